Background: an optimization exercise with open tools, aiming at small area and a short achievable clock period. Do not read the settings as production practice. RTL that was checked went through simulation tests only; none was proved equivalent to the original. Order is by start time. A run may have started before the one above it ended, and the first run may already hold edits. The series may have gaps, and a smaller design here may also do less where the tests do not look. No functional check of the RTL was part of run 4.

$ cat design/flow/design.v
`timescale 1ns / 1ps
module power_of_8(
    input 			clk,
    input 			reset_n,
	input 			i_valid,
    input	[31:0] 	i_value,
	output 			o_valid,
    output 	[63:0] 	o_power_of_8
    );
	reg 	[2:0] 	r_valid;  
	reg 	[63:0] 	r_power_of_2;  
	reg 	[63:0] 	r_power_of_4;  
	reg 	[63:0] 	r_power_of_8;  
	wire 	[63:0] 	power_of_2;  
	wire 	[63:0] 	power_of_4;  
	wire 	[63:0] 	power_of_8;  
	always @(posedge clk or negedge reset_n) begin
	    if(!reset_n) begin
			r_valid <= 3'd0;
	    end else begin
			r_valid <= {r_valid[1:0], i_valid};
	    end
	end
	always @(posedge clk or negedge reset_n) begin
	    if(!reset_n) begin
			r_power_of_2 <= 64'd0;
			r_power_of_4 <= 64'd0;
			r_power_of_8 <= 64'd0;
	    end else begin
			r_power_of_2 <= power_of_2;
			r_power_of_4 <= power_of_4;
			r_power_of_8 <= power_of_8;
	    end
	end
	assign power_of_2 = i_value * i_value;
	assign power_of_4 = r_power_of_2 * r_power_of_2;
	assign power_of_8 = r_power_of_4 * r_power_of_4;
	assign o_valid = r_valid[2];
	assign o_power_of_8 = r_power_of_8;
endmodule
$ cat design/flow/run.sh
#!/bin/bash
# synth_recipe.tcl (not shown) runs the flow's synth.tcl, then flattens the netlist and writes it again
# the make line also repeats each setting of config.mk as NAME=value (left out here)
make -C /OpenROAD-flow-scripts/flow DESIGN_CONFIG=/design/flow/config.mk WORK_HOME=/design/flow/orfs CLKGATE_MAP_FILE= SYNTH_SCRIPT=/design/flow/synth_recipe.tcl finish
$ cat design/flow/config.mk
export PLATFORM = sky130hd
export DESIGN_NAME = power_of_8
export DESIGN_NICKNAME = power_of_8
export VERILOG_FILES = /design/flow/design.v
export SDC_FILE = /design/flow/constraint.sdc
export NUM_CORES = 4
export LEC_CHECK = 0
export CAP_MARGIN = 20
export CORE_MARGIN = 2
export CORE_UTILIZATION = 40
export SLEW_MARGIN = 20
$ cat design/flow/constraint.sdc
create_clock -name core_clock -period 11.0 [get_ports {clk}]
set_input_delay 2.2000 -clock core_clock [delete_from_list [all_inputs] [get_ports {clk}]]
set_output_delay 2.2000 -clock core_clock [all_outputs]
set_load 0.01 [all_outputs]
==> results by group, run 1 <==
GRT
  • Global Route met2 Usage: 37.8%
  • Vias in the first global route: 101,672
  • GRT Residual Overflow: 0
  • Initial antenna violation count: 12
  • Top Usage Layer GRT: met2
  • M3 GR Usage: 2.84%
  • Largest net degree at the start of global routing: 106
  • First-pass GRT wire length: 595 mm
  • GRT Overall Usage: 22.3%
  • GR Layer Usage met1: 30.0%

Placement
  • HPWL reported at the end of detailed placement: 322 mm
  • IO Port Bufs: 98
  • Area after DPL: 0.146 mm2
  • GP Congestion: 0.904

CTS
  • Clock Latency Late Sink: 0.60 ns
  • Post-cts sizing count: 0
  • CTS tree: built
  • Clock Sinks: 190
  • H-tree Lvls: 4
  • Post-CTS setup repair buffer count: 0
  • Clock root buffer master: clkbuf_16
  • # hold bufs at CTS: 0
  • Worst-path clk slew: 0.06 ns
  • TritonCTS buffer count: 25
  • Clock tree buffer depth: 3

Route
  • Post-route ant nets: 0
  • DRC: 0
  • Drt wl/cell: 19.7 um
  • Total Wirelength: 371 mm
  • Via count: 89,214
  • Initial DRC count: 4,927
  • DR pass1 iterations: 6
  • Via density: 4.73

Setup path
  • Reg2Reg Setup Slack: 0.94 ns
  • Crit Path Class: primary input to flop
  • Crit path capture type: flop
  • Peak fanout along the critical path: 15
  • Worst reg2reg startpoint: r_power_of_2[12]$_DFF_PN0_
  • Required @ worst endpoint: 11.50 ns
  • Setup crit start: i_value[12]
  • CP Launch Type: primary input
  • Worst Path Arrival: 10.58 ns
  • Reg2reg path depth: 30

Layout
  • Area of the multi-input gates: 0.113 mm2
  • # fillers: 33,893
  • Register area: 0.00480 mm2
  • Synthesis-to-layout area growth: 5.76%
  • Share of cells above drive strength 1: 2.59%
  • Final #Nets: 19,396
  • Fin area: 0.146 mm2

Hold path
  • Hold Startpoint: r_valid[1]$_DFF_PN0_
  • Min-Delay Path Class: flop to flop
  • Hold path cells: 0

Timing
  • Count of final setup violators: 0
  • RSZ-0062 raised after global routing: no
  • Slew margin rel.: 27.7%
  • Final Critical Period: 10.08 ns
  • Hold Fails Final Rpt: 0
  • Slew Limit Fails: 0
  • Fin Clk Skew: 0.0328 ns
  • Tcrit/Tclk final: 91.7%
  • Worst slew pin tran: 1.08 ns
  • Fmax achieved: 0.0992 GHz
  • Total negative slack: 0 ns

Logic synthesis
  • Synth Cell Area: 0.138 mm2
  • Synth top area share: 58.2%
  • Ranking of synthesized cells by area: fa_1 (58%), inv_1 (13%), ha_1 (9.6%)
  • Ys async rst share: 100%
  • Cell taking the most area after synthesis: fa_1
  • EDFF count, synth: 0
  • #FFs+latches synth: 190
  • Avg Cell Area, Syn: 9.67 um2
  • Ys flop type: dfrtp_1
  • Cell count after synthesis: 14,322
  • YS warnings: 1
  • Cell with the most instances after synthesis: inv_1
  • Top cells by count, synth: inv_1 (4,971), fa_1 (4,028), nand2_1 (1,285), ha_1 (1,059), and2_1 (1,056)
  • Sequential element share of the synthesized area: 3.43%
  • Post-synth cell types: 76

Run
  • Max_cap viols: 0

Floorplan
  • Core area: 0.345 mm2
  • I/O pins: 100
  • Horiz. Die Dim: 592 um
  • Die area: 0.351 mm2
  • Row cnt: 216
  • Starting density of the core: 40.1%
  • Die height: 592 um

Status
  • Status: no timing/DRC/antenna violations
## worst max-delay path: stages
cell	delay (ns)
clkdlybuf4s50_1	1.01
buf_4	0.27
buf_4	0.24
and2_1	0.24
fa_1	0.45
fa_1	0.48
fa_1	0.54
inv_1	0.05
fa_1	0.53
fa_1	0.47
fa_1	0.54
inv_1	0.06
fa_1	0.49
fa_1	0.43
ha_1	0.39
a21oi_1	0.21
o21ai_0	0.14
a221oi_1	0.43
o211ai_1	0.16
a22oi_1	0.38
a21o_1	0.28
o21bai_1	0.16
a31o_2	0.27
a32oi_1	0.14
## area by class of cell
type	count	area share, %
diodes	4	0.00683
clock buffers	29	0.444
clock inverters	4	0.0325
inverters	4990	12.8
multi-input cells	8714	77.4
flip-flops and latches	190	3.28
well taps	4578	3.91
repair buffers	353	2.12
## path summary, 6_finish.rpt
check,end
min reg2reg,r_valid[2]$_DFF_PN0_
min in group asynchronous,r_power_of_8[4]$_DFF_PN0_
max,r_power_of_2[62]$_DFF_PN0_
min,r_valid[2]$_DFF_PN0_
max reg2reg,r_power_of_4[56]$_DFF_PN0_
max in group asynchronous,r_power_of_2[19]$_DFF_PN0_
## cell families (layout without fill, tap and decap cells)
group | Yosys count | in the layout | synth area share (%)
xor gates and xnor gates | 265 | 265 | 1.68
adders and majority gates | 5087 | 5087 | 67.8
other | 2 | 46 | 0.00542
and+or+nand+nor | 2770 | 2770 | 9.74
AOI/OAI and AO/OA | 544 | 544 | 2.52
muxes | 6 | 6 | 0.0443
DFF | 190 | 190 | 3.43
buffers and inverters | 5458 | 5376 | 14.8
## per-layer routing
layer / share of wire, % / wire (um) / vias up
met1: 43 / 159000 / 46991
li1: - / - / 39491
met5: 0 / 0 / -
met3: 5.4 / 20200 / 460
met2: 49 / 180000 / 2272
met4: 3.3 / 12200 / 0
## cells in the final DEF (no fill, tap or decap), types with 78 or more instances in the layout
| cell | n |
|---|---|
| nand2_1 | 1285 |
| xnor2_1 | 180 |
| a21o_1 | 78 |
| clkdlybuf4s50_1 | 97 |
| fa_1 | 4028 |
| and2_1 | 1056 |
| nor2_1 | 242 |
| ha_1 | 1059 |
| inv_1 | 4971 |
| a21oi_1 | 191 |
| buf_4 | 239 |
| xor2_1 | 85 |
| dfrtp_1 | 154 |
| o21ai_0 | 96 |
## state kept, by name, indices dropped and copies added (netlist names)
name / count
r_power_of_2: 62
r_power_of_4: 62
r_power_of_8: 63
r_valid: 3
## metrics by stage
stage                     hold slack (ns)  std cells  util, %  setup WS (ns)
final                               0.349      18862     42.4          0.918
after global placement              0.336      18825     42.2          0.447
after detailed placement            0.337      18825     42.2          0.418
after floorplan                     0.331      14362        -           1.63
after CTS                           0.354      18858     42.4          0.895
after global routing                0.362      18861     42.4          0.483
Power of run 1 is left out: the tool's default activity adds up to more than one toggle a clock period on the data nets, which glitch-free logic cannot reach.
--- run 2: outline of the changes from run 1 ---
design/flow/design.v: 40 -> 6640 lines; modules unchanged: 0
  power_of_8: edited, 39 -> 6636 lines, shown in part
  p8_fa: new, 4 lines
  code outside the modules changed too, not shown
==> module power_of_8, changes in run 2, first 61 of 6673 lines <==
@@ -1,39 +1,6636 @@
 module power_of_8(
-    input 			clk,
-    input 			reset_n,
-	input 			i_valid,
-    input	[31:0] 	i_value,
-	output 			o_valid,
-    output 	[63:0] 	o_power_of_8
+    input         clk,
+    input         reset_n,
+    input         i_valid,
+    input  [31:0] i_value,
+    output        o_valid,
+    output [63:0] o_power_of_8
     );
-	reg 	[2:0] 	r_valid;  
-	reg 	[63:0] 	r_power_of_2;  
-	reg 	[63:0] 	r_power_of_4;  
-	reg 	[63:0] 	r_power_of_8;  
-	wire 	[63:0] 	power_of_2;  
-	wire 	[63:0] 	power_of_4;  
-	wire 	[63:0] 	power_of_8;  
-	always @(posedge clk or negedge reset_n) begin
-	    if(!reset_n) begin
-			r_valid <= 3'd0;
-	    end else begin
-			r_valid <= {r_valid[1:0], i_valid};
-	    end
-	end
-	always @(posedge clk or negedge reset_n) begin
-	    if(!reset_n) begin
-			r_power_of_2 <= 64'd0;
-			r_power_of_4 <= 64'd0;
-			r_power_of_8 <= 64'd0;
-	    end else begin
-			r_power_of_2 <= power_of_2;
-			r_power_of_4 <= power_of_4;
-			r_power_of_8 <= power_of_8;
-	    end
-	end
-	assign power_of_2 = i_value * i_value;
-	assign power_of_4 = r_power_of_2 * r_power_of_2;
-	assign power_of_8 = r_power_of_4 * r_power_of_4;
-	assign o_valid = r_valid[2];
-	assign o_power_of_8 = r_power_of_8;
+  reg [2:0] r_valid;
+  always @(posedge clk or negedge reset_n) begin
+    if (!reset_n) r_valid <= 3'd0;
+    else          r_valid <= {r_valid[1:0], i_valid};
+  end
+  assign o_valid = r_valid[2];
+  reg [61:0] r1;
+  reg [59:0] r2;
+  reg [59:0] r3;
+  wire p0 = i_value[0] & i_value[1];
+  wire p1 = i_value[0] & i_value[2];
+  wire p2 = i_value[0] & i_value[3];
+  wire p3 = i_value[0] & i_value[4];
+  wire p4 = i_value[0] & i_value[5];
+  wire p5 = i_value[0] & i_value[6];
+  wire p6 = i_value[0] & i_value[7];
==> module p8_fa as of run 2 <==
module p8_fa(input a, input b, input c, output s, output co);
  assign s  = a ^ b ^ c;
  assign co = (a & b) | (a & c) | (b & c);
endmodule
--- a/design/flow/config.mk
+++ b/design/flow/config.mk
@@ -9,3 +9,5 @@
 export CORE_MARGIN = 2
 export CORE_UTILIZATION = 40
 export SLEW_MARGIN = 20
+export SYNTH_HIERARCHICAL = 1
+export SYNTH_MINIMUM_KEEP_SIZE = 0
==> run 2 against run 1 <==
Area after synthesis fell by 54%. Highest routed layer is now met5. Critical endpoint is now r1[57]$_DFF_P_. Final cell count fell by 57%. Via count fell by 47%. Still clean. Clock-buffer cell count fell by 8. Flip-flop and latch count fell by 6. Clock skew fell by 0.0034 ns. Wire length fell by 46%. Global-route usage rose by 2.7 points. Critical path depth fell by 6. Core utilization fell by 0.27 points. Worst hold slack improved by 0.0083 ns. Die area fell by 53%.
==> results by group, run 2 <==
Setup path
  • CP Launch Type: primary input
  • Cell mode on critical path: fa_1
  • Slowest stage delay, CP: 0.98 ns
  • Reg2Reg Setup Slack: 3.13 ns
  • Worst Path Arrival: 8.93 ns
  • Crit Path Class: primary input to flop
  • Peak fanout along the critical path: 22
  • Worst reg2reg startpoint: r2[1]$_DFF_P_
  • Required @ worst endpoint: 11.38 ns
  • Crit path capture type: flop
  • Cells along the critical path: clkdlybuf4s50_1 -> and2_1 -> fa_1 -> fa_1 -> fa_1 -> fa_1 -> fa_1 -> ha_1 -> nand2_1 -> nor4_1 -> a21oi_1 -> o21ai_0 -> a31oi_1 -> o21ai_1 -> a21oi_2 -> o41ai_2 -> a311oi_1 -> xor2_1
  • Slowest stage cell, crit path: clkdlybuf4s50_1
  • R2R Path End: r3[59]$_DFF_P_
  • Reg2reg path depth: 17

Logic synthesis
  • Avg Cell Area, Syn: 10.2 um2
  • Sequential element share of the synthesized area: 5.75%
  • Synth Cell Area: 0.0643 mm2
  • Ys flop type: dfxtp_1
  • Synth top area share: 58.9%
  • Top cells by count, synth: fa_1 (1,892), nor2_1 (1,797), and2_1 (503), clkbuf_1 (436), ha_1 (309)
  • #FFs+latches synth: 184
  • Ys async rst share: 1.63%
  • EDFF count, synth: 0
  • Cell with the most instances after synthesis: fa_1
  • Cell count after synthesis: 6,327
  • Ranking of synthesized cells by area: fa_1 (59%), nor2_1 (10%), ha_1 (6.0%)
  • Cell taking the most area after synthesis: fa_1
  • YS warnings: 7
  • Post-synth cell types: 83

Layout
  • Final #Nets: 8,283
  • Finished Layout Cells: 8,147
  • Fin area: 0.0674 mm2
  • Max FFs per register: 61
  • Commonest non-fill, non-tap cells in the layout: fa_1 (1,892), nor2_1 (1,797), and2_1 (503)
  • Post-layout util: 42.1%
  • Share of cells above drive strength 1: 3.50%
  • Largest registers: r1: 61 flops, r2: 60 flops, r3: 60 flops
  • Biggest register: r1
  • Synthesis-to-layout area growth: 4.90%
  • Commonest non-fill, non-tap cell in the layout: fa_1

CTS
  • H-tree Lvls: 4
  • CTS tree: built
  • Post-cts sizing count: 0
  • Post-CTS setup repair buffer count: 0
  • # hold bufs at CTS: 0
  • Clock Latency Late Sink: 0.52 ns
  • Clock tree buffer depth: 2
  • TritonCTS buffer count: 17
  • Clock Sinks: 184
  • Worst-path clk slew: 0.09 ns
  • Clock root buffer master: clkbuf_16

Route
  • Via count: 46,880
  • Total Wirelength: 199 mm
  • DRC: 0
  • Via density: 5.75
  • Initial DRC count: 3,860
  • Post-route ant nets: 0
  • Drt wl/cell: 24.4 um
  • DR pass1 iterations: 8

GRT
  • GRT Residual Overflow: 0
  • Largest net degree at the start of global routing: 59
  • Initial antenna violation count: 2
  • First-pass GRT wire length: 312 mm
  • GRT Overall Usage: 25.0%
  • Vias in the first global route: 53,411

Timing
  • Slew Limit Fails: 0
  • Worst slew pin tran: 1.11 ns
  • Fmax achieved: 0.117 GHz
  • RSZ-0062 raised after global routing: no
  • Fin Clk Skew: 0.0294 ns
  • Total negative slack: 0 ns
  • Hold Fails Final Rpt: 0
  • Final Critical Period: 8.55 ns
  • Slew margin rel.: 25.5%
  • Count of final setup violators: 0
  • Tcrit/Tclk final: 77.7%

Placement
  • IO Port Bufs: 95
  • GP Congestion: 0.895
  • Area after DPL: 0.0669 mm2
  • DP Cell Count: 8,114
  • HPWL reported at the end of detailed placement: 140 mm

Hold path
  • Worst Hold Path EP: r_valid[1]$_DFF_PN0_
  • Min-Delay Path Class: flop to flop
  • Hold path cells: 0
  • Hold Startpoint: r_valid[0]$_DFF_PN0_

Floorplan
  • Die area: 0.164 mm2
  • Horiz. Die Dim: 405 um
  • Core area: 0.160 mm2
  • I/O pins: 100
  • Row cnt: 147
  • Starting density of the core: 40.2%
  • Die height: 405 um

Run
  • Max_cap viols: 0

Status
  • Status: no timing/DRC/antenna violations
[run 2: changes by cell type after synthesis, sizes merged, moves of 553 or more]
| cell | change |
|---|---|
| and2 | -553 |
| fa | -2136 |
| ha | -750 |
| inv | -4869 |
| nand2 | -1160 |
| nor2 | +1555 |
[run 2: final cells by class]
| cell class | instances | area, um2 |
|---|---|---|
| fill | 15310 | 92600 |
| multi-input combinational | 5518 | 58200 |
| sequential | 184 | 3780 |
| tap | 2086 | 2610 |
| timing repair buffer | 216 | 1850 |
| clock buffer | 21 | 462 |
| inverter | 110 | 413 |
| clock inverter | 11 | 101 |
| antenna | 1 | 2.50 |
[run 2: worst max path at each step]
stage	startpoint	endpoint	slack [ns]	cells after the start
floorplan	i_value[31]	r1[60]$_DFF_P_	3.50	21
global placement	i_value[22]	r1[57]$_DFF_P_	2.09	18
detailed placement	i_value[8]	r1[54]$_DFF_P_	2.07	19
CTS	i_value[14]	r1[57]$_DFF_P_	2.59	19
global route	i_value[22]	r1[59]$_DFF_P_	2.02	18
finish	i_value[22]	r1[57]$_DFF_P_	2.45	18
[run 2: metrics by stage]
step / setup WS [ns] / hold slack [ns]
3_5_place_dp: 2.07 / 0.340
6_report: 2.45 / 0.357
4_1_cts: 2.59 / 0.363
2_1_floorplan: 3.50 / 0.329
5_1_grt: 2.02 / 0.376
3_3_place_gp: 2.09 / 0.338
[run 2: modules after synthesis, one instance, submodules excluded]
module      flip-flops and latches  cells inside
p8_fa                            0             1
power_of_8                     184          4435
[run 2: logic make-up (layout without fill, tap and decap cells)]
kind of cell	count (synthesis)	count (layout)	synth area share, %
DFF	184	184	5.75
adders and majority gates	2201	2201	64.9
and+or+nand+nor	2595	2595	17.7
AOI/OAI and AO/OA	552	552	5.60
muxes	1	1	0.0156
xor gates and xnor gates	165	165	2.25
buffers and inverters	628	358	3.71
other	1	5	0.00583
[run 2: metal layers]
metal | share of wire [%] | track usage (%) | wire, um | up-vias
li1 | - | - | - | 19050
met1 | 39 | 31.1 | 77100 | 24996
met2 | 50 | 43.6 | 99400 | 2296
met3 | 7.6 | 4.26 | 15200 | 536
met4 | 3.7 | 8.83 | 7450 | 2
met5 | 0.0085 | 0 | 17 | -
[run 2: critical path, delay by kind of cell]
kind | cells | cell delay [ns]
compound gates | 7 | 1.86
buf+inv | 1 | 0.98
simple gates | 3 | 0.89
xor+xnor | 1 | 0.19
fa+ha+maj | 6 | 2.81
Power of run 2 is left out for the same reason.
--- run 3: outline of the changes from run 2 ---
design/flow/design.v: 6640 -> 6759 lines; modules unchanged: 1
  power_of_8: edited, 6636 -> 6755 lines, shown in part
==> module power_of_8, changes in run 3, first 22 of 9287 lines <==
@@ -12,9 +12,12 @@
     else          r_valid <= {r_valid[1:0], i_valid};
   end
   assign o_valid = r_valid[2];
-  reg [61:0] r1;
-  reg [59:0] r2;
-  reg [59:0] r3;
+  reg [61:0] r1a;
+  reg [59:0] r1b;
+  reg [61:0] r2a;
+  reg [58:0] r2b;
+  reg [59:0] r3a;
+  reg [54:0] r3b;
   wire p0 = i_value[0] & i_value[1];
   wire p1 = i_value[0] & i_value[2];
   wire p2 = i_value[0] & i_value[3];
@@ -1381,5256 +1384,5372 @@
   p8_fa u929 (p489, p491, c873, s929, c929);
   wire s930, c930;
   p8_fa u930 (i_value[30], p492, p493, s930, c930);
-  wire [63:0] ra931 = {1'b0, i_value[31], c930, c929, c928, c927, c926, c925, c924, c923, c922, c921, c920, c919, c918, c917, c916, c915, c914, c913, c912, c911, c910, c909, c908, c907, c906, c905, c904, c903, c902, c901, c900, c899, c898, c897, c896, c895, c894, c893, c892, c891, c890, c889, c888, c887, c886, c885, c884, c883, c882, c881, c880, c879, c878, c877, c876, c875, c874, s874, p1, i_value[1], 1'b0, i_value[0]};
-  wire [63:0] rb931 = {1'b0, p495, p494, s930, s929, s928, s927, s926, s925, s924, s923, s922, s921, s920, s919, s918, s917, s916, s915, s914, s913, s912, s911, s910, s909, s908, s907, s906, s905, s904, s903, s902, s901, s900, s899, s898, s897, s896, s895, s894, s893, s892, s891, s890, s889, s888, s887, s886, s885, s884, s883, s882, s881, s880, s879, s878, s877, s876, s875, p31, 1'b0, p0, 1'b0, 1'b0};
==> run 3 against run 2 <==
Still clean on timing, DRC and antenna. Clock skew up 0.015 ns. Via count up 3.6%. Critical path depth unchanged. Synthesized cell count up 2.6%. Core utilization up 1.2 points. Maximum frequency up 11%. Setup slack better by 0.88 ns. Final cell count up 5.0%. Die area up 5.7%. Highest routed layer is now met4.
==> results by group, run 3 <==
Timing
  • Tcrit/Tclk final: 69.7%
  • Final setup margin: 3.33 ns
  • Worst slew pin tran: 1.18 ns
  • Fmax achieved: 0.130 GHz
  • RSZ-0062 raised after global routing: no
  • Count of final setup violators: 0
  • Final Critical Period: 7.67 ns
  • Slew Limit Fails: 0
  • Hold slack: 0.353 ns
  • Hold Fails Final Rpt: 0
  • Slew margin rel.: 21.1%
  • Fin Clk Skew: 0.0441 ns
  • Total negative slack: 0 ns

Hold path
  • Hold path cells: 0
  • Hold Startpoint: r_valid[1]$_DFF_PN0_
  • Min-Delay Path Class: flop to flop
  • Worst Hold Path EP: r_valid[2]$_DFF_PN0_

CTS
  • CTS tree: built
  • TritonCTS buffer count: 44
  • Post-CTS setup repair buffer count: 0
  • Worst-path clk slew: 0.06 ns
  • Clock root buffer master: clkbuf_16
  • H-tree Lvls: 2
  • # hold bufs at CTS: 0
  • Post-cts sizing count: 0
  • Clock Latency Late Sink: 0.66 ns
  • Clock tree buffer depth: 3
  • Clock Sinks: 356

Logic synthesis
  • Ys async rst share: 0.843%
  • EDFF count, synth: 0
  • Cell with the most instances after synthesis: fa_1
  • Sequential element share of the synthesized area: 10.5%
  • Avg Cell Area, Syn: 10.5 um2
  • YS warnings: 7
  • Cell taking the most area after synthesis: fa_1
  • Top cells by count, synth: fa_1 (1,892), nor2_1 (1,774), and2_1 (529), clkbuf_1 (413), dfxtp_1 (353)
  • Ys flop type: dfxtp_1
  • Ranking of synthesized cells by area: fa_1 (56%), dfxtp_1 (10%), nor2_1 (9.8%)
  • Cell count after synthesis: 6,491
  • Synth Cell Area: 0.0680 mm2
  • #FFs+latches synth: 356
  • Post-synth cell types: 82
  • Synth top area share: 55.7%

GRT
  • Vias in the first global route: 55,171
  • GRT Residual Overflow: 0
  • GRT Overall Usage: 24.1%
  • Initial antenna violation count: 1
  • Largest net degree at the start of global routing: 57
  • First-pass GRT wire length: 323 mm

Setup path
  • Reg2Reg Setup Slack: 3.33 ns
  • Cells along the critical path: ha_1 -> ha_1 -> a211oi_1 -> o21ai_0 -> a41oi_1 -> o21ai_1 -> a21oi_2 -> o22ai_1 -> a31oi_1 -> xor2_2 -> nor2_1 -> fa_1 -> fa_1 -> fa_1 -> fa_1 -> fa_1 -> fa_1 -> fa_1
  • Crit Path Class: flop to flop
  • Cell mode on critical path: fa_1
  • Required @ worst endpoint: 11.54 ns
  • Crit path buf inv count: 0
  • R2R Path End: r3b[54]$_DFF_P_
  • Worst reg2reg startpoint: r2a[2]$_DFF_P_
  • Slowest stage delay, CP: 0.90 ns
  • CP Launch Type: flop
  • Reg2reg path depth: 18
  • Crit. path cell count: 18
  • Worst Path Arrival: 8.21 ns
  • Peak fanout along the critical path: 14
  • Crit path capture type: flop
  • Slowest stage cell, crit path: xor2_2
  • CP delay by family, top: adder cells

Layout
  • Largest registers: r1a: 61 flops, r2a: 60 flops, r3a: 60 flops
  • Synthesis-to-layout area growth: 7.88%
  • Biggest register: r1a
  • Finished Layout Cells: 8,551
  • Share of cells above drive strength 1: 5.32%
  • Final #Nets: 8,531
  • Max FFs per register: 61
  • Commonest non-fill, non-tap cells in the layout: fa_1 (1,892), nor2_1 (1,774), and2_1 (529)
  • Commonest non-fill, non-tap cell in the layout: fa_1

Route
  • Initial DRC count: 4,178
  • Via count: 48,579
  • Total Wirelength: 205 mm
  • Drt wl/cell: 24.0 um
  • Via density: 5.68
  • DR pass1 iterations: 7
  • DRC: 0
  • Post-route ant nets: 0

Floorplan
  • Horiz. Die Dim: 416 um
  • Die area: 0.173 mm2
  • Die height: 416 um
  • Starting density of the core: 40.2%
  • Row cnt: 151
  • I/O pins: 100
  • Core area: 0.169 mm2

Status
  • Status: no timing/DRC/antenna violations

Placement
  • Setup WS pre-CTS: 3.35 ns
  • IO Port Bufs: 95
  • HPWL reported at the end of detailed placement: 141 mm
  • DP Cell Count: 8,470
  • GP Congestion: 0.876

Run
  • Max_cap viols: 0
run 3: changes by cell type after synthesis, sizes merged, moves of 8 or more:
cell / delta
inv: -12
nor4: +8
a221oi: +8
clkbuf: -23
and2: +28
nor2: -23
buf: -27
a21o: +9
dfxtp: +172
nand4: +13
xor2: -8
run 3: worst max-delay path by stage:
stage                         startpoint               to
after floorplan           r2a[5]$_DFF_P_  r3b[49]$_DFF_P_
after global placement    r1a[3]$_DFF_P_  r2b[45]$_DFF_P_
after CTS                 r2a[2]$_DFF_P_  r3b[54]$_DFF_P_
final                     r2a[2]$_DFF_P_  r3b[54]$_DFF_P_
after detailed placement  r2a[2]$_DFF_P_  r3b[54]$_DFF_P_
after global routing      r1a[3]$_DFF_P_  r2b[45]$_DFF_P_
run 3: cell type report:
cell class	instances	area [um2]
fill	15891	95700
multi-input combinational	5572	59600
sequential	356	7140
tap	2218	2780
timing repair buffer	227	1920
clock buffer	54	1190
clock inverter	25	372
inverter	98	368
antenna	1	2.50
run 3: modules after synthesis, one instance, submodules excluded:
| module | cell area (um2) | cells inside | flip-flops and latches |
|---|---|---|---|
| p8_fa | 20.0 | 1 | 0 |
| power_of_8 | 30100 | 4599 | 356 |
run 3: logic make-up (layout without fill, tap and decap cells):
family,count (synthesis),in the layout,share of synthesized area (%)
other cells,1,5,0.00552
simple gates,2627,2627,17.1
compound gates,575,575,5.55
flops,356,356,10.5
xor+xnor,164,164,2.17
fa+ha+maj,2197,2197,61.3
mux,5,5,0.0736
buf+inv,566,404,3.25
run 3: per-layer routing:
| layer | vias up | GRT usage (%) | share of wire, % |
|---|---|---|---|
| li1 | 19856 | - | - |
| met1 | 25889 | 30.5 | 39 |
| met2 | 2367 | 41.3 | 49 |
| met3 | 467 | 4.40 | 8.1 |
| met4 | 0 | 8.92 | 3.9 |
| met5 | - | 0 | 0 |
run 3: metrics by stage:
step / instance area [um2] / utilization, %
3_5_place_dp: 71800 / 42.4
2_1_floorplan: 68000 / -
5_1_grt: 73300 / 43.4
3_3_place_gp: 71700 / 42.4
4_1_cts: 73300 / 43.4
6_report: 73300 / 43.4
run 3: worst register-to-register path, cell delays in order, from the launching register on:
cell and delay (ns):
dfxtp_1 0.30, ha_1 0.22, ha_1 0.24, a211oi_1 0.22, o21ai_0 0.17, a41oi_1 0.70
o21ai_1 0.26, a21oi_2 0.41, o22ai_1 0.24, a31oi_1 0.32, xor2_2 0.91, nor2_1 0.16
fa_1 0.55, fa_1 0.48, fa_1 0.58, fa_1 0.47, fa_1 0.43, fa_1 0.51
fa_1 0.40
Power of run 3 is left out for the same reason.
==> run 4: too many edits to list; what changed since run 3 <==
design/flow/design.v: 6759 -> 9158 lines; modules unchanged: 1
  power_of_8: edited, 6755 -> 9151 lines, shown in part
  p8_nor: new, 3 lines
==> module power_of_8 as of run 4, first 75 of 9151 lines <==
module power_of_8(
    input         clk,
    input         reset_n,
    input         i_valid,
    input  [31:0] i_value,
    output        o_valid,
    output [63:0] o_power_of_8
    );
  reg [2:0] r_valid;
  always @(posedge clk or negedge reset_n) begin
    if (!reset_n) r_valid <= 3'd0;
    else          r_valid <= {r_valid[1:0], i_valid};
  end
  assign o_valid = r_valid[2];
  reg [61:0] r1a;
  reg [59:0] r1b;
  reg [61:0] r2a;
  reg [58:0] r2b;
  reg [59:0] r3a;
  reg [54:0] r3b;
  wire q0 = ~i_value[0];
  wire q1 = ~i_value[1];
  wire q2 = ~i_value[2];
  wire q3 = ~i_value[3];
  wire q4 = ~i_value[4];
  wire q5 = ~i_value[5];
  wire q6 = ~i_value[6];
  wire q7 = ~i_value[7];
  wire q8 = ~i_value[8];
  wire q9 = ~i_value[9];
  wire q10 = ~i_value[10];
  wire q11 = ~i_value[11];
  wire q12 = ~i_value[12];
  wire q13 = ~i_value[13];
  wire q14 = ~i_value[14];
  wire q15 = ~i_value[15];
  wire q16 = ~i_value[16];
  wire q17 = ~i_value[17];
  wire q18 = ~i_value[18];
  wire q19 = ~i_value[19];
  wire q20 = ~i_value[20];
  wire q21 = ~i_value[21];
  wire q22 = ~i_value[22];
  wire q23 = ~i_value[23];
  wire q24 = ~i_value[24];
  wire q25 = ~i_value[25];
  wire q26 = ~i_value[26];
  wire q27 = ~i_value[27];
  wire q28 = ~i_value[28];
  wire q29 = ~i_value[29];
  wire q30 = ~i_value[30];
  wire q31 = ~i_value[31];
  wire p32;
  p8_nor v32 (q0, q1, p32);
  wire p33;
  p8_nor v33 (q0, q2, p33);
  wire p34;
  p8_nor v34 (q0, q3, p34);
  wire p35;
  p8_nor v35 (q0, q4, p35);
  wire p36;
  p8_nor v36 (q0, q5, p36);
  wire p37;
  p8_nor v37 (q0, q6, p37);
  wire p38;
  p8_nor v38 (q0, q7, p38);
  wire p39;
  p8_nor v39 (q0, q8, p39);
  wire p40;
  p8_nor v40 (q0, q9, p40);
  wire p41;
  p8_nor v41 (q0, q10, p41);
  wire p42;
  p8_nor v42 (q0, q11, p42);
  wire p43;
==> module p8_nor as of run 4 <==
module p8_nor(input an, input bn, output y);
  assign y = ~(an | bn);
endmodule
--- a/design/flow/config.mk
+++ b/design/flow/config.mk
@@ -8,6 +8,7 @@
 export CAP_MARGIN = 20
 export CORE_MARGIN = 2
 export CORE_UTILIZATION = 40
+export SETUP_SLACK_MARGIN = 5
 export SLEW_MARGIN = 20
 export SYNTH_HIERARCHICAL = 1
 export SYNTH_MINIMUM_KEEP_SIZE = 0
==> run 4 against run 3 <==
Still clean on timing, DRC and antenna. Core utilization up 6.0 points. Wire length up 4.8%. First-iteration DRC count increased by 9.1%. Clock skew increased by 0.012 ns. Cell area up 8.3%. Final cell count rose by 2.8%. Critical path type unchanged. Critical endpoint is now r2b[56]$_DFF_P_. Largest cell class unchanged. Highest routed layer unchanged.
==> results by group, run 4 <==
Status
  • Status: no timing/DRC/antenna violations

CTS
  • Clock Latency Late Sink: 0.65 ns
  • TritonCTS buffer count: 44
  • Clock Sinks: 356
  • Worst-path clk slew: 0.06 ns
  • Clock tree buffer depth: 3
  • H-tree Lvls: 2
  • Clock root buffer master: clkbuf_16
  • CTS tree: built

Route
  • Initial DRC count: 4,559
  • Drt wl/cell: 24.5 um
  • Post-route ant nets: 0
  • DR pass1 iterations: 8
  • Total Wirelength: 215 mm
  • DRC: 0
  • Via density: 5.73
  • Via count: 50,352

Logic synthesis
  • EDFF count, synth: 0
  • Synth Cell Area: 0.0650 mm2
  • Cell taking the most area after synthesis: fa_1
  • Cell count after synthesis: 6,064
  • Ys async rst share: 0.843%
  • YS warnings: 7
  • Avg Cell Area, Syn: 10.7 um2
  • Post-synth cell types: 75
  • Cell with the most instances after synthesis: nor2_1
  • Ranking of synthesized cells by area: fa_1 (58%), nor2_1 (13%), dfxtp_1 (11%)
  • Synth top area share: 58.3%
  • Top cells by count, synth: nor2_1 (2,282), fa_1 (1,892), dfxtp_1 (353), ha_1 (310), a21oi_1 (177)
  • #FFs+latches synth: 356
  • Sequential element share of the synthesized area: 11.0%
  • Ys flop type: dfxtp_1

Floorplan
  • Starting density of the core: 40.4%
  • Horiz. Die Dim: 407 um
  • I/O pins: 100
  • Die height: 407 um
  • Row cnt: 147
  • Core area: 0.161 mm2
  • Die area: 0.166 mm2

Layout
  • Commonest non-fill, non-tap cells in the layout: nor2_1 (2,166), fa_1 (1,508), fa_2 (384)
  • Largest registers: r1a: 61 flops, r2a: 60 flops, r3a: 60 flops
  • Commonest non-fill, non-tap cell in the layout: nor2_1
  • Area of the multi-input gates: 0.0620 mm2
  • Register area: 0.00718 mm2
  • Inserted Diodes: 0
  • Max FFs per register: 61
  • Final #Nets: 8,829
  • Synthesis-to-layout area growth: 22.1%
  • # fillers: 14,100
  • Share of cells above drive strength 1: 22.0%
  • Biggest register: r1a

Setup path
  • Worst reg2reg startpoint: r1a[8]$_DFF_P_
  • Reg2reg path depth: 20
  • Crit path capture type: flop
  • Required @ worst endpoint: 11.50 ns
  • Peak fanout along the critical path: 4
  • Reg2Reg Setup Slack: 4.45 ns
  • R2R Path End: r2b[56]$_DFF_P_
  • CP Launch Type: flop
  • Crit Path Class: flop to flop
  • Worst Path Arrival: 7.05 ns

Timing
  • Fmax achieved: 0.153 GHz
  • Slew margin rel.: 38.3%
  • Hold Fails Final Rpt: 0
  • Worst slew pin tran: 0.926 ns
  • Count of final setup violators: 0
  • RSZ-0062 raised after global routing: yes
  • Total negative slack: 0 ns
  • Slew Limit Fails: 0
  • Tcrit/Tclk final: 59.6%
  • Fin Clk Skew: 0.0556 ns
  • Final Critical Period: 6.55 ns

GRT
  • GRT Overall Usage: 25.9%
  • Largest net degree at the start of global routing: 49
  • First-pass GRT wire length: 332 mm
  • GRT Residual Overflow: 0
  • Initial antenna violation count: 0
  • Vias in the first global route: 56,489

Hold path
  • Hold Startpoint: r1a[0]$_DFF_P_
  • Hold path cells: 0
  • Min-Delay Path Class: flop to flop
  • Worst Hold Path EP: r2a[0]$_DFF_P_

Run
  • Max_cap viols: 0

Placement
  • IO Port Bufs: 95
  • HPWL reported at the end of detailed placement: 144 mm
  • GP Congestion: 0.891
[run 4: changes by cell type after synthesis, moves of 15 or more]
cell      previous run  this run
nor2_1            1774      2282
inv_1               92       129
a21o_1              98       116
buf_2               27         3
clkbuf_1           413        52
buf_1               15         0
and2_1             529         8
[run 4: how the worst max path moves through the flow]
| stage | depth (start not counted) | start | endpoint | slack (ns) |
|---|---|---|---|---|
| floorplan | 20 | r2a[26]$_DFF_P_ | r3b[52]$_DFF_P_ | 4.85 |
| global placement | 19 | r2a[7]$_DFF_P_ | r3b[52]$_DFF_P_ | 3.75 |
| detailed placement | 19 | r1a[1]$_DFF_P_ | r2b[56]$_DFF_P_ | 3.74 |
| CTS | 21 | r1a[8]$_DFF_P_ | r2b[56]$_DFF_P_ | 4.50 |
| global route | 20 | r1a[8]$_DFF_P_ | r2b[56]$_DFF_P_ | 4.32 |
| finish | 20 | r1a[8]$_DFF_P_ | r2b[56]$_DFF_P_ | 4.45 |
[run 4: cell type report]
cell class | instances | share of cell area (%)
clock buffers | 47 | 1.43
clock inverters | 35 | 0.534
inverters | 129 | 0.737
multi-input cells | 5526 | 78.0
flip-flops and latches | 356 | 9.04
well taps | 2160 | 3.40
repair buffers | 529 | 6.74
repair inverters | 6 | 0.0693
[run 4: cells by family (layout without fill, tap and decap cells)]
family                     Yosys count  after routing  synth area share (%)
AOI/OAI and AO/OA                  568            568                  5.78
xor gates and xnor gates           168            177                  2.26
adders and majority gates         2202           2202                  64.2
buffers and inverters              194            746                  1.19
DFF                                356            356                  11.0
muxes                                1              1                0.0173
other                                1              4               0.00577
and+or+nand+nor                   2574           2574                  15.5
[run 4: per-layer routing]
layer	track usage, %	up-vias	part of all wire (%)
met2	43.0	2853	48
met3	5.44	630	9.7
li1	-	20370	-
met1	32.4	26499	37
met4	11.9	0	5.0
met5	0	-	0
[run 4: modules after synthesis (local to each module, per instance)]
| module | times used | cells inside | flops+latches | cell area [um2] |
|---|---|---|---|---|
| power_of_8 | 1 | 1962 | 356 | 18800 |
| p8_nor | 2210 | 1 | 0 | 3.75 |
| p8_fa | 1892 | 1 | 0 | 20.0 |
[run 4: stage by stage]
stage          util, %  setup WS [ns]  cells  instance area (um2)  hold slack [ns]
3_5_place_dp      43.6           3.74   8375                70200            0.338
6_report          49.3           4.45   8788                79400            0.334
5_1_grt           49.3           4.32   8788                79400            0.346
3_3_place_gp      43.6           3.75   8375                70200            0.337
2_1_floorplan        -           4.85   6067                65900            0.331
4_1_cts           48.0           4.50   8710                77200            0.326
[run 4: timing repair]
action / 4_1_cts / 5_1_grt
pin swaps: 233 / 274
hold buffers: 0 / 0
setup buffers: 232 / 69
resized for setup: 693 / 441
cloned: 21 / 8
setup endpoints to repair: 181 / 143
[run 4: critical path, stage by stage (launching register included)]
cell and delay, ns:
dfxtp_2 0.33, ha_4 0.25, a2111oi_4 0.32, o21ai_2 0.15, a31oi_4 0.26, nor2b_4 0.23, o31a_4 0.20, o21ai_4 0.08
and4_1 0.18, a211o_1 0.28, o41ai_4 0.34, xor2_2 0.28, buf_6 0.17, nor2_4 0.03, fa_2 0.54, fa_2 0.46
fa_1 0.52, fa_2 0.44, fa_2 0.35, fa_1 0.55, fa_2 0.45
Power of run 4 is left out for the same reason.
==> inputs of run 5 (changes only) <==
==> design/flow/design.v: back to that of run 3 <==
==> run 5 against run 4 <==
Clock-buffer cell count increased by 11. Wire length increased by 4.6%. Area after synthesis increased by 4.6%. Flip-flop and latch count unchanged. Core utilization decreased by 0.94 points. Die area increased by 4.5%. Sequential share of layout area decreased by 0.27 points.
==> results by group, run 5 <==
Status
  • Status: no timing/DRC/antenna violations

Logic synthesis
  • EDFF count, synth: 0
  • Cell count after synthesis: 6,491
  • Cell with the most instances after synthesis: fa_1
  • #FFs+latches synth: 356
  • Synth Cell Area: 0.0680 mm2
  • Top cells by count, synth: fa_1 (1,892), nor2_1 (1,774), and2_1 (529), clkbuf_1 (413), dfxtp_1 (353)
  • Post-synth cell types: 82
  • Synth top area share: 55.7%
  • Sequential element share of the synthesized area: 10.5%
  • YS warnings: 7
  • Ys flop type: dfxtp_1
  • Avg Cell Area, Syn: 10.5 um2
  • Ys async rst share: 0.843%
  • Ranking of synthesized cells by area: fa_1 (56%), dfxtp_1 (10%), nor2_1 (9.8%)
  • Cell taking the most area after synthesis: fa_1

CTS
  • TritonCTS buffer count: 45
  • Clock Sinks: 356
  • # hold bufs at CTS: 0
  • H-tree Lvls: 2
  • Clock Latency Late Sink: 0.70 ns
  • Worst-path clk slew: 0.06 ns
  • Clock root buffer master: clkbuf_16
  • CTS tree: built
  • Clock tree buffer depth: 3

GRT
  • GRT Residual Overflow: 0
  • GRT Overall Usage: 26.0%
  • Initial antenna violation count: 2
  • First-pass GRT wire length: 345 mm
  • Vias in the first global route: 57,979
  • Largest net degree at the start of global routing: 56

Timing
  • Hold slack: 0.348 ns
  • Slew margin rel.: 26.6%
  • Worst slew pin tran: 1.10 ns
  • Fmax achieved: 0.158 GHz
  • Tcrit/Tclk final: 57.6%
  • RSZ-0062 raised after global routing: yes
  • Total negative slack: 0 ns
  • Count of final setup violators: 0
  • Final Critical Period: 6.33 ns
  • Fin Clk Skew: 0.0835 ns
  • Slew Limit Fails: 0
  • Hold Fails Final Rpt: 0

Setup path
  • CP Launch Type: flop
  • Peak fanout along the critical path: 12
  • Required @ worst endpoint: 11.49 ns
  • CP delay by family, top: adder cells
  • Crit path buf inv count: 2
  • Crit path capture type: flop
  • Slowest stage cell, crit path: fa_2
  • Worst Path Arrival: 6.82 ns
  • Slowest stage delay, CP: 0.62 ns
  • Cells along the critical path: ha_4 -> nand2_1 -> o21ai_0 -> a31oi_1 -> o21ai_1 -> a21oi_4 -> buf_4 -> nor3_2 -> nor2_2 -> o21ai_2 -> xnor2_4 -> buf_12 -> nor2_1 -> fa_2 -> fa_2 -> fa_2 -> fa_2 -> fa_2 -> fa_2 -> fa_2
  • Crit Path Class: flop to flop
  • Cell mode on critical path: fa_2

Layout
  • Final #Nets: 8,875
  • Post-layout util: 48.4%
  • Commonest non-fill, non-tap cells in the layout: nor2_1 (1,672), fa_1 (1,494), and2_1 (522)
  • Commonest non-fill, non-tap cell in the layout: nor2_1
  • Largest registers: r1a: 61 flops, r2a: 60 flops, r3a: 60 flops
  • Synthesis-to-layout area growth: 20.4%
  • Biggest register: r1a
  • Share of cells above drive strength 1: 22.5%
  • Max FFs per register: 61

Floorplan
  • I/O pins: 100
  • Starting density of the core: 40.2%
  • Row cnt: 151
  • Core area: 0.169 mm2
  • Horiz. Die Dim: 416 um
  • Die area: 0.173 mm2
  • Die height: 416 um

Placement
  • IO Port Bufs: 95
  • HPWL reported at the end of detailed placement: 143 mm
  • GP Congestion: 0.878

Route
  • Drt wl/cell: 25.3 um
  • Initial DRC count: 4,551
  • DRC: 0
  • Post-route ant nets: 0
  • DR pass1 iterations: 8
  • Total Wirelength: 225 mm
  • Via density: 5.75
  • Via count: 51,147

Hold path
  • Min-Delay Path Class: flop to flop

Run
  • Max_cap viols: 0
-- run 5: cell types whose count changed after synthesis, moves of 12 or more --
cell / change
and2_1: +521
nor2_1: -508
clkbuf_1: +361
inv_1: -37
buf_2: +24
a21o_1: -18
buf_1: +15
nor4_1: +13
nand2_1: +12
-- run 5: final cells by class --
cell class,instances,area [um2]
Clock buffer,58,1230
Timing Repair Buffer,568,6300
Antenna cell,1,2.50
Tap cell,2218,2780
Sequential cell,356,7180
Clock inverter,23,332
Fill cell,14950,87300
Multi-Input combinational cell,5574,63700
Inverter,98,368
-- run 5: timing repair --
action | in CTS | in global routing
setup buffers | 203 | 100
pin swaps | 262 | 304
hold endpoints to repair | 0 | 0
cloned | 27 | 8
resized for setup | 841 | 454
endpoints found under the setup margin | 159 | 130
-- run 5: per-layer routing --
layer	vias up	track usage, %	wire length [um]
met2	2858	44.1	108000
li1	20597	-	-
met5	-	0	0
met1	27006	32.0	84400
met3	686	4.98	20300
met4	0	12.0	12200
-- run 5: through the flow --
stage / instances / area [um2] / setup WS (ns)
after floorplan: 6494 / 68100 / 5.00
after global placement: 8475 / 71900 / 3.35
after detailed placement: 8475 / 71900 / 3.65
after CTS: 8786 / 79500 / 4.65
after global routing: 8896 / 81800 / 4.52
final: 8896 / 81800 / 4.67
-- run 5: cell families (layout without fill, tap and decap cells) --
family	after synthesis	count (layout)	share of synthesized area, %
other	1	5	0.00552
adders and majority gates	2197	2197	61.3
and+or+nand+nor	2627	2627	17.1
buffers and inverters	566	747	3.25
AOI/OAI and AO/OA	575	575	5.55
xor gates and xnor gates	164	166	2.17
muxes	5	5	0.0736
DFF	356	356	10.5
-- run 5: worst paths after layout --
kind | from | endpoint | slack, ns | cells past startpoint
hold / removal | r_valid[0]$_DFF_PN0_ | r_valid[1]$_DFF_PN0_ | 0.35 | 0
hold reg to reg | r_valid[0]$_DFF_PN0_ | r_valid[1]$_DFF_PN0_ | 0.35 | 0
setup / recovery | r1a[28]$_DFF_P_ | r2b[56]$_DFF_P_ | 4.67 | 20
min in group asynchronous | reset_n | r_valid[1]$_DFF_PN0_ | 1.71 | 1
max in group asynchronous | reset_n | r_valid[2]$_DFF_PN0_ | 9.15 | 1
setup reg to reg | r1a[28]$_DFF_P_ | r2b[56]$_DFF_P_ | 4.67 | 20
-- run 5: Yosys stat by module, one instance, submodules excluded --
| module | times used | flops+latches | area (um2) | cells inside |
|---|---|---|---|---|
| p8_fa | 1892 | 0 | 20.0 | 1 |
| power_of_8 | 1 | 356 | 30100 | 4599 |
-- run 5: worst reg2reg max path, cell delays in order, from the launching register on --
cell and delay, ns:
dfxtp_1 0.33, ha_4 0.36, nand2_1 0.18, o21ai_0 0.24, a31oi_1 0.12, o21ai_1 0.36, a21oi_4 0.08, buf_4 0.16
nor3_2 0.19, nor2_2 0.11, o21ai_2 0.24, xnor2_4 0.11, buf_12 0.16, nor2_1 0.16, fa_2 0.49, fa_2 0.62
fa_2 0.46, fa_2 0.49, fa_2 0.35, fa_2 0.54, fa_2 0.43
Power of run 5 is left out for the same reason.
--- run 6: outline of the changes from run 5 ---
design/flow/design.v: 6759 -> 11121 lines; modules unchanged: 1
  power_of_8: edited, 6755 -> 11114 lines, shown in part
  p8_nor: new, 3 lines
==> module power_of_8 as of run 6, first 74 of 11114 lines <==
module power_of_8(
    input         clk,
    input         reset_n,
    input         i_valid,
    input  [31:0] i_value,
    output        o_valid,
    output [63:0] o_power_of_8
    );
  reg [2:0] r_valid;
  always @(posedge clk or negedge reset_n) begin
    if (!reset_n) r_valid <= 3'd0;
    else          r_valid <= {r_valid[1:0], i_valid};
  end
  assign o_valid = r_valid[2];
  reg [120:0] r1;
  reg [117:0] r2;
  reg [113:0] r3;
  wire q0 = ~i_value[0];
  wire q1 = ~i_value[1];
  wire q2 = ~i_value[2];
  wire q3 = ~i_value[3];
  wire q4 = ~i_value[4];
  wire q5 = ~i_value[5];
  wire q6 = ~i_value[6];
  wire q7 = ~i_value[7];
  wire q8 = ~i_value[8];
  wire q9 = ~i_value[9];
  wire q10 = ~i_value[10];
  wire q11 = ~i_value[11];
  wire q12 = ~i_value[12];
  wire q13 = ~i_value[13];
  wire q14 = ~i_value[14];
  wire q15 = ~i_value[15];
  wire q16 = ~i_value[16];
  wire q17 = ~i_value[17];
  wire q18 = ~i_value[18];
  wire q19 = ~i_value[19];
  wire q20 = ~i_value[20];
  wire q21 = ~i_value[21];
  wire q22 = ~i_value[22];
  wire q23 = ~i_value[23];
  wire q24 = ~i_value[24];
  wire q25 = ~i_value[25];
  wire q26 = ~i_value[26];
  wire q27 = ~i_value[27];
  wire q28 = ~i_value[28];
  wire q29 = ~i_value[29];
  wire q30 = ~i_value[30];
  wire q31 = ~i_value[31];
  wire p32;
  p8_nor v32 (q0, q1, p32);
  wire p33;
  p8_nor v33 (q0, q2, p33);
  wire p34;
  p8_nor v34 (q0, q3, p34);
  wire p35;
  p8_nor v35 (q0, q4, p35);
  wire p36;
  p8_nor v36 (q0, q5, p36);
  wire p37;
  p8_nor v37 (q0, q6, p37);
  wire p38;
  p8_nor v38 (q0, q7, p38);
  wire p39;
  p8_nor v39 (q0, q8, p39);
  wire p40;
  p8_nor v40 (q0, q9, p40);
  wire p41;
  p8_nor v41 (q0, q10, p41);
  wire p42;
  p8_nor v42 (q0, q11, p42);
  wire p43;
  p8_nor v43 (q0, q12, p43);
  wire p44;
==> module p8_nor as of run 6 <==
module p8_nor(input an, input bn, output y);
  assign y = ~(an | bn);
endmodule
--- a/design/flow/config.mk
+++ b/design/flow/config.mk
@@ -7,7 +7,7 @@
 export LEC_CHECK = 0
 export CAP_MARGIN = 20
 export CORE_MARGIN = 2
-export CORE_UTILIZATION = 40
+export CORE_UTILIZATION = 60
 export SETUP_SLACK_MARGIN = 5
 export SLEW_MARGIN = 20
 export SYNTH_HIERARCHICAL = 1
==> run 6 against run 5 <==
Still clean on timing, DRC and antenna. Cell area decreased by 5.2%. Via count fell by 1.1%. Clock skew fell by 0.033 ns. Wire length down 5.1%. Global-route usage up 14 points. Worst hold slack better by 0.0017 ns. First-iteration DRC count is 3.5% higher. Sequential share of layout area up 0.46 points. Final cell count fell by 10%. Non-clock buffer count fell by 72. Maximum frequency down 5.0%. Largest cell class unchanged. Highest routed layer unchanged.
==> results by group, run 6 <==
Route
  • DR pass1 iterations: 9
  • DRC: 0
  • Post-route ant nets: 0
  • Initial DRC count: 4,711
  • Via density: 6.32
  • Total Wirelength: 214 mm
  • Via count: 50,564
  • Drt wl/cell: 26.7 um

Setup path
  • Worst reg2reg startpoint: r2[4]$_DFF_P_
  • Slowest stage delay, CP: 0.58 ns
  • Crit path capture type: flop
  • Reg2reg path depth: 23
  • R2R Path End: r3[107]$_DFF_P_
  • Worst Path Arrival: 7.27 ns
  • Peak fanout along the critical path: 4
  • Crit path buf inv count: 2
  • Crit Path Class: flop to flop
  • Crit. path cell count: 23
  • Cells along the critical path: ha_4 -> a21o_1 -> o2111ai_4 -> a2111oi_4 -> o21a_2 -> o21ai_4 -> a311oi_4 -> buf_6 -> buf_6 -> nor2_4 -> o21bai_4 -> a21oi_4 -> o21ai_2 -> xnor2_2 -> nor2_2 -> fa_2 -> fa_2 -> fa_1 -> fa_2 -> fa_2 -> fa_2 -> fa_1 -> ha_2
  • Reg2Reg Setup Slack: 4.33 ns
  • Cell mode on critical path: fa_2
  • Required @ worst endpoint: 11.60 ns
  • Slowest stage cell, crit path: fa_2
  • CP delay by family, top: adder cells
  • CP Launch Type: flop

Hold path
  • Hold Startpoint: r_valid[0]$_DFF_PN0_
  • Hold path cells: 0
  • Min-Delay Path Class: flop to flop
  • Worst Hold Path EP: r_valid[1]$_DFF_PN0_

Floorplan
  • Core area: 0.107 mm2
  • Die height: 333 um
  • Starting density of the core: 60.6%
  • Row cnt: 120
  • I/O pins: 100
  • Die area: 0.111 mm2
  • Horiz. Die Dim: 333 um

Logic synthesis
  • YS warnings: 7
  • Cell taking the most area after synthesis: fa_1
  • Cell with the most instances after synthesis: nor2_1
  • Synth Cell Area: 0.0651 mm2
  • Synth top area share: 58.2%
  • Avg Cell Area, Syn: 10.6 um2
  • Ys flop type: dfxtp_1
  • #FFs+latches synth: 353
  • Post-synth cell types: 73
  • Ranking of synthesized cells by area: fa_1 (58%), nor2_1 (13%), dfxtp_1 (11%)
  • Cell count after synthesis: 6,109
  • Ys async rst share: 0.850%
  • Top cells by count, synth: nor2_1 (2,307), fa_1 (1,892), dfxtp_1 (350), ha_1 (310), a21oi_1 (212)
  • EDFF count, synth: 0
  • Sequential element share of the synthesized area: 10.9%

Placement
  • GP Congestion: 0.911
  • IO Port Bufs: 95
  • HPWL reported at the end of detailed placement: 144 mm

Timing
  • Slew margin rel.: 26.1%
  • Fmax achieved: 0.150 GHz
  • Tcrit/Tclk final: 60.6%
  • Hold Fails Final Rpt: 0
  • Total negative slack: 0 ns
  • Final Critical Period: 6.67 ns
  • RSZ-0062 raised after global routing: yes
  • Slew Limit Fails: 0
  • Count of final setup violators: 0
  • Worst slew pin tran: 1.10 ns
  • Fin Clk Skew: 0.0505 ns

GRT
  • GRT Overall Usage: 39.5%
  • First-pass GRT wire length: 331 mm
  • Initial antenna violation count: 0
  • Vias in the first global route: 56,260
  • Largest net degree at the start of global routing: 54
  • GRT Residual Overflow: 0

Layout
  • Commonest non-fill, non-tap cells in the layout: nor2_1 (2,152), fa_1 (1,537), fa_2 (355)
  • Synthesis-to-layout area growth: 19.2%
  • Max FFs per register: 119
  • Biggest register: r1
  • Final #Nets: 8,801
  • Share of cells above drive strength 1: 20.7%
  • Largest registers: r1: 119 flops, r2: 117 flops, r3: 114 flops
  • Inserted Diodes: 0
  • Commonest non-fill, non-tap cell in the layout: nor2_1

CTS
  • # hold bufs at CTS: 0
  • Clock Latency Late Sink: 0.66 ns
  • Worst-path clk slew: 0.06 ns
  • TritonCTS buffer count: 45
  • Clock tree buffer depth: 3
  • Clock Sinks: 353
  • CTS tree: built
  • Clock root buffer master: clkbuf_16
  • H-tree Lvls: 2

Run
  • Max_cap viols: 0

Status
  • Status: no timing/DRC/antenna violations
==> run 6: cell count changes in the layout (fill, tap and decap cells not counted), sizes merged, moves of 28 or more <==
cell	delta
and2	-526
a21o	-31
inv	+28
a21oi	+32
nor2	+533
buf	-84
==> run 6: layout make-up <==
| cell class | count | area [um2] |
|---|---|---|
| multi-input combinational | 5519 | 61100 |
| inverter | 144 | 692 |
| sequential | 353 | 7160 |
| clock buffer | 56 | 1240 |
| tap | 1403 | 1760 |
| timing repair inverter | 5 | 50.0 |
| timing repair buffer | 496 | 5210 |
| clock inverter | 26 | 319 |
| fill | 7692 | 29800 |
==> run 6: through the flow <==
step | util [%] | area (um2) | hold slack (ns) | setup WS [ns] | instances
after detailed placement | 64.4 | 69100 | 0.340 | 3.63 | 7606
after global routing | 72.2 | 77500 | 0.363 | 4.16 | 8002
after CTS | 70.0 | 75100 | 0.353 | 4.40 | 7906
after global placement | 64.4 | 69100 | 0.332 | 3.69 | 7606
final | 72.2 | 77500 | 0.349 | 4.33 | 8002
after floorplan | - | 66200 | 0.331 | 4.69 | 6112
==> run 6: how the worst max path moves through the flow <==
stage,start,to
after floorplan,r1[3]$_DFF_P_,r2[107]$_DFF_P_
after global placement,r2[3]$_DFF_P_,r3[105]$_DFF_P_
after detailed placement,r1[3]$_DFF_P_,r2[107]$_DFF_P_
after CTS,r1[3]$_DFF_P_,r2[113]$_DFF_P_
after global routing,r1[3]$_DFF_P_,r2[101]$_DFF_P_
final,r2[4]$_DFF_P_,r3[107]$_DFF_P_
==> run 6: cells by family (layout without fill, tap and decap cells) <==
family / count (synthesis) / count (layout) / synth area share (%)
compound gates: 558 / 558 / 5.41
xor+xnor: 172 / 185 / 2.32
fa+ha+maj: 2202 / 2202 / 64.2
buf+inv: 253 / 727 / 1.85
flops: 353 / 353 / 10.9
other cells: 1 / 4 / 0.00576
simple gates: 2570 / 2570 / 15.4
==> run 6: routing by layer <==
metal | vias up | wire length, um | GRT usage [%]
met4 | 0 | 14100 | 21.5
li1 | 20250 | - | -
met5 | - | 0 | 0
met2 | 3314 | 102000 | 64.4
met3 | 842 | 22500 | 9.29
met1 | 26158 | 74900 | 49.2
==> run 6: what timing repair did <==
item,4_1_cts,5_1_grt
endpoints found under the hold margin,0,0
endpoints found under the setup margin,180,151
setup buffers,196,86
gates resized for setup,508,438
gates cloned,22,10
pin swaps,249,221
==> run 6: modules after synthesis (local to each module, per instance) <==
module | flops+latches | cell area (um2) | cells
p8_fa | 0 | 20.0 | 1
p8_nor | 0 | 3.75 | 1
power_of_8 | 353 | 18900 | 2007
Power of run 6 is left out for the same reason.
==> inputs of run 7 (changes only) <==
--- a/design/flow/config.mk
+++ b/design/flow/config.mk
@@ -5,9 +5,11 @@
 export SDC_FILE = /design/flow/constraint.sdc
 export NUM_CORES = 4
 export LEC_CHECK = 0
+export ABC_AREA = 1
 export CAP_MARGIN = 20
 export CORE_MARGIN = 2
-export CORE_UTILIZATION = 60
+export CORE_UTILIZATION = 65
+export PLACE_DENSITY = 0.8
 export SETUP_SLACK_MARGIN = 5
 export SLEW_MARGIN = 20
 export SYNTH_HIERARCHICAL = 1
==> run 7 against run 6 <==
Critical path depth decreased by 5. Worst hold slack about the same. Clock-buffer cell count decreased by 6. Clock skew decreased by 0.013 ns. Maximum frequency increased by 11%. Flip-flop and latch count unchanged. Area after synthesis increased by 9.2%. Register-to-register slack improved by 0.65 ns. Sequential share of layout area decreased by 0.097 points. Wire length increased by 12%. Critical path type unchanged.
==> results by group, run 7 <==
CTS
  • # hold bufs at CTS: 0
  • Worst-path clk slew: 0.06 ns
  • Clock root buffer master: clkbuf_16
  • Clock Latency Late Sink: 0.66 ns
  • Clock tree buffer depth: 3
  • TritonCTS buffer count: 45
  • Clock Sinks: 353
  • CTS tree: built
  • H-tree Lvls: 2

Timing
  • Tcrit/Tclk final: 54.7%
  • Fin Clk Skew: 0.0375 ns
  • RSZ-0062 raised after global routing: yes
  • Count of final setup violators: 0
  • Fmax achieved: 0.166 GHz
  • Slew margin rel.: 35.4%
  • Worst slew pin tran: 0.970 ns
  • Hold Fails Final Rpt: 0
  • Total negative slack: 0 ns
  • Slew Limit Fails: 0
  • Final Critical Period: 6.02 ns

Placement
  • GP Congestion: 1.01
  • IO Port Bufs: 95
  • HPWL reported at the end of detailed placement: 175 mm

Setup path
  • Slowest stage cell, crit path: fa_1
  • CP Launch Type: flop
  • Peak fanout along the critical path: 40
  • Required @ worst endpoint: 11.53 ns
  • Crit Path Class: flop to flop
  • Cells along the critical path: nand2_1 -> nor2_2 -> nand2_1 -> nand3_2 -> nand2_1 -> nand2_2 -> xor2_2 -> inv_1 -> buf_6 -> nor2_1 -> fa_1 -> fa_1 -> fa_1 -> fa_1 -> fa_1 -> fa_1 -> fa_1 -> ha_1
  • Crit path buf inv count: 2
  • Slowest stage delay, CP: 0.57 ns
  • Reg2Reg Setup Slack: 4.98 ns
  • Worst Path Arrival: 6.55 ns
  • Cell mode on critical path: fa_1
  • Crit path capture type: flop
  • CP delay by family, top: adder cells

Status
  • Status: no timing/DRC/antenna violations

Floorplan
  • I/O pins: 100
  • Starting density of the core: 65.4%
  • Die height: 335 um
  • Die area: 0.112 mm2
  • Core area: 0.109 mm2
  • Row cnt: 121
  • Horiz. Die Dim: 335 um

Logic synthesis
  • Synth top area share: 53.3%
  • Ranking of synthesized cells by area: fa_1 (53%), nor2_1 (13%), dfxtp_1 (9.9%)
  • EDFF count, synth: 0
  • Synth Cell Area: 0.0711 mm2
  • #FFs+latches synth: 353
  • Ys flop type: dfxtp_1
  • Cell taking the most area after synthesis: fa_1
  • Cell count after synthesis: 8,066
  • Sequential element share of the synthesized area: 9.97%
  • Top cells by count, synth: nor2_1 (2,500), fa_1 (1,892), nand2_1 (1,533), inv_1 (872), dfxtp_1 (350)
  • Cell with the most instances after synthesis: nor2_1
  • Post-synth cell types: 33
  • Avg Cell Area, Syn: 8.81 um2
  • Ys async rst share: 0.850%
  • YS warnings: 7

Layout
  • Biggest register: r1
  • Max FFs per register: 119
  • Largest registers: r1: 119 flops, r2: 117 flops, r3: 114 flops
  • Share of cells above drive strength 1: 7.14%
  • Final #Nets: 10,566
  • Commonest non-fill, non-tap cell in the layout: nor2_1
  • Synthesis-to-layout area growth: 10.6%
  • Commonest non-fill, non-tap cells in the layout: nor2_1 (2,458), fa_1 (1,887), nand2_1 (1,475)
  • Inserted Diodes: 0

GRT
  • GRT Overall Usage: 43.7%
  • First-pass GRT wire length: 368 mm
  • Initial antenna violation count: 1
  • GRT Residual Overflow: 0
  • Largest net degree at the start of global routing: 55
  • Vias in the first global route: 66,113

Route
  • DRC: 0
  • Via density: 6.17
  • DR pass1 iterations: 8
  • Post-route ant nets: 0
  • Total Wirelength: 239 mm
  • Initial DRC count: 6,228
  • Via count: 60,354
  • Drt wl/cell: 24.4 um

Run
  • Max_cap viols: 0

Hold path
  • Min-Delay Path Class: flop to flop
run 7: routing by layer:
layer	routed length (um)	track usage, %	share of wire [%]
met3	29400	11.5	12
met4	18600	27.5	7.8
met1	78700	51.7	33
met5	13	0	0.0054
met2	112000	71.4	47
run 7: through the flow:
step | setup WS (ns) | cell area, um2 | instances | hold WS (ns) | utilization [%]
final | 4.98 | 78600 | 9778 | 0.349 | 72.3
after global routing | 4.91 | 78600 | 9778 | 0.355 | 72.3
after CTS | 4.94 | 77200 | 9733 | 0.353 | 71.0
after detailed placement | 4.33 | 74400 | 9628 | 0.342 | 68.4
after global placement | 4.35 | 74400 | 9627 | 0.337 | 68.4
after floorplan | 5.05 | 71200 | 8069 | 0.331 | -
run 7: kinds of logic (layout without fill, tap and decap cells):
family | after synthesis | after routing | synth area share [%]
buffers and inverters | 944 | 1237 | 5.32
AO/OA/AOI/OAI | 132 | 132 | 0.991
AND/OR/NAND/NOR | 4332 | 4332 | 23.7
flip-flops | 353 | 353 | 9.97
other | 1 | 4 | 0.00528
XOR/XNOR | 102 | 104 | 1.26
adder cells (fa/ha/maj) | 2202 | 2202 | 58.8
run 7: final timing paths:
kind,start,endpoint,cells past startpoint
worst max-delay path,r2[13]$_DFF_P_,r3[103]$_DFF_P_,18
worst min-delay path,r_valid[0]$_DFF_PN0_,r_valid[1]$_DFF_PN0_,0
worst max register to register,r2[13]$_DFF_P_,r3[103]$_DFF_P_,18
worst min register to register,r_valid[0]$_DFF_PN0_,r_valid[1]$_DFF_PN0_,0
max in group asynchronous,reset_n,r_valid[0]$_DFF_PN0_,1
min in group asynchronous,reset_n,r_valid[2]$_DFF_PN0_,1
run 7: modules after synthesis (local to each module, per instance):
module,times used,flops+latches,cells
p8_fa,1892,0,1
p8_nor,2210,0,1
power_of_8,1,353,3964
run 7: final cells by class:
cell class	instances	area, um2
Fill cell	8066	30100
Sequential cell	353	7180
Tap cell	1414	1770
Clock inverter	32	495
Clock buffer	50	1180
Timing Repair Buffer	275	2890
Inverter	880	3350
Multi-Input combinational cell	6774	61700
run 7: timing repair:
item                                    in CTS  in global routing
gates cloned                                 2                  4
endpoints found under the setup margin      91                 92
setup buffers                               21                 41
gates resized for setup                    198                273
pin swaps                                   13                 28
Power of run 7 is left out for the same reason.
## Run 8: large edit since run 7, in outline
design/flow/design.v: 11121 -> 9405 lines; modules unchanged: 2
  power_of_8: edited, 11114 -> 9398 lines, shown in part
==> module power_of_8, changes in run 8, first 67 of 5162 lines <==
@@ -2692,1808 +2692,907 @@
   wire q1743 = ~sum1681;
   wire q1744 = ~sum1682;
   wire q1745 = ~sum1683;
-  wire p1746;
-  p8_nor v1746 (q1685, q1686, p1746);
-  wire p1747;
-  p8_nor v1747 (q1685, q1687, p1747);
-  wire p1748;
-  p8_nor v1748 (q1685, q1688, p1748);
-  wire p1749;
-  p8_nor v1749 (q1685, q1689, p1749);
-  wire p1750;
-  p8_nor v1750 (q1685, q1690, p1750);
-  wire p1751;
-  p8_nor v1751 (q1685, q1691, p1751);
-  wire p1752;
-  p8_nor v1752 (q1685, q1692, p1752);
-  wire p1753;
-  p8_nor v1753 (q1685, q1693, p1753);
-  wire p1754;
-  p8_nor v1754 (q1685, q1694, p1754);
-  wire p1755;
-  p8_nor v1755 (q1685, q1695, p1755);
-  wire p1756;
-  p8_nor v1756 (q1685, q1696, p1756);
-  wire p1757;
-  p8_nor v1757 (q1685, q1697, p1757);
-  wire p1758;
-  p8_nor v1758 (q1685, q1698, p1758);
-  wire p1759;
-  p8_nor v1759 (q1685, q1699, p1759);
-  wire p1760;
-  p8_nor v1760 (q1685, q1700, p1760);
-  wire p1761;
-  p8_nor v1761 (q1685, q1701, p1761);
-  wire p1762;
-  p8_nor v1762 (q1685, q1702, p1762);
-  wire p1763;
-  p8_nor v1763 (q1685, q1703, p1763);
-  wire p1764;
-  p8_nor v1764 (q1685, q1704, p1764);
-  wire p1765;
-  p8_nor v1765 (q1685, q1705, p1765);
-  wire p1766;
-  p8_nor v1766 (q1685, q1706, p1766);
-  wire p1767;
-  p8_nor v1767 (q1685, q1707, p1767);
-  wire p1768;
-  p8_nor v1768 (q1685, q1708, p1768);
-  wire p1769;
-  p8_nor v1769 (q1685, q1709, p1769);
-  wire p1770;
-  p8_nor v1770 (q1685, q1710, p1770);
-  wire p1771;
-  p8_nor v1771 (q1685, q1711, p1771);
-  wire p1772;
-  p8_nor v1772 (q1685, q1712, p1772);
-  wire p1773;
-  p8_nor v1773 (q1685, q1713, p1773);
-  wire p1774;
-  p8_nor v1774 (q1685, q1714, p1774);
-  wire p1775;
-  p8_nor v1775 (q1685, q1715, p1775);
-  wire p1776;
-  p8_nor v1776 (q1685, q1716, p1776);
-  wire p1777;
==> run 8 against run 7 <==
Critical path depth down 1. Cell area down 1.6%. Highest routed layer unchanged. Global-route usage down 0.54 points. Critical path type unchanged. Final cell count down 7.7%. Critical endpoint is now r2[103]$_DFF_P_.
==> results by group, run 8 <==
CTS
  • CTS tree: built
  • Clock root buffer master: clkbuf_16
  • H-tree Lvls: 2
  • # hold bufs at CTS: 0
  • Worst-path clk slew: 0.06 ns
  • Clock Sinks: 353
  • TritonCTS buffer count: 44
  • Clock Latency Late Sink: 0.63 ns
  • Clock tree buffer depth: 3

Timing
  • RSZ-0062 raised after global routing: yes
  • Fin Clk Skew: 0.0303 ns
  • Worst slew pin tran: 0.899 ns
  • Hold slack: 0.354 ns
  • Count of final setup violators: 0
  • Final Critical Period: 6.13 ns
  • Slew Limit Fails: 0
  • Hold Fails Final Rpt: 0
  • Fmax achieved: 0.163 GHz
  • Tcrit/Tclk final: 55.7%
  • Total negative slack: 0 ns
  • Slew margin rel.: 40.0%

Route
  • Post-route ant nets: 0
  • Via density: 6.54
  • DR pass1 iterations: 7
  • Initial DRC count: 7,837
  • Total Wirelength: 243 mm
  • Drt wl/cell: 26.9 um
  • Via count: 59,011
  • DRC: 0

Layout
  • # fillers: 7,564
  • Largest registers: r1: 119 flops, r2: 117 flops, r3: 114 flops
  • Max FFs per register: 119
  • Synthesis-to-layout area growth: 10.5%
  • Final #Nets: 9,811
  • Commonest non-fill, non-tap cells in the layout: nor2_1 (2,554), fa_1 (1,865), nand2_1 (649)
  • Biggest register: r1
  • Commonest non-fill, non-tap cell in the layout: nor2_1
  • Share of cells above drive strength 1: 8.74%

Status
  • Status: no timing/DRC/antenna violations

Logic synthesis
  • Synth top area share: 54.1%
  • Ys async rst share: 0.850%
  • Synth Cell Area: 0.0700 mm2
  • #FFs+latches synth: 353
  • Cell taking the most area after synthesis: fa_1
  • EDFF count, synth: 0
  • YS warnings: 7
  • Ys flop type: dfxtp_1
  • Sequential element share of the synthesized area: 10.1%
  • Avg Cell Area, Syn: 9.25 um2
  • Post-synth cell types: 53
  • Cell with the most instances after synthesis: nor2_1
  • Ranking of synthesized cells by area: fa_1 (54%), nor2_1 (14%), dfxtp_1 (10%)
  • Cell count after synthesis: 7,568
  • Top cells by count, synth: nor2_1 (2,596), fa_1 (1,892), nand2_1 (724), inv_1 (489), dfxtp_1 (350)

GRT
  • Largest net degree at the start of global routing: 57
  • Vias in the first global route: 64,488
  • Global Route met2 Usage: 68.1%
  • GRT Overall Usage: 43.1%
  • Top Usage Layer GRT: met2
  • First-pass GRT wire length: 360 mm
  • M3 GR Usage: 14.2%
  • Initial antenna violation count: 4
  • GR Layer Usage met1: 51.4%
  • GRT Residual Overflow: 0

Setup path
  • Cells along the critical path: a21oi_1 -> o21ai_1 -> a21oi_2 -> nor2_1 -> nor2_1 -> nand2_2 -> xnor2_4 -> clkbuf_16 -> nor2_1 -> fa_1 -> fa_2 -> fa_1 -> fa_1 -> fa_1 -> fa_1 -> fa_1 -> ha_1
  • Required @ worst endpoint: 11.51 ns
  • Worst Path Arrival: 6.64 ns
  • Peak fanout along the critical path: 16
  • CP delay by family, top: adder cells
  • Slowest stage delay, CP: 0.59 ns
  • CP Launch Type: flop
  • Slowest stage cell, crit path: fa_1
  • Crit Path Class: flop to flop
  • Crit path buf inv count: 1
  • Crit path capture type: flop
  • Cell mode on critical path: fa_1

Floorplan
  • Row cnt: 120
  • I/O pins: 100
  • Horiz. Die Dim: 332 um
  • Core area: 0.107 mm2
  • Die area: 0.110 mm2
  • Starting density of the core: 65.5%
  • Die height: 332 um

Placement
  • IO Port Bufs: 95
  • GP Congestion: 1.02
  • HPWL reported at the end of detailed placement: 164 mm

Run
  • Max_cap viols: 0

Hold path
  • Min-Delay Path Class: flop to flop
## run 8: per-module statistics from Yosys (local to each module, per instance)
module	cell area, um2	flip-flops and latches	cells
p8_nor	3.75	0	1
power_of_8	30200	353	5181
p8_fa	20.0	0	1
## run 8: cell type report
| cell class | instances | area, um2 | area share (%) |
|---|---|---|---|
| repair buffers | 323 | 3690 | 4.77 |
| well taps | 1403 | 1760 | 2.27 |
| flip-flops and latches | 353 | 7170 | 9.28 |
| clock buffers | 51 | 1160 | 1.50 |
| multi-input cells | 6347 | 61100 | 79.0 |
| clock inverters | 30 | 493 | 0.638 |
| inverters | 512 | 1970 | 2.55 |
| repair inverters | 1 | 5.00 | 0.00647 |
| diodes | 1 | 2.50 | 0.00324 |
## run 8: repair_timing
| action | CTS | global route |
|---|---|---|
| buffers inserted | 28 | 76 |
| resized for setup | 169 | 372 |
| gates cloned | 13 | 18 |
| pin swaps | 9 | 69 |
| setup endpoints to repair | 142 | 90 |
## run 8: per-stage QoR
stage,worst slack [ns],cell area [um2],util [%],cells
after floorplan,5.08,70000,-,7571
final,4.87,77300,72.3,9021
after global routing,4.68,77300,72.3,9020
after global placement,4.10,71900,67.3,8803
after CTS,4.96,74900,70.1,8926
after detailed placement,4.10,71900,67.3,8804
## run 8: worst paths after layout
kind,startpoint,to,slack (ns),cells after the start
worst max-delay path,r1[24]$_DFF_P_,r2[103]$_DFF_P_,4.87,17
worst min-delay path,r_valid[1]$_DFF_PN0_,r_valid[2]$_DFF_PN0_,0.35,0
worst max register to register,r1[24]$_DFF_P_,r2[103]$_DFF_P_,4.87,17
worst min register to register,r_valid[1]$_DFF_PN0_,r_valid[2]$_DFF_PN0_,0.35,0
max in group asynchronous,reset_n,r_valid[2]$_DFF_PN0_,9.10,1
min in group asynchronous,reset_n,r_valid[0]$_DFF_PN0_,1.76,1
## run 8: layer usage
| metal | routed length, um | up-vias | part of all wire (%) |
|---|---|---|---|
| met4 | 20000 | 6 | 8.2 |
| li1 | - | 22987 | - |
| met1 | 77700 | 28956 | 32 |
| met3 | 35100 | 1648 | 14 |
| met2 | 110000 | 5414 | 45 |
| met5 | 40 | - | 0.016 |
## run 8: cells by family (layout without fill, tap and decap cells)
family | count (synthesis) | count (layout) | synth area share (%)
simple gates | 3561 | 3568 | 19.7
fa+ha+maj | 2194 | 2194 | 59.5
buf+inv | 884 | 917 | 5.38
compound gates | 461 | 461 | 3.61
flops | 353 | 353 | 10.1
xor+xnor | 114 | 120 | 1.65
other cells | 1 | 5 | 0.00536
Power of run 8 is left out for the same reason.

-- port drivers added, routing unchanged --
The results above use ideal ports. As a check the final layouts listed here were re-extracted and re-timed, cells and wires unchanged.
Step 1 assumes that a clkbuf_16 drives the clock port and a buf_2 every other input.
Step 2 also shifts input and output timing later by t, the mid clock arrival at the registers, as if the neighbouring blocks saw the same clock.
Slacks: no drivers / after step 1 / after step 2; pairs: no drivers / after step 1.
run	t, ns	setup slack, ns	hold WS [ns]	worst setup path after step 2	latest minus earliest clock arrival (ns)
run 1	0.674	0.918 / 0.940 / 0.317	0.349 / 0.349 / 0.349	input to register	0.033 / 0.033
run 2	0.583	2.454 / 2.509 / 1.926	0.357 / 0.357 / 0.357	input to register	0.030 / 0.030
run 3	0.720	3.335 / 3.335 / 3.335	0.353 / 0.353 / 0.353	register to register	0.044 / 0.045
run 4	0.705	4.447 / 4.447 / 4.447	0.334 / 0.334 / 0.334	register to register	0.055 / 0.056
run 5	0.750	4.668 / 4.668 / 4.668	0.348 / 0.348 / 0.348	register to register	0.088 / 0.088
run 6	0.705	4.333 / 4.333 / 4.333	0.349 / 0.349 / 0.349	register to register	0.055 / 0.054
run 7	0.720	4.979 / 4.979 / 4.417	0.349 / 0.349 / 0.349	input to register	0.045 / 0.044
run 8	0.693	4.875 / 4.875 / 4.414	0.354 / 0.354 / 0.354	input to register	0.032 / 0.032
After both steps every run listed still meets setup and hold. For run 1, which loses most, drivers alone change the setup slack by +0.022 ns; drivers and shift together by -0.601 ns.
